Context: an optimization exercise on an open-source flow, tuned for small area. The choices shown serve that exercise and are no tape-out recipe.
In this exercise RTL edits were held to simulation tests only and were not proved equivalent to the original.
The runs stand in the order in which they began. Some may have run side by side, so a run need not build on the results above it, and the first need not be the original design.
Not every run is shown, and edits may drop behaviour that the tests do not exercise.
Power is estimated from default activity; no workload was simulated.

==> flow/design.v <==
module Generador(input Clk, Reset,                      
                 input START_STB, RNW,                  
                 input [6:0] I2C_ADDR,                  
                 input [15:0] WR_DATA,                  
                 input SDA_IN,                          
                 output SCL,                            
                 output reg [15:0] RD_DATA,             
                 output reg SDA_OUT, SDA_OE);           
    reg [6:0] EstPres, ProxEstado;
    reg [1:0] cont_SCL;                           
    reg start_SCL, next_start_SCL;                
    reg prev_SCL;                                 
    assign SCL = cont_SCL[1];                     
    wire posedge_SCL;                             
    wire negedge_SCL;                             
    assign posedge_SCL = !prev_SCL && SCL;
    assign negedge_SCL = prev_SCL && !SCL;
    reg [4:0] cont_BYTES, next_cont_BYTES;
    reg next_SDA_OUT, next_SDA_OE;
    reg [15:0] next_RD_DATA;
    localparam Estado_Idle        = 7'b0000001;
    localparam Iniciar_Trans      = 7'b0000010;
    localparam Ack_Nack_Lectura   = 7'b0000100;
    localparam Estado_Lectura     = 7'b0001000;
    localparam Ack_Nack_Escritura = 7'b0010000;
    localparam Estado_Escritura   = 7'b0100000;
    localparam Parar_Trans        = 7'b1000000;
    always @(posedge Clk, negedge Reset)
        if (~Reset)  begin
            EstPres    <= Estado_Idle;
            cont_SCL   <= 2'b11;
            SDA_OUT    <= 1'b1;
            SDA_OE     <= 1'b1;
            start_SCL  <= 1'b0;
            prev_SCL   <= 1'b1;
            cont_BYTES <= 5'b0;
            RD_DATA    <= 16'b0;
        end
        else begin
            EstPres    <= ProxEstado;
            SDA_OUT    <= next_SDA_OUT;
            SDA_OE     <= next_SDA_OE;
            prev_SCL   <= SCL;
            start_SCL  <= next_start_SCL;
            cont_BYTES <= next_cont_BYTES;
            RD_DATA    <= next_RD_DATA;
            if(start_SCL) cont_SCL <= cont_SCL + 1;
            else cont_SCL <= 2'b11;
        end
    always @(*) begin
    ProxEstado = EstPres;
    next_start_SCL = start_SCL;
    next_cont_BYTES = cont_BYTES;
    next_RD_DATA = RD_DATA;
    next_SDA_OUT = SDA_OUT;
    next_SDA_OE = SDA_OE;
    case (EstPres)
        Estado_Idle: begin
            if(START_STB) begin
                next_SDA_OUT = 1'b0;
                next_start_SCL = 1'b1;
                ProxEstado = Iniciar_Trans;
            end
        end
        Iniciar_Trans:
            if(negedge_SCL) begin
                next_cont_BYTES = cont_BYTES + 1;
                if(cont_BYTES == 5'd7) begin
                    next_SDA_OUT = RNW;
                end
                else if (cont_BYTES == 5'd8) begin
                    next_SDA_OE = 5'b0;
                    next_SDA_OUT = 1'b1;
                    next_cont_BYTES = 5'b0;
                    if(RNW) ProxEstado = Ack_Nack_Lectura;
                    else    ProxEstado = Ack_Nack_Escritura;
                end
                else begin
                    next_SDA_OUT = I2C_ADDR[6-cont_BYTES];
                    ProxEstado = Iniciar_Trans;
                end
            end
        Ack_Nack_Lectura: begin
            if(posedge_SCL && cont_BYTES == 5'd0) begin
                if(SDA_IN) ProxEstado = Parar_Trans;
                else       ProxEstado = Estado_Lectura;
            end
            if(posedge_SCL && SDA_OE) begin
                if(cont_BYTES == 5'd8) ProxEstado = Estado_Lectura;
                else ProxEstado = Parar_Trans;
            end
            else if(negedge_SCL) begin
                if(cont_BYTES == 5'd8) begin
                    next_SDA_OUT = 1'b0;
                    next_SDA_OE = 1'b1;
                end
                if(cont_BYTES == 5'd16) begin
                    next_SDA_OUT = 1'b1;
                    next_SDA_OE = 1'b1;
                end
            end
        end
        Estado_Lectura: begin
            if(negedge_SCL) begin
                next_SDA_OUT = 1'b1;
                next_SDA_OE = 1'b0; 
            end
            if(posedge_SCL) begin
                if(cont_BYTES == 5'd7 || cont_BYTES == 5'd15) ProxEstado = Ack_Nack_Lectura;
                next_cont_BYTES = cont_BYTES + 1;
                next_RD_DATA = {RD_DATA[14:0], SDA_IN}; 
            end
        end
        Ack_Nack_Escritura: begin
            if(posedge_SCL) begin
                if(!SDA_IN) ProxEstado = Estado_Escritura;
                else ProxEstado = Parar_Trans;
            end
            if(negedge_SCL) next_SDA_OE = 4'b0;
        end
        Estado_Escritura: begin
            if(posedge_SCL) begin
                if(cont_BYTES == 5'd8 || cont_BYTES == 5'd16) ProxEstado = Ack_Nack_Escritura;
            end
            if(negedge_SCL) begin
                next_SDA_OE = 1'b1;
                next_cont_BYTES = cont_BYTES + 1;
                next_SDA_OUT = WR_DATA[4'd15-cont_BYTES[3:0]];
            end
        end
        Parar_Trans: begin
            if(negedge_SCL) begin
                next_SDA_OUT = 1'b0;
                next_SDA_OE = 1'b1; 
            end
            if(posedge_SCL) begin
                next_cont_BYTES = 5'b0;      
                next_start_SCL = 1'b0;       
                next_SDA_OUT = 1'b1;         
                ProxEstado = Estado_Idle;    
            end
        end
        default: ProxEstado = Estado_Idle;
    endcase
    end
endmodule
module Receptor(input Clk, Reset,                      
                input [6:0] I2C_ADDR,                  
                input [15:0] RD_DATA,                  
                input SCL,                             
                input SDA_OUT, SDA_OE,                  
                output reg SDA_IN,                     
                output reg [15:0] WR_DATA);            
    reg [6:0] EstPres, ProxEstado;
    reg prev_SCL;                                 
    wire posedge_SCL;                             
    wire negedge_SCL;                             
    assign posedge_SCL = !prev_SCL && SCL;
    assign negedge_SCL = prev_SCL && !SCL;
    reg prev_SDA_OUT;
    wire posedge_SDA_OUT;
    wire negedge_SDA_OUT;
    assign posedge_SDA_OUT = !prev_SDA_OUT && SDA_OUT;
    assign negedge_SDA_OUT = prev_SDA_OUT && !SDA_OUT;
    reg [4:0] cont_BYTES, next_cont_BYTES;
    reg next_SDA_IN;
    reg [15:0] next_WR_DATA;
    localparam Estado_Idle        = 7'b0000001;
    localparam Iniciar_Trans      = 7'b0000010;
    localparam Ack_Nack_Lectura   = 7'b0000100;
    localparam Estado_Lectura     = 7'b0001000;
    localparam Ack_Nack_Escritura = 7'b0010000;
    localparam Estado_Escritura   = 7'b0100000;
    localparam Parar_Trans        = 7'b1000000;
    always @(posedge Clk, negedge Reset)
        if (~Reset)  begin
            EstPres    <= Estado_Idle;
            prev_SCL   <= 1'b1;
            cont_BYTES <= 5'b0;
            WR_DATA    <= 16'b0;
            SDA_IN     <= 1'b1;
            prev_SDA_OUT <= 1'b1;
        end
        else begin
            EstPres    <= ProxEstado;
            prev_SCL   <= SCL;
            cont_BYTES <= next_cont_BYTES;
            WR_DATA    <= next_WR_DATA;
            SDA_IN     <= next_SDA_IN;
            prev_SDA_OUT <= SDA_OUT;
        end
    always @(*) begin
    ProxEstado = EstPres;
    next_cont_BYTES = cont_BYTES;
    next_WR_DATA = WR_DATA;
    next_SDA_IN = SDA_IN;
    case (EstPres)
        Estado_Idle:
            if(negedge_SDA_OUT && SCL) ProxEstado = Iniciar_Trans;
        Iniciar_Trans:
            if(posedge_SCL) begin
                next_cont_BYTES = cont_BYTES + 1;
                if(cont_BYTES == 5'd7) begin
                    next_cont_BYTES = 5'b0;
                    if(SDA_OUT) ProxEstado = Ack_Nack_Lectura;
                    else        ProxEstado = Ack_Nack_Escritura;
                end
                else if (!(I2C_ADDR[6-cont_BYTES] == SDA_OUT)) begin
                    ProxEstado = Parar_Trans;
                end
            end
        Ack_Nack_Lectura: begin
            if(negedge_SCL && cont_BYTES == 5'b0) begin
                next_SDA_IN = 1'b0;
                ProxEstado = Estado_Lectura;
            end
            else if(negedge_SCL) begin
                if(SDA_OUT == 1'b0) ProxEstado = Estado_Lectura;
                else ProxEstado = Parar_Trans;
            end
        end
        Estado_Lectura: begin
            if(negedge_SCL) begin
                next_cont_BYTES = cont_BYTES + 1;
                next_SDA_IN = RD_DATA[4'd15-cont_BYTES[3:0]];
                if(cont_BYTES == 5'd8 || cont_BYTES == 5'd15) ProxEstado = Ack_Nack_Lectura;
            end
        end
        Ack_Nack_Escritura: begin
            if(posedge_SCL) begin
                if(cont_BYTES == 5'd16) ProxEstado = Parar_Trans;
                else ProxEstado = Estado_Escritura;
            end
            if(negedge_SCL) begin
                if(cont_BYTES == 5'd16) next_SDA_IN = 1'b1;
                else next_SDA_IN = 1'b0;      
            end
        end
        Estado_Escritura: begin
            if(negedge_SCL) next_SDA_IN = 1'b1;  
            if(posedge_SCL) begin
                if(cont_BYTES == 5'd7 || cont_BYTES == 5'd15) ProxEstado = Ack_Nack_Escritura;
                next_cont_BYTES = cont_BYTES + 1;
                next_WR_DATA = {WR_DATA[14:0], SDA_OUT};
            end
        end
        Parar_Trans: begin
            if(negedge_SCL) next_SDA_IN = 1'b1;
            if(posedge_SDA_OUT && SCL) begin
                ProxEstado = Estado_Idle;
                next_cont_BYTES = 5'b0;
            end
        end
        default: ProxEstado = Estado_Idle;
    endcase
    end
endmodule
module I2C_Sistema(input         Clk, Reset,
                   input         START_STB, RNW,
                   input  [6:0]  I2C_ADDR_Gen,
                   input  [15:0] WR_DATA_Gen,
                   input  [6:0]  I2C_ADDR_Rec,
                   input  [15:0] RD_DATA_Rec,
                   output [15:0] RD_DATA_Gen,
                   output [15:0] WR_DATA_Rec,
                   output        SCL, SDA_OUT, SDA_OE, SDA_IN);
    Generador G1 (
        .Clk(Clk),
        .Reset(Reset),
        .START_STB(START_STB),
        .RNW(RNW),
        .I2C_ADDR(I2C_ADDR_Gen),
        .WR_DATA(WR_DATA_Gen),
        .SDA_IN(SDA_IN),
        .SCL(SCL),
        .RD_DATA(RD_DATA_Gen),
        .SDA_OUT(SDA_OUT),
        .SDA_OE(SDA_OE)
    );
    Receptor R1 (
        .Clk(Clk),
        .Reset(Reset),
        .I2C_ADDR(I2C_ADDR_Rec),
        .WR_DATA(WR_DATA_Rec),
        .SDA_IN(SDA_IN),
        .SCL(SCL),
        .RD_DATA(RD_DATA_Rec),
        .SDA_OUT(SDA_OUT),
        .SDA_OE(SDA_OE)
    );
endmodule
==> flow/run.sh <==
#!/bin/bash
# synth_recipe.tcl (not shown) runs the flow's synth.tcl, then flattens the netlist and writes it again
# the make line also repeats each setting of config.mk as NAME=value (left out here)
make -C /OpenROAD-flow-scripts/flow DESIGN_CONFIG=/design/flow/config.mk WORK_HOME=/design/flow/orfs CLKGATE_MAP_FILE= SYNTH_SCRIPT=/design/flow/synth_recipe.tcl finish
==> flow/config.mk <==
export PLATFORM = sky130hd
export DESIGN_NAME = I2C_Sistema
export DESIGN_NICKNAME = I2C_Sistema
export VERILOG_FILES = /design/flow/design.v
export SDC_FILE = /design/flow/constraint.sdc
export NUM_CORES = 4
export LEC_CHECK = 0
export CAP_MARGIN = 20
export CORE_MARGIN = 2
export CORE_UTILIZATION = 40
export SLEW_MARGIN = 20
==> flow/constraint.sdc <==
create_clock -name core_clock -period 5.0 [get_ports {Clk}]
set_input_delay 1.0000 -clock core_clock [delete_from_list [all_inputs] [get_ports {Clk}]]
set_output_delay 1.0000 -clock core_clock [all_outputs]
set_load 0.01 [all_outputs]
==> results_dict.tcl, run 1 <==
set metrics [dict create \
    setup_slack_ns 2.05 \
    clk_transition_reported_paths_ns 0.07 \
    ir_worst_vdd_uv 199 \
    initialDrtViolationCount 247 \
    share_of_flip_flops_with_an_asynchronous_set_or_reset_pct 100 \
    floorplan.core_area_um2 9770 \
    pre_cts_slack_ns 1.72 \
    detail_route.wirelength_um 9190 \
    register_area_um2 1610 \
    grt_antenna_before_repair 0 \
    worst_setup_sp_type "primary input" \
    gp_congestion 0.886 \
    synth.avg_cell_area_um2 10.3 \
    final_period_minus_worst_setup_slack_ns 2.95 \
    cts_setup_buffers 0 \
    final_min_period_over_clock_period_pct 59.0 \
    totalPowerFinal_mw 2.04 \
    timing.hold.worst.class "reg2reg" \
    yosys_warnings 2 \
    cts-resized-gates 0 \
    p_leak_nw 2.09 \
    status "timing/DRC/antenna clean" \
    postCtsHoldBufs 0 \
    setup_tns_ns 0 \
    final_antenna_net_count 0 \
    worst_slew_pin_slew_ns 0.823 \
    p_per_area_nw_per_um2 399 \
    synth.distinct_cells 70 \
    area_of_the_multi_input_gates_um2 2270 \
    synth_top_area_share_pct 34.2 \
    vias 3341 \
    initial_util_pct 41.2 \
    synth-seq-area-share_pct 40.1 \
    nets 520 \
    clk_latency_ns 0.34 \
    drcViolationCount 0 \
    post_layout_instance_count_excluding_filler_cells 602 \
    critical_path.max_stage_delay_ns 0.61 \
    first_global_vias 3112 \
    cts-root-to-sink-buffers 2 \
    die_w_um 104 \
    cell_count_after_placement 586 \
    numCtsBuffers 9 \
    syn2layout_area_growth_pct 27.2 \
    grt_usage_pct 17.3 \
    cp_data_arrival_time_ns 3.17 \
    cpMaxStageDelayCell "a211oi_1" \
    timing.final.hold_violations 0 \
    drive_above_1_share_pct 15.1 \
    htreeDepth 3 \
    postSynthRegisterBits 64 \
    die_y_um 104 \
    n_antenna_cell 0 \
    dpl.hpwl_um 6980 \
    synth_nets 447 \
    floorplan.die_area_um2 10900 \
    finClkSkew_ns 0.0128 \
    synth_top_cell_by_area "dfrtp_1" \
    numPortBuffers 85 \
    report.final.slew_viol_count 0 \
    worst-endpoint-required_ns 5.22 \
    vias_per_cell 5.55 \
    drtPass1Iterations 4 \
    crit_path_max_fanout 5 \
    tritoncts "yes" \
    synth-main-ff-cell "dfrtp_1" \
    slew-limit-headroom_pct 45.0 \
    rsz0062_at_grt "no" \
    post_syn_area_um2 4020 \
    numClockSinks 64 \
    timing.final.setup_violations 0 \
    avgRoutedWirePerCell_um 15.3 \
    cts-root-buf "clkbuf_8" \
    drv.max_cap_violation_count 0 \
    design.portCount 86 \
    maximum_number_of_pins_on_one_net_before_global_route_repair 47 \
    critical_path_cell_by_cell "clkdlybuf4s50_1 -> mux4_2 -> mux2i_1 -> nor2_1 -> a211oi_1 -> mux2_1" \
    post_synth_main_area_contributors "dfrtp_1, mux4_2, dfstp_2, mux2_1, mux2_2" \
    synth-edff-count 0 \
    global_route_wire_length_before_repair_um 15300 \
    end_kind "register" \
    setup.worst_path.class "in2reg" \
    fmax_mhz 339 \
    core.rowCount 36 \
    grt_total_ovfl 0 \
    fill_cells 899 \
    postSynthCellCount 391 \
]
[metrics by stage]
stage	util [%]	hold WS (ns)	instance area, um2
2_1_floorplan	-	0.381	4020
3_3_place_gp	50.6	0.403	4950
3_5_place_dp	50.6	0.405	4950
4_1_cts	52.4	0.416	5120
5_1_grt	52.4	0.426	5120
6_report	52.4	0.423	5120
[cell type report]
type,count,area share [%]
multi-input combinational,292,44.4
sequential,64,31.5
timing repair buffer,86,16.7
tap,133,3.25
clock buffer,9,2.42
clock inverter,7,0.953
inverter,11,0.807
[state kept, by name (all words and copies together) (netlist names)]
name             cells
G1.EstPres           7
G1.RD_DATA          16
G1.SDA_OE            1
G1.SDA_OUT           1
G1.cont_BYTES        5
G1.cont_SCL          2
G1.start_SCL         1
R1.EstPres           7
R1.SDA_IN            1
R1.WR_DATA          16
R1.cont_BYTES        5
R1.prev_SCL          1
R1.prev_SDA_OUT      1
[critical path, delay by kind of cell]
| kind | cells | cell delay (ns) |
|---|---|---|
| muxes | 3 | 1.07 |
| buffers and inverters | 1 | 0.40 |
| and+or+nand+nor | 1 | 0.10 |
| AOI/OAI and AO/OA | 1 | 0.61 |
[metal layers]
metal	routed length [um]	part of all wire (%)	GRT usage (%)	vias up
met3	655	7.1	4.20	5
li1	-	-	-	1621
met2	4100	45	26.9	133
met1	4380	48	23.9	1582
met5	0	0	0	-
met4	54	0.59	4.92	0
[report_power, final]
group	total [mW]	internal [mW]	switching, mW
Clock	0.390	0.178	0.211
Combinational	0.856	0.419	0.437
Sequential	0.796	0.613	0.182
Total	2.04	1.21	0.831
[cells in the final DEF, fill, tap and decap left out, types with 5 or more instances in the layout]
master,n
clkdlybuf4s50_1,84
dfrtp_1,55
nand2_1,27
mux2_1,21
nor2_1,19
nand2b_1,18
o21ai_0,18
mux2_2,18
o21ai_1,16
a21oi_1,16
inv_1,11
mux4_2,11
dfstp_2,9
nand3_1,9
nor3_1,9
clkbuf_8,9
nor2b_1,6
nor4_1,6
ha_1,6
a211oi_1,5
xnor2_1,5
[logic make-up after synthesis]
logic type / count (synthesis) / share of synthesized area (%)
flops: 64 / 40.1
xor+xnor: 7 / 1.52
simple gates: 134 / 19.9
buf+inv: 35 / 3.45
compound gates: 91 / 15.1
mux: 54 / 18.1
fa+ha+maj: 6 / 1.87
[Yosys cell counts (4+ instances only)]
cell type and number:
dfrtp_1 55, nand2_1 27, mux2_1 21, nor2_1 19, mux2_2 18, nand2b_1 18, o21ai_0 18, a21oi_1 16
clkbuf_1 16, o21ai_1 16, inv_1 11, mux4_2 11, dfstp_2 9, nand3_1 9, nor3_1 9, buf_2 6
ha_1 6, nor2b_1 6, nor4_1 6, a211oi_1 5, xnor2_1 5, a31oi_1 4, mux2i_1 4, nand3b_1 4
nor4b_1 4, o31ai_1 4, or4_1 4, or4b_1 4
[final timing paths]
check	start	cells past startpoint	slack, ns	end
hold reg to reg	G1.SDA_OUT	0	0.42	R1.prev_SDA_OUT
min in group asynchronous	Reset	1	0.58	G1.EstPres[3]
max in group asynchronous	Reset	2	3.48	G1.RD_DATA[14]
setup / recovery	I2C_ADDR_Rec[1]	6	2.05	R1.EstPres[3]
hold / removal	G1.SDA_OUT	0	0.42	R1.prev_SDA_OUT
setup reg to reg	R1.cont_BYTES[0]	8	2.07	R1.EstPres[3]
==> run 2: changes to the inputs <==
==> flow/design.v (replaced) <==
module I2C_Sistema(input         Clk, Reset,
                   input         START_STB, RNW,
                   input  [6:0]  I2C_ADDR_Gen,
                   input  [15:0] WR_DATA_Gen,
                   input  [6:0]  I2C_ADDR_Rec,
                   input  [15:0] RD_DATA_Rec,
                   output reg [15:0] RD_DATA_Gen,
                   output reg [15:0] WR_DATA_Rec,
                   output        SCL,
                   output reg    SDA_OUT, SDA_OE, SDA_IN);
    localparam [2:0] G_IDLE = 3'd0, G_INI = 3'd1, G_ANL = 3'd2, G_LEC = 3'd3,
                     G_ANE  = 3'd4, G_ESC = 3'd5, G_PAR = 3'd6;
    localparam [2:0] R_IDLE = 3'd0, R_INI = 3'd1, R_ANL = 3'd2, R_LEC = 3'd3,
                     R_ANE  = 3'd4, R_ESC = 3'd5, R_PAR = 3'd6;
    reg [2:0] gst, rst;
    reg [1:0] c;           
    reg [4:0] gb, rb;      
    assign SCL = c[1];
    wire pos = c[1] & ~c[0];     
    wire neg = ~c[1] & ~c[0];    
    wire [7:0] addr_v = {I2C_ADDR_Gen, RNW};
    always @(posedge Clk, negedge Reset)
        if (~Reset) begin
            gst <= G_IDLE; c <= 2'b11; SDA_OUT <= 1'b1; SDA_OE <= 1'b1;
            gb <= 5'd0; RD_DATA_Gen <= 16'd0;
        end else begin
            c <= (gst == G_IDLE) ? 2'b11 : c + 2'd1;
            case (gst)
                G_IDLE: if (START_STB) begin SDA_OUT <= 1'b0; gst <= G_INI; end
                G_INI: if (neg) begin
                    if (gb[3]) begin
                        SDA_OE <= 1'b0; SDA_OUT <= 1'b1; gb <= 5'd0;
                        gst <= RNW ? G_ANL : G_ANE;
                    end else begin
                        gb <= gb + 5'd1;
                        SDA_OUT <= addr_v[~gb[2:0]];
                    end
                end
                G_ANL: begin
                    if (pos) begin
                        if (SDA_OE) gst <= gb[3] ? G_LEC : G_PAR;
                        else if (~gb[3] & ~gb[4]) gst <= SDA_IN ? G_PAR : G_LEC;
                    end
                    if (neg) begin
                        if (gb[3]) begin SDA_OUT <= 1'b0; SDA_OE <= 1'b1; end
                        if (gb[4]) begin SDA_OUT <= 1'b1; SDA_OE <= 1'b1; end
                    end
                end
                G_LEC: begin
                    if (neg) begin SDA_OUT <= 1'b1; SDA_OE <= 1'b0; end
                    if (pos) begin
                        if (gb[2:0] == 3'd7) gst <= G_ANL;
                        gb <= gb + 5'd1;
                        RD_DATA_Gen <= {RD_DATA_Gen[14:0], SDA_IN};
                    end
                end
                G_ANE: begin
                    if (pos) gst <= SDA_IN ? G_PAR : G_ESC;
                    if (neg) SDA_OE <= 1'b0;
                end
                G_ESC: begin
                    if (pos & (gb == 5'd8 || gb == 5'd16)) gst <= G_ANE;
                    if (neg) begin
                        SDA_OE <= 1'b1; gb <= gb + 5'd1;
                        SDA_OUT <= WR_DATA_Gen[~gb[3:0]];
                    end
                end
                default: begin  
                    if (neg) begin SDA_OUT <= 1'b0; SDA_OE <= 1'b1; end
                    if (pos) begin gb <= 5'd0; SDA_OUT <= 1'b1; gst <= G_IDLE; end
                end
            endcase
        end
    wire start_seen = (gst == G_INI) & (gb == 5'd0) & c[1];
    wire stop_seen  = (gst == G_IDLE);
    always @(posedge Clk, negedge Reset)
        if (~Reset) begin
            rst <= R_IDLE; rb <= 5'd0; SDA_IN <= 1'b1; WR_DATA_Rec <= 16'd0;
        end else begin
            case (rst)
                R_IDLE: if (start_seen) rst <= R_INI;
                R_INI: if (pos) begin
                    if (rb[2:0] == 3'd7) begin
                        rb <= 5'd0; rst <= SDA_OUT ? R_ANL : R_ANE;
                    end else begin
                        rb <= rb + 5'd1;
                        if (I2C_ADDR_Rec[3'd6 - rb[2:0]] != SDA_OUT) rst <= R_PAR;
                    end
                end
                R_ANL: if (neg) begin
                    if (rb == 5'd0) begin SDA_IN <= 1'b0; rst <= R_LEC; end
                    else rst <= SDA_OUT ? R_PAR : R_LEC;
                end
                R_LEC: if (neg) begin
                    rb <= rb + 5'd1;
                    SDA_IN <= RD_DATA_Rec[~rb[3:0]];
                    if (rb == 5'd8 || rb == 5'd15) rst <= R_ANL;
                end
                R_ANE: begin
                    if (pos) rst <= rb[4] ? R_PAR : R_ESC;
                    if (neg) SDA_IN <= rb[4];
                end
                R_ESC: begin
                    if (neg) SDA_IN <= 1'b1;
                    if (pos) begin
                        if (rb[2:0] == 3'd7) rst <= R_ANE;
                        rb <= rb + 5'd1;
                        WR_DATA_Rec <= {WR_DATA_Rec[14:0], SDA_OUT};
                    end
                end
                default: begin  
                    if (neg) SDA_IN <= 1'b1;
                    if (stop_seen) begin rst <= R_IDLE; rb <= 5'd0; end
                end
            endcase
        end
endmodule
==> run 2 against run 1 <==
Against the previous run: largest power group unchanged; fmax is 16% higher; first-iteration DRC count decreased by 58%; routed wire length shrank 27%; setup slack improved by 0.40 ns; synthesized area decreased by 21%.
==> results_dict.tcl, run 2 <==
set metrics [dict create \
    status "timing/DRC/antenna clean" \
    postSynthCellCount 296 \
    post_synth_main_area_contributors "dfrtp_1, mux2_2, mux4_2, ha_1, dfstp_2" \
    drcViolationCount 0 \
    die_y_um 93.1 \
    post_synthesis_compound_gate_area_fraction_pct 13.6 \
    cpMaxStageDelayCell "dfstp_2" \
    cts-root-buf "clkbuf_8" \
    synth_nets 357 \
    drtPass1Iterations 6 \
    r2r_setup_slack_ns 2.46 \
    drv.max_cap_violation_count 0 \
    dpl.hpwl_um 4950 \
    cp_data_arrival_time_ns 1.55 \
    synth.distinct_cells 53 \
    initial_util_pct 41.3 \
    final_period_minus_worst_setup_slack_ns 2.55 \
    holdCritStartpoint "c[0]" \
    synth-edff-count 0 \
    grt_antenna_before_repair 0 \
    p_leak_nw 1.79 \
    rsz0062_at_grt "no" \
    clk_transition_reported_paths_ns 0.11 \
    postCtsHoldBufs 0 \
    syn2layout_area_growth_pct 30.6 \
    fmax_mhz 392 \
    first_global_vias 2444 \
    numPortBuffers 85 \
    mostFrequentLayoutCell "clkdlybuf4s50_1" \
    worst_slew_pin_slew_ns 0.786 \
    synth-seq-area-share_pct 42.0 \
    finClkSkew_ns 0.0131 \
    r2r_end "rst[0]" \
    worst-endpoint-required_ns 4.00 \
    floorplan.die_area_um2 8660 \
    post_syn_area_um2 3170 \
    avgRoutedWirePerCell_um 14.1 \
    setup_slack_ns 2.45 \
    timing.final.setup_violations 0 \
    top_layer_used "met4" \
    final_min_period_over_clock_period_pct 51.0 \
    post_synth_mux_area_share_pct 21.6 \
    drive_above_1_share_pct 17.2 \
    synth_xor_xnor_area_share_pct 0.552 \
    yosys_warnings 1 \
    met3WireLength_um 371 \
    crit_path_max_fanout 9 \
    synth_top_cell_by_area "dfrtp_1" \
    reg.largest.list "RD_DATA_Gen (16), WR_DATA_Rec (16)" \
    end_kind "output pin" \
    numCtsBuffers 5 \
    design.portCount 86 \
    synthTopCellsByCount "dfrtp_1, mux2_2, nand2_1" \
    postSynthRegisterBits 53 \
    nets 432 \
    reg2reg_from "rb[0]" \
    grt_total_ovfl 0 \
    worstPathBufferInverterCount 1 \
    cts-resized-gates 0 \
    worst_setup_sp_type "register" \
    setup.worst_path.class "reg2out" \
    synth.avg_cell_area_um2 10.7 \
    timing.hold.worst.class "reg2reg" \
    clk_latency_ns 0.30 \
    ir_worst_vdd_uv 250 \
    numClockSinks 53 \
    cts-root-to-sink-buffers 2 \
    critical_path.max_stage_delay_ns 0.67 \
    timing.final.hold_violations 0 \
    vias 2514 \
    rr_worst_depth 8 \
    vias_per_cell 5.30 \
    min_path_cells 1 \
    fill_cells 719 \
    synth_top_area_share_pct 37.9 \
    tritoncts "yes" \
    pre_cts_slack_ns 2.25 \
    synth_top_family_by_area "multiplexers" \
    totalPowerFinal_mw 1.78 \
    grt_usage_pct 16.1 \
    die_w_um 93.1 \
    floorplan.core_area_um2 7690 \
    core.rowCount 32 \
    synth-main-ff-cell "dfrtp_1" \
    detail_route.wirelength_um 6680 \
    share_of_flip_flops_with_an_asynchronous_set_or_reset_pct 100 \
    initialDrtViolationCount 103 \
    gp_congestion 0.806 \
    min_to "c[0]" \
    route.layer.met1.wl_um 3290 \
    global_route_wire_length_before_repair_um 11400 \
    synth_simple_gate_area_share_pct 12.8 \
    maximum_number_of_pins_on_one_net_before_global_route_repair 54 \
    layout.cells.most_common_list "clkdlybuf4s50_1, dfrtp_1, mux2_2" \
    slew-limit-headroom_pct 47.4 \
    final_core_utilization_pct 53.9 \
    area_share_of_fa_ha_maj_cells_after_synthesis_pct 4.34 \
    area_of_the_multi_input_gates_um2 1680 \
    critical_path.top_delay_family "flip-flops" \
    setup_tns_ns 0 \
    final_antenna_net_count 0 \
    htreeDepth 2 \
    cts_setup_buffers 0 \
    register_area_um2 1330 \
    yosysMostFrequentCell "dfrtp_1" \
    p_per_area_nw_per_um2 430 \
    n_antenna_cell 0 \
    report.final.slew_viol_count 0 \
    critical_path_cell_by_cell "clkdlybuf4s50_1" \
    wl_met2_um 3000 \
]
run 2: cell types whose count changed after synthesis, moves of 7 or more:
| cell | change |
|---|---|
| mux2_1 | -21 |
| mux2_2 | +16 |
| o21ai_1 | -16 |
| clkbuf_1 | -14 |
| nand2b_1 | -13 |
| dfrtp_1 | -7 |
run 2: kinds of logic (layout without fill, tap and decap cells):
group,count (synthesis),count (layout)
AOI/OAI and AO/OA,63,63
xor gates and xnor gates,2,2
adders and majority gates,11,11
buffers and inverters,35,111
DFF,53,53
muxes,53,53
and+or+nand+nor,79,79
run 2: how the worst max path moves through the flow:
stage,startpoint,end,depth (start not counted)
after global routing,rb[0],rst[0],8
after global placement,I2C_ADDR_Rec[2],rst[0],7
after floorplan,rb[1],rst[0],8
final,SDA_OUT,SDA_OUT,1
after CTS,rb[0],rst[0],8
after detailed placement,I2C_ADDR_Rec[2],rst[0],7
run 2: per-layer routing:
metal  GRT usage (%)  up-vias
met5               0        -
met4            2.70        0
met3            3.06        2
met2            25.9       86
met1            23.1     1187
li1                -     1239
run 2: report_power, final:
part	total [mW]	switching [mW]	internal, mW
sequential	0.716	0.192	0.524
combinational	0.823	0.396	0.428
clock	0.241	0.142	0.0990
total	1.78	0.730	1.05
run 2: cell type report:
cell class	count	area share, %
Clock buffer	6	1.75
Clock inverter	2	0.362
Inverter	17	1.54
Multi-Input combinational cell	208	40.5
Sequential cell	53	32.2
Tap cell	102	3.08
Timing Repair Buffer	86	20.6
run 2: metrics by stage:
step | std cells | hold slack (ns) | cell area (um2)
after floorplan | 296 | 0.434 | 3170
after CTS | 474 | 0.484 | 4140
after global routing | 474 | 0.495 | 4140
after detailed placement | 466 | 0.464 | 4060
final | 474 | 0.477 | 4140
after global placement | 466 | 0.440 | 4060
==> run 3: changes to the inputs <==
==> flow/flow/run.sh (new file) <==
#!/bin/bash
set -euo pipefail
export BUFFER_PORTS_ARGS="-buffer_cell sky130_fd_sc_hd__buf_1"
bash standard.sh > standard_flow.log 2>&1
==> flow/standard.sh (new file) <==
#!/bin/bash
# synth_recipe.tcl (not shown) runs the flow's synth.tcl, then flattens the netlist and writes it again
# the make line also repeats each setting of config.mk as NAME=value (left out here)
make -C /OpenROAD-flow-scripts/flow DESIGN_CONFIG=/design/flow/config.mk WORK_HOME=/design/flow/orfs CLKGATE_MAP_FILE= SYNTH_SCRIPT=/design/flow/synth_recipe.tcl "${@:-finish}"
removed: flow/run.sh
==> run 3 against run 2 <==
Against the previous run: setup slack better by 0.0050 ns; largest power group unchanged; critical endpoint is now rst[0]; non-clock buffer count stayed put; power is 3.2% lower; first-iteration DRC count is 13% higher.
==> results_dict.tcl, run 3 <==
set metrics [dict create \
    worst_setup_sp_type "register" \
    floorplan.die_area_um2 8660 \
    r2r_end "rst[0]" \
    cts-resized-gates 0 \
    cts_setup_buffers 0 \
    synth.avg_cell_area_um2 10.7 \
    final_design_area_no_fill_um2 3620 \
    yosysMostFrequentCell "dfrtp_1" \
    nets 432 \
    rr_worst_depth 8 \
    synth-edff-count 0 \
    syn2layout_area_growth_pct 14.0 \
    maximum_number_of_pins_on_one_net_before_global_route_repair 54 \
    drive_above_1_share_pct 17.2 \
    rsz0062_at_grt "no" \
    gp_congestion 0.793 \
    grt_total_ovfl 0 \
    worst-endpoint-required_ns 5.24 \
    share_of_flip_flops_with_an_asynchronous_set_or_reset_pct 100 \
    fmax_mhz 393 \
    timing.hold.worst.class "reg2reg" \
    design.portCount 86 \
    r2r_setup_slack_ns 2.45 \
    htreeDepth 2 \
    postSynthCellCount 296 \
    initialDrtViolationCount 116 \
    placedInstanceArea_um2 3530 \
    slew-limit-headroom_pct 43.6 \
    area_of_the_multi_input_gates_um2 1680 \
    post_layout_instance_count_excluding_filler_cells 474 \
    register_area_um2 1330 \
    ir_worst_vdd_uv 206 \
    die_w_um 93.1 \
    initial_util_pct 41.3 \
    drtPass1Iterations 5 \
    status "timing/DRC/antenna clean" \
    reg2reg_from "rb[0]" \
    layout.cells.most_common_list "buf_1, dfrtp_1, mux2_2" \
    setup_tns_ns 0 \
    p_leak_nw 1.57 \
    end_kind "register" \
    detail_route.wirelength_um 6590 \
    synth.distinct_cells 53 \
    numCtsBuffers 5 \
    synthTopCellsByCount "dfrtp_1, mux2_2, nand2_1" \
    dpl.hpwl_um 4830 \
    drcViolationCount 0 \
    timing.final.setup_violations 0 \
    grt_antenna_before_repair 0 \
    whs_ns 0.464 \
    p_per_area_nw_per_um2 476 \
    yosys_warnings 1 \
    floorplan.core_area_um2 7690 \
    cts-root-to-sink-buffers 2 \
    tritoncts "yes" \
    final_antenna_net_count 0 \
    post_synth_main_area_contributors "dfrtp_1, mux2_2, mux4_2, ha_1, dfstp_2" \
    numClockSinks 53 \
    synth_top_cell_by_area "dfrtp_1" \
    postSynthRegisterBits 53 \
    cts-root-buf "clkbuf_8" \
    report.final.slew_viol_count 0 \
    setup.worst_path.class "reg2reg" \
    n_antenna_cell 0 \
    reg.largest.list "RD_DATA_Gen (16), WR_DATA_Rec (16)" \
    synth-main-ff-cell "dfrtp_1" \
    die_y_um 93.1 \
    post_syn_area_um2 3170 \
    core.rowCount 32 \
    postCtsHoldBufs 0 \
    fill_cells 752 \
    startpoint "rb[0]" \
    vias 2522 \
    cell_count_after_placement 466 \
    worst_slew_pin_slew_ns 0.843 \
    drv.max_cap_violation_count 0 \
    synth_nets 357 \
    grt_usage_pct 16.2 \
    synth_top_area_share_pct 37.9 \
    final_min_period_over_clock_period_pct 50.9 \
    final_period_minus_worst_setup_slack_ns 2.55 \
    mostFrequentLayoutCell "buf_1" \
    vias_per_cell 5.32 \
    crit_path_max_fanout 9 \
    synth-seq-area-share_pct 42.0 \
    clk_latency_ns 0.30 \
    timing.critical_path.to "rst[0]" \
    global_route_wire_length_before_repair_um 11500 \
    first_global_vias 2493 \
    cp_data_arrival_time_ns 2.78 \
    avgRoutedWirePerCell_um 13.9 \
    timing.final.hold_violations 0 \
    finClkSkew_ns 0.0110 \
    numPortBuffers 85 \
    final_core_utilization_pct 47.1 \
    clk_transition_reported_paths_ns 0.10 \
]
run 3: per-stage QoR:
stage / setup slack, ns / power [mW]
finish: 2.45 / 1.72
global route: 2.24 / 1.89
CTS: 2.45 / 1.74
detailed placement: 2.48 / 1.49
global placement: 2.54 / 1.48
floorplan: 2.78 / 1.32
run 3: area by class of cell:
cell class / instances / share of cell area, %
Timing Repair Buffer: 86 / 9.06
Clock inverter: 2 / 0.415
Inverter: 17 / 1.76
Multi-Input combinational cell: 208 / 46.4
Sequential cell: 53 / 36.8
Clock buffer: 6 / 2.01
Tap cell: 102 / 3.53
run 3: worst min-delay path by stage:
stage,cells after the start,end,from
final,1,c[0],c[0]
after global routing,1,c[0],c[0]
after CTS,1,c[0],c[0]
after detailed placement,1,c[0],c[0]
after global placement,1,c[0],c[0]
after floorplan,1,c[0],c[0]
run 3: power by group:
part | switching (mW) | internal (mW)
Sequential | 0.191 | 0.524
Combinational | 0.395 | 0.370
Clock | 0.143 | 0.0990
run 3: worst max-delay path, stage by stage, from the launching register on:
cell	delay, ns
dfrtp_1	0.53
ha_1	0.30
ha_1	0.34
mux2i_1	0.15
a22oi_1	0.23
a21oi_1	0.10
or4_4	0.43
nor2_2	0.20
mux2i_1	0.20
run 3: cell families after synthesis:
group                      after synthesis  share of synthesized area [%]
and+or+nand+nor                         79                           12.8
AOI/OAI and AO/OA                       63                           13.6
muxes                                   53                           21.6
DFF                                     53                           42.0
buffers and inverters                   35                           5.09
adders and majority gates               11                           4.34
xor gates and xnor gates                 2                          0.552
run 3: layer usage:
layer / GRT usage, % / vias up / part of all wire (%)
li1: - / 1233 / -
met1: 23.0 / 1194 / 50
met2: 26.0 / 89 / 43
met3: 2.74 / 6 / 5.9
met4: 3.92 / 0 / 0.88
met5: 0 / - / 0
==> run 4: changes to the inputs <==
--- a/flow/config.mk
+++ b/flow/config.mk
@@ -8,4 +8,7 @@
 export CAP_MARGIN = 20
 export CORE_MARGIN = 2
 export CORE_UTILIZATION = 40
+export CTS_BUF_LIST = sky130_fd_sc_hd__clkbuf_8
+export CTS_CLUSTER_DIAMETER = 100
+export CTS_CLUSTER_SIZE = 30
 export SLEW_MARGIN = 20
==> run 4 against run 3 <==
Against the previous run: first-iteration DRC count did not move; hold slack did not move; die area did not move; sequential power barely moved; register-to-register slack barely moved; sequential share of layout area did not move; setup slack barely moved; power fell by 0.12%; non-clock buffer count did not move; clock-buffer cell count fell by 1; clock skew did not move; critical endpoint unchanged; largest power group unchanged.
==> results_dict.tcl, run 4 <==
set metrics [dict create \
    status "timing/DRC/antenna clean" \
    floorplan.core_area_um2 7690 \
    final_min_period_over_clock_period_pct 50.9 \
    synthTopCellsByCount "dfrtp_1, mux2_2, nand2_1" \
    first_global_vias 2493 \
    grt_antenna_before_repair 0 \
    power.sequential.fraction_pct 41.6 \
    die_w_um 93.1 \
    tritoncts "yes" \
    slew-limit-headroom_pct 43.6 \
    layout.cells.most_common_list "buf_1, dfrtp_1, mux2_2" \
    placedInstanceArea_um2 3530 \
    timing.final.setup_violations 0 \
    timing.hold.worst.class "reg2reg" \
    design.portCount 86 \
    share_of_flip_flops_with_an_asynchronous_set_or_reset_pct 100 \
    report.final.slew_viol_count 0 \
    internal_cell_power_mw 0.991 \
    synth_top_cell_by_area "dfrtp_1" \
    final_design_area_no_fill_um2 3620 \
    setup.worst_path.class "reg2reg" \
    post_synth_main_area_contributors "dfrtp_1, mux2_2, mux4_2, ha_1, dfstp_2" \
    end_kind "register" \
    detail_route.wirelength_um 6590 \
    synth-main-ff-cell "dfrtp_1" \
    syn2layout_area_growth_pct 14.0 \
    grtUsageMet2_pct 26.0 \
    numPortBuffers 85 \
    worst_setup_sp_type "register" \
    r2r_setup_slack_ns 2.45 \
    crit_path_max_fanout 9 \
    worst-endpoint-required_ns 5.24 \
    grt_util_met3_pct 2.74 \
    postCtsHoldBufs 0 \
    grtUsageMet1_pct 23.0 \
    core.rowCount 32 \
    post_layout_instance_count_excluding_filler_cells 474 \
    worst_slew_pin_slew_ns 0.843 \
    initial_util_pct 41.3 \
    post_syn_area_um2 3170 \
    final_antenna_net_count 0 \
    initialDrtViolationCount 116 \
    drive_above_1_share_pct 17.2 \
    clk_transition_reported_paths_ns 0.10 \
    fmax_mhz 393 \
    htreeDepth 2 \
    timing.final.hold_violations 0 \
    clk_latency_ns 0.30 \
    reg.largest.list "RD_DATA_Gen (16), WR_DATA_Rec (16)" \
    numCtsBuffers 5 \
    synth_nets 357 \
    grt_total_ovfl 0 \
    synth.distinct_cells 53 \
    postSynthRegisterBits 53 \
    vias 2521 \
    synth-edff-count 0 \
    grt_usage_pct 16.2 \
    gp_congestion 0.793 \
    p_leak_nw 1.58 \
    cts_setup_buffers 0 \
    power_switching_mw 0.729 \
    die_y_um 93.1 \
    mostFrequentLayoutCell "buf_1" \
    cts-root-to-sink-buffers 2 \
    cts-resized-gates 0 \
    global_route_wire_length_before_repair_um 11500 \
    drcViolationCount 0 \
    pre_cts_slack_ns 2.48 \
    p_clk_share_pct 14.0 \
    postSynthCellCount 296 \
    synth-seq-area-share_pct 42.0 \
    drv.max_cap_violation_count 0 \
    n_antenna_cell 0 \
    swShare_pct 42.4 \
    avgRoutedWirePerCell_um 13.9 \
    most_congested_layer_reported_by_global_routing "met2" \
    rsz0062_at_grt "no" \
    setup_tns_ns 0 \
    cp_data_arrival_time_ns 2.79 \
    synth.avg_cell_area_um2 10.7 \
    ir_worst_vdd_uv 206 \
    drtPass1Iterations 4 \
    final_period_minus_worst_setup_slack_ns 2.55 \
    cts-root-buf "clkbuf_8" \
    yosys_warnings 1 \
    vias_per_cell 5.32 \
    floorplan.die_area_um2 8660 \
    nets 432 \
    yosysMostFrequentCell "dfrtp_1" \
    dpl.hpwl_um 4830 \
    setup_slack_ns 2.45 \
    combPwrFrac_pct 44.5 \
    cell_count_after_placement 466 \
    maximum_number_of_pins_on_one_net_before_global_route_repair 54 \
    synth_top_area_share_pct 37.9 \
    numClockSinks 53 \
    p_per_area_nw_per_um2 475 \
    finClkSkew_ns 0.0110 \
]
[run 4: final cells by class]
class	instances	area [um2]
fill	752	4070
sequential	53	1330
tap	102	128
clock inverter	3	18.8
multi-input combinational	208	1680
inverter	17	63.8
timing repair buffer	86	328
clock buffer	5	68.8
[run 4: worst paths after layout]
| kind | depth (start not counted) | startpoint | end |
|---|---|---|---|
| min | 1 | c[0] | c[0] |
| max in group asynchronous | 2 | Reset | gst[1] |
| min reg2reg | 1 | c[0] | c[0] |
| min in group asynchronous | 2 | Reset | WR_DATA_Rec[8] |
| max | 8 | rb[0] | rst[0] |
| max reg2reg | 8 | rb[0] | rst[0] |
[run 4: routing by layer]
layer | up-vias | part of all wire, %
li1 | 1232 | -
met1 | 1194 | 50
met2 | 89 | 43
met3 | 6 | 5.9
met4 | 0 | 0.88
met5 | - | 0
[run 4: power groups by stage]
| stage | logic, mW | clock network (mW) | registers [mW] |
|---|---|---|---|
| after CTS | 0.769 | 0.254 | 0.716 |
| after floorplan | 0.723 | 0 | 0.602 |
| after global routing | 0.874 | 0.271 | 0.745 |
| final | 0.765 | 0.240 | 0.715 |
| after global placement | 0.752 | 0 | 0.725 |
| after detailed placement | 0.766 | 0 | 0.725 |
[run 4: critical path, stage by stage, from the launching register on]
cell	delay (ns)
dfrtp_1	0.53
ha_1	0.30
ha_1	0.34
mux2i_1	0.15
a22oi_1	0.23
a21oi_1	0.10
or4_4	0.43
nor2_2	0.20
mux2i_1	0.20
[run 4: stage by stage]
step,hold slack [ns],power [mW],utilization (%)
global route,0.483,1.89,47.1
finish,0.464,1.72,47.1
detailed placement,0.450,1.49,45.9
CTS,0.470,1.74,47.1
floorplan,0.434,1.32,-
global placement,0.440,1.48,45.9
[run 4: cells by family (layout without fill, tap and decap cells)]
kind of cell | after synthesis | after routing | share of synthesized area, %
DFF | 53 | 53 | 42.0
buffers and inverters | 35 | 111 | 5.09
adders and majority gates | 11 | 11 | 4.34
xor gates and xnor gates | 2 | 2 | 0.552
AOI/OAI and AO/OA | 63 | 63 | 13.6
and+or+nand+nor | 79 | 79 | 12.8
muxes | 53 | 53 | 21.6
==> run 5: changes to the inputs <==
--- a/flow/config.mk
+++ b/flow/config.mk
@@ -8,7 +8,7 @@
 export CAP_MARGIN = 20
 export CORE_MARGIN = 2
 export CORE_UTILIZATION = 40
-export CTS_BUF_LIST = sky130_fd_sc_hd__clkbuf_8
-export CTS_CLUSTER_DIAMETER = 100
-export CTS_CLUSTER_SIZE = 30
+export CTS_BUF_LIST = sky130_fd_sc_hd__clkbuf_16
+export CTS_CLUSTER_DIAMETER = 200
+export CTS_CLUSTER_SIZE = 60
 export SLEW_MARGIN = 20
==> run 5 against run 4 <==
Against the previous run: global-route usage rose by 0.22 points; register-to-register slack barely moved; final cell count did not move; hold slack got worse by 0.0064 ns; critical path depth did not move; still clean on timing, DRC and antenna; setup slack improved by 0.0034 ns; non-clock buffer count did not move; power rose by 5.7%; sequential power barely moved; combinational power barely moved.
==> results_dict.tcl, run 5 <==
set metrics [dict create \
    synth-seq-area-share_pct 42.0 \
    status "timing/DRC/antenna clean" \
    reg.largest.list "RD_DATA_Gen (16), WR_DATA_Rec (16)" \
    synth_xor_xnor_area_share_pct 0.552 \
    numCtsBuffers 5 \
    final_antenna_net_count 0 \
    synth_nets 357 \
    synth.avg_cell_area_um2 10.7 \
    layout.cells.most_common_list "buf_1, dfrtp_1, mux2_2" \
    postCtsHoldBufs 0 \
    nets 432 \
    setup_tns_ns 0 \
    final_min_period_over_clock_period_pct 50.9 \
    fmax_mhz 393 \
    drcViolationCount 0 \
    initialDrtViolationCount 118 \
    worst_slew_pin_slew_ns 0.841 \
    gp_congestion 0.793 \
    dpl.hpwl_um 4830 \
    finClkSkew_ns 0.00692 \
    vias_per_cell 5.28 \
    pre_cts_slack_ns 2.48 \
    numClockSinks 53 \
    global_route_wire_length_before_repair_um 11600 \
    timing.hold.worst.class "reg2reg" \
    die_y_um 93.1 \
    maximum_number_of_pins_on_one_net_before_global_route_repair 54 \
    postSynthCellCount 296 \
    share_of_flip_flops_with_an_asynchronous_set_or_reset_pct 100 \
    synthTopCellsByCount "dfrtp_1, mux2_2, nand2_1" \
    first_global_vias 2494 \
    die_w_um 93.1 \
    drv.max_cap_violation_count 0 \
    synth_simple_gate_area_share_pct 12.8 \
    vias 2504 \
    critical_path_cell_by_cell "ha_1 -> ha_1 -> mux2i_1 -> a22oi_1 -> a21oi_1 -> or4_4 -> nor2_2 -> mux2i_1" \
    tritoncts "yes" \
    synth.distinct_cells 53 \
    postSynthRegisterBits 53 \
    startpoint "rb[0]" \
    timing.final.setup_violations 0 \
    cts-root-buf "clkbuf_16" \
    grt_antenna_before_repair 0 \
    drive_above_1_share_pct 17.2 \
    synth_top_family_by_area "multiplexers" \
    syn2layout_area_growth_pct 15.8 \
    setup_slack_ns 2.46 \
    synth_top_area_share_pct 37.9 \
    htreeDepth 2 \
    cts_setup_buffers 0 \
    floorplan.core_area_um2 7690 \
    p_per_area_nw_per_um2 495 \
    end_kind "register" \
    report.final.slew_viol_count 0 \
    final_core_utilization_pct 47.8 \
    cpMaxStageDelayCell "dfrtp_1" \
    slew-limit-headroom_pct 43.8 \
    numPortBuffers 85 \
    post_synth_mux_area_share_pct 21.6 \
    core.rowCount 32 \
    critical_path.max_stage_delay_ns 0.52 \
    rsz0062_at_grt "no" \
    cp_data_arrival_time_ns 2.76 \
    clk_latency_ns 0.29 \
    worst-endpoint-required_ns 5.22 \
    area_share_of_fa_ha_maj_cells_after_synthesis_pct 4.34 \
    reg2reg_from "rb[0]" \
    post_syn_area_um2 3170 \
    post_synth_main_area_contributors "dfrtp_1, mux2_2, mux4_2, ha_1, dfstp_2" \
    post_synthesis_compound_gate_area_fraction_pct 13.6 \
    mostFrequentLayoutCell "buf_1" \
    synth-edff-count 0 \
    avgRoutedWirePerCell_um 13.9 \
    register_area_um2 1330 \
    initial_util_pct 41.3 \
    fill_cells 754 \
    cts-root-to-sink-buffers 2 \
    floorplan.die_area_um2 8660 \
    p_leak_nw 1.60 \
    worst_setup_sp_type "register" \
    timing.final.hold_violations 0 \
    final_period_minus_worst_setup_slack_ns 2.54 \
    setup.worst_path.class "reg2reg" \
    design.portCount 86 \
    ir_worst_vdd_uv 204 \
    clk_transition_reported_paths_ns 0.07 \
    grt_usage_pct 16.4 \
    cts-resized-gates 0 \
    yosys_warnings 1 \
    detail_route.wirelength_um 6590 \
    grt_total_ovfl 0 \
    area_of_the_multi_input_gates_um2 1680 \
    yosysMostFrequentCell "dfrtp_1" \
    synth-main-ff-cell "dfrtp_1" \
    holdCritStartpoint "c[0]" \
    crit_path_max_fanout 9 \
    synth_top_cell_by_area "dfrtp_1" \
    drtPass1Iterations 4 \
    n_antenna_cell 0 \
]
[run 5: final cells by class]
| cell class | count | share of cell area [%] |
|---|---|---|
| Inverter | 17 | 1.74 |
| Clock buffer | 5 | 3.40 |
| Multi-Input combinational cell | 208 | 45.7 |
| Sequential cell | 53 | 36.3 |
| Timing Repair Buffer | 86 | 8.92 |
| Clock inverter | 3 | 0.511 |
| Tap cell | 102 | 3.47 |
[run 5: logic make-up (layout without fill, tap and decap cells)]
family          Yosys count  in the layout
flops                    53             53
simple gates             79             79
xor+xnor                  2              2
fa+ha+maj                11             11
compound gates           63             63
buf+inv                  35            111
mux                      53             53
[run 5: power by group]
part | leakage (nW) | switching, mW | internal, mW | total, mW
Clock | 0.0672 | 0.152 | 0.184 | 0.336
Sequential | 0.701 | 0.193 | 0.524 | 0.717
Combinational | 0.834 | 0.395 | 0.370 | 0.766
[run 5: critical path, delay by kind of cell (launching register included)]
| family | cells | cell delay (ns) |
|---|---|---|
| flops | 1 | 0.52 |
| mux | 2 | 0.35 |
| simple gates | 2 | 0.63 |
| compound gates | 2 | 0.33 |
| fa+ha+maj | 2 | 0.64 |
[run 5: final timing paths]
path | end | slack [ns] | cells after the start
max | rst[0] | 2.46 | 8
min | c[0] | 0.46 | 1
max reg2reg | rst[0] | 2.46 | 8
min reg2reg | c[0] | 0.46 | 1
max in group asynchronous | gst[2] | 3.72 | 2
min in group asynchronous | WR_DATA_Rec[8] | 0.83 | 2
[run 5: routing by layer]
layer	vias to the layer above	track usage [%]	wire length, um
met3	5	2.98	374
met5	-	0	0
met4	0	5.02	77
li1	1238	-	-
met2	84	25.9	2850
met1	1177	23.1	3290
[run 5: per-stage QoR]
step | hold WS (ns) | power, mW | cells | area (um2)
finish | 0.458 | 1.82 | 474 | 3670
CTS | 0.463 | 1.84 | 474 | 3670
detailed placement | 0.450 | 1.49 | 466 | 3530
global placement | 0.440 | 1.48 | 466 | 3530
floorplan | 0.434 | 1.32 | 296 | 3170
global route | 0.474 | 1.99 | 474 | 3670
==> run 6: changes to the inputs <==
==> flow/flow/run.sh (replaced) <==
#!/bin/bash
set -euo pipefail
export BUFFER_PORTS_ARGS="-buffer_cell sky130_fd_sc_hd__buf_1"
export CTS_ARGS="-sink_clustering_enable -repair_clock_nets -dont_use_dummy_load"
bash standard.sh > standard_flow.log 2>&1
--- a/flow/config.mk
+++ b/flow/config.mk
@@ -8,7 +8,4 @@
 export CAP_MARGIN = 20
 export CORE_MARGIN = 2
 export CORE_UTILIZATION = 40
-export CTS_BUF_LIST = sky130_fd_sc_hd__clkbuf_16
-export CTS_CLUSTER_DIAMETER = 200
-export CTS_CLUSTER_SIZE = 60
 export SLEW_MARGIN = 20
==> run 6 against run 5 <==
Against the previous run: still clean on timing, DRC and antenna; non-clock buffer count stayed put; hold slack gained 0.0063 ns; routed wire length grew 0.27%; synthesized area unchanged; fmax fell by 0.24%; combinational power is essentially flat; synthesized cell count is the same; setup slack worse by 0.0061 ns; critical path depth stayed put; final cell count shrank 0.63%; critical path type unchanged; critical endpoint unchanged; largest cell class unchanged.
==> results_dict.tcl, run 6 <==
set metrics [dict create \
    postCtsHoldBufs 0 \
    post_synth_main_area_contributors "dfrtp_1, mux2_2, mux4_2, ha_1, dfstp_2" \
    maximum_number_of_pins_on_one_net_before_global_route_repair 54 \
    crit_path_max_fanout 9 \
    vias_per_cell 5.34 \
    drv.max_cap_violation_count 0 \
    tritoncts "yes" \
    drtPass1Iterations 4 \
    fill_cells 758 \
    setup_tns_ns 0 \
    timing.final.hold_violations 0 \
    reg.largest.list "RD_DATA_Gen (16), WR_DATA_Rec (16)" \
    power_switching_mw 0.717 \
    numCtsBuffers 5 \
    synth-main-ff-cell "dfrtp_1" \
    share_of_flip_flops_with_an_asynchronous_set_or_reset_pct 100 \
    numPortBuffers 85 \
    grt_antenna_before_repair 0 \
    ir_worst_vdd_uv 206 \
    cts-root-to-sink-buffers 2 \
    gp_congestion 0.793 \
    cp_data_arrival_time_ns 2.77 \
    slew-limit-headroom_pct 43.8 \
    synthTopCellsByCount "dfrtp_1, mux2_2, nand2_1" \
    timing.hold.worst.class "reg2reg" \
    global_route_wire_length_before_repair_um 11500 \
    design.portCount 86 \
    cts-root-buf "clkbuf_8" \
    setup.worst_path.class "reg2reg" \
    cpMaxStageDelayCell "dfrtp_1" \
    clk_latency_ns 0.30 \
    synth_top_area_share_pct 37.9 \
    whs_ns 0.464 \
    postSynthRegisterBits 53 \
    core.rowCount 32 \
    p_leak_nw 1.57 \
    cts-resized-gates 0 \
    post_synth_mux_area_share_pct 21.6 \
    syn2layout_area_growth_pct 13.4 \
    timing.final.setup_violations 0 \
    p_clk_share_pct 12.9 \
    yosysMostFrequentCell "dfrtp_1" \
    cts_setup_buffers 0 \
    synth-edff-count 0 \
    grt_usage_pct 16.3 \
    first_global_vias 2481 \
    grt_total_ovfl 0 \
    swShare_pct 42.1 \
    final_period_minus_worst_setup_slack_ns 2.55 \
    synth_top_family_by_area "multiplexers" \
    die_w_um 93.1 \
    area_share_of_fa_ha_maj_cells_after_synthesis_pct 4.34 \
    final_antenna_net_count 0 \
    clk_transition_reported_paths_ns 0.09 \
    power.sequential.fraction_pct 42.1 \
    area_of_the_multi_input_gates_um2 1680 \
    die_y_um 93.1 \
    worst_slew_pin_slew_ns 0.841 \
    register_area_um2 1330 \
    synth.avg_cell_area_um2 10.7 \
    finClkSkew_ns 0.0113 \
    p_per_area_nw_per_um2 473 \
    internal_cell_power_mw 0.985 \
    numClockSinks 53 \
    avgRoutedWirePerCell_um 14.0 \
    dpl.hpwl_um 4830 \
    synth_simple_gate_area_share_pct 12.8 \
    nets 432 \
    final_min_period_over_clock_period_pct 51.0 \
    initialDrtViolationCount 86 \
    detail_route.wirelength_um 6610 \
    drcViolationCount 0 \
    floorplan.die_area_um2 8660 \
    mostFrequentLayoutCell "buf_1" \
    post_syn_area_um2 3170 \
    layout.cells.most_common_list "buf_1, dfrtp_1, mux2_2" \
    yosys_warnings 1 \
    initial_util_pct 41.3 \
    synth_top_cell_by_area "dfrtp_1" \
    critical_path_cell_by_cell "ha_1 -> ha_1 -> mux2i_1 -> a22oi_1 -> a21oi_1 -> or4_4 -> nor2_2 -> mux2i_1" \
    rsz0062_at_grt "no" \
    synth_xor_xnor_area_share_pct 0.552 \
    drive_above_1_share_pct 16.8 \
    end_kind "register" \
    synth.distinct_cells 53 \
    status "timing/DRC/antenna clean" \
    worst_setup_sp_type "register" \
    synth_nets 357 \
    report.final.slew_viol_count 0 \
    n_antenna_cell 0 \
    post_synthesis_compound_gate_area_fraction_pct 13.6 \
    critical_path.max_stage_delay_ns 0.52 \
    htreeDepth 2 \
    vias 2514 \
    floorplan.core_area_um2 7690 \
    combPwrFrac_pct 45.1 \
    worst-endpoint-required_ns 5.22 \
    postSynthCellCount 296 \
    synth-seq-area-share_pct 42.0 \
    fmax_mhz 392 \
]
## run 6: cell counts after synthesis
No cell type changed its count.
## run 6: cell families (layout without fill, tap and decap cells)
logic type	after synthesis	after routing
mux	53	53
flops	53	53
xor+xnor	2	2
fa+ha+maj	11	11
buf+inv	35	108
simple gates	79	79
compound gates	63	63
## run 6: critical path, delay by kind of cell, from the launching register on
family	cells	cell delay, ns
adder cells (fa/ha/maj)	2	0.64
AND/OR/NAND/NOR	2	0.63
flip-flops	1	0.52
AO/OA/AOI/OAI	2	0.33
multiplexers	2	0.35
## run 6: layout make-up
cell class,instances,share of cell area [%]
timing repair buffer,86,9.11
sequential,53,37.0
tap,102,3.55
clock buffer,5,1.91
multi-input combinational,208,46.6
inverter,17,1.77
## run 6: worst paths after layout
kind	start	end	slack [ns]	depth (start not counted)
worst max-delay path	rb[0]	rst[0]	2.45	8
worst min-delay path	c[0]	c[0]	0.46	1
min in group asynchronous	Reset	WR_DATA_Rec[8]	0.81	2
worst max register to register	rb[0]	rst[0]	2.45	8
worst min register to register	c[0]	c[0]	0.46	1
max in group asynchronous	Reset	gst[1]	3.72	2
## run 6: through the flow
step                cells  area (um2)  setup slack (ns)  util (%)  power, mW
global route          471        3600              2.25      46.8       1.87
floorplan             296        3170              2.78         -       1.32
CTS                   471        3600              2.46      46.8       1.72
detailed placement    466        3530              2.48      45.9       1.49
global placement      466        3530              2.54      45.9       1.48
finish                471        3600              2.45      46.8       1.70
## run 6: power by group through the flow
| stage | Sequential, mW | Clock (mW) | Combinational, mW |
|---|---|---|---|
| 4_1_cts | 0.717 | 0.235 | 0.769 |
| 2_1_floorplan | 0.602 | 0 | 0.723 |
| 5_1_grt | 0.746 | 0.251 | 0.874 |
| 6_report | 0.716 | 0.219 | 0.767 |
| 3_5_place_dp | 0.725 | 0 | 0.766 |
| 3_3_place_gp | 0.725 | 0 | 0.752 |
## run 6: layer usage
metal | global-route usage (%) | routed length (um) | up-vias
met5 | 0 | 0 | -
met4 | 3.92 | 36 | 0
met3 | 2.98 | 372 | 4
met2 | 26.1 | 2890 | 82
met1 | 22.9 | 3310 | 1195
li1 | - | - | 1233
==> run 7: changes to the inputs <==
==> flow/flow/run.sh (replaced) <==
#!/bin/bash
set -euo pipefail
export BUFFER_PORTS_ARGS="-buffer_cell sky130_fd_sc_hd__buf_1"
export CTS_ARGS="-sink_clustering_enable -repair_clock_nets -dont_use_dummy_load -buf_list sky130_fd_sc_hd__clkbuf_16 -root_buf sky130_fd_sc_hd__clkbuf_16 -sink_clustering_size 60 -sink_clustering_max_diameter 300 -sink_clustering_levels 1"
bash standard.sh > standard_flow.log 2>&1
==> run 7 against run 6 <==
Against the previous run: still clean on timing, DRC and antenna; clock skew down 0.0039 ns; critical path depth unchanged; register-to-register slack hardly changed; global-route usage increased by 0.086 points; setup slack better by 0.0058 ns.
==> results_dict.tcl, run 7 <==
set metrics [dict create \
    status "timing/DRC/antenna clean" \
    synth.distinct_cells 53 \
    syn2layout_area_growth_pct 15.2 \
    fill_cells 758 \
    synth_top_area_share_pct 37.9 \
    drtPass1Iterations 4 \
    yosysMostFrequentCell "dfrtp_1" \
    grt_usage_pct 16.4 \
    worst_setup_sp_type "register" \
    die_w_um 93.1 \
    cp_data_arrival_time_ns 2.75 \
    fmax_mhz 393 \
    timing.hold.worst.class "reg2reg" \
    vias_per_cell 5.31 \
    design.portCount 86 \
    critical_path.top_delay_family "adder cells" \
    holdCritStartpoint "c[0]" \
    grt_total_ovfl 0 \
    finClkSkew_ns 0.00742 \
    avgRoutedWirePerCell_um 14.1 \
    p_per_area_nw_per_um2 492 \
    tritoncts "yes" \
    synth-main-ff-cell "dfrtp_1" \
    yosys_warnings 1 \
    gp_congestion 0.793 \
    share_of_flip_flops_with_an_asynchronous_set_or_reset_pct 100 \
    final_min_period_over_clock_period_pct 50.9 \
    startpoint "rb[0]" \
    mostFrequentLayoutCell "buf_1" \
    grt_antenna_before_repair 0 \
    numClockSinks 53 \
    floorplan.die_area_um2 8660 \
    numCtsBuffers 5 \
    cts_setup_buffers 0 \
    nets 432 \
    worst_slew_pin_slew_ns 0.843 \
    die_y_um 93.1 \
    critical_path_cell_by_cell "ha_1 -> ha_1 -> mux2i_1 -> a22oi_1 -> a21oi_1 -> or4_4 -> nor2_2 -> mux2i_1" \
    synthTopCellsByCount "dfrtp_1, mux2_2, nand2_1" \
    area_of_the_multi_input_gates_um2 1680 \
    final_antenna_net_count 0 \
    drive_above_1_share_pct 16.8 \
    cpMaxStageDelayCell "dfrtp_1" \
    clk_latency_ns 0.28 \
    drcViolationCount 0 \
    timing.final.hold_violations 0 \
    detail_route.wirelength_um 6630 \
    initialDrtViolationCount 114 \
    vias 2501 \
    critical_path.max_stage_delay_ns 0.51 \
    end_kind "register" \
    initial_util_pct 41.3 \
    worstPathBufferInverterCount 0 \
    layout.cells.most_common_list "buf_1, dfrtp_1, mux2_2" \
    htreeDepth 2 \
    cts-resized-gates 0 \
    postSynthCellCount 296 \
    post_layout_instance_count_excluding_filler_cells 471 \
    worst-endpoint-required_ns 5.21 \
    n_antenna_cell 0 \
    cts-root-to-sink-buffers 2 \
    synth-seq-area-share_pct 42.0 \
    rsz0062_at_grt "no" \
    setup_slack_ns 2.46 \
    slew-limit-headroom_pct 43.6 \
    post_synth_main_area_contributors "dfrtp_1, mux2_2, mux4_2, ha_1, dfstp_2" \
    report.final.slew_viol_count 0 \
    cell_count_after_placement 466 \
    pre_cts_slack_ns 2.48 \
    synth_top_cell_by_area "dfrtp_1" \
    p_leak_nw 1.60 \
    postCtsHoldBufs 0 \
    first_global_vias 2485 \
    clk_transition_reported_paths_ns 0.07 \
    synth.avg_cell_area_um2 10.7 \
    timing.final.setup_violations 0 \
    core.rowCount 32 \
    numPortBuffers 85 \
    ir_worst_vdd_uv 205 \
    drv.max_cap_violation_count 0 \
    register_area_um2 1330 \
    maximum_number_of_pins_on_one_net_before_global_route_repair 54 \
    dpl.hpwl_um 4830 \
    postSynthRegisterBits 53 \
    crit_path_max_fanout 9 \
    final_period_minus_worst_setup_slack_ns 2.54 \
    reg2reg_from "rb[0]" \
    setup_tns_ns 0 \
    cts-root-buf "clkbuf_16" \
    synth-edff-count 0 \
    floorplan.core_area_um2 7690 \
    reg.largest.list "RD_DATA_Gen (16), WR_DATA_Rec (16)" \
    global_route_wire_length_before_repair_um 11500 \
    synth_nets 357 \
    post_syn_area_um2 3170 \
    setup.worst_path.class "reg2reg" \
]
-- run 7: logic make-up (layout without fill, tap and decap cells) --
group	Yosys count	after routing	share of synthesized area (%)
AND/OR/NAND/NOR	79	79	12.8
AO/OA/AOI/OAI	63	63	13.6
multiplexers	53	53	21.6
flip-flops	53	53	42.0
buffers and inverters	35	108	5.09
adder cells (fa/ha/maj)	11	11	4.34
XOR/XNOR	2	2	0.552
-- run 7: final timing paths --
| kind | endpoint | slack [ns] | cells past startpoint |
|---|---|---|---|
| worst max-delay path | rst[0] | 2.46 | 8 |
| max in group asynchronous | gst[1] | 3.69 | 2 |
| worst max register to register | rst[0] | 2.46 | 8 |
| worst min-delay path | c[0] | 0.46 | 1 |
| min in group asynchronous | WR_DATA_Rec[8] | 0.83 | 2 |
| worst min register to register | c[0] | 0.46 | 1 |
-- run 7: layer usage --
metal,wire length [um],GRT usage [%],vias to the layer above,part of all wire (%)
met5,0,0,-,0
met4,77,5.15,0,1.2
met3,386,2.98,5,5.8
met2,2860,25.5,79,43
met1,3310,23.1,1185,50
li1,-,-,1232,-
-- run 7: final cells by class --
cell class / count / share of cell area (%)
multi-input cells: 208 / 45.9
flip-flops and latches: 53 / 36.4
repair buffers: 86 / 8.97
well taps: 102 / 3.49
clock buffers: 5 / 3.42
inverters: 17 / 1.75
-- run 7: power breakdown --
part / switching (mW) / internal (mW) / leakage [nW] / total (mW)
Sequential: 0.194 / 0.524 / 0.701 / 0.718
Combinational: 0.396 / 0.370 / 0.834 / 0.766
Clock: 0.138 / 0.177 / 0.0616 / 0.315
-- run 7: through the flow --
stage	power, mW	hold slack (ns)	area (um2)	util, %
after CTS	1.82	0.463	3660	47.6
after global placement	1.48	0.440	3530	45.9
after detailed placement	1.49	0.450	3530	45.9
final	1.80	0.458	3660	47.6
after floorplan	1.32	0.434	3170	-
after global routing	1.97	0.474	3660	47.6
==> run 8: changes to the inputs <==
==> flow/flow/run.sh (replaced) <==
#!/bin/bash
set -euo pipefail
export BUFFER_PORTS_ARGS="-buffer_cell sky130_fd_sc_hd__buf_1"
export CTS_ARGS="-sink_clustering_enable -repair_clock_nets -dont_use_dummy_load -root_buf sky130_fd_sc_hd__clkbuf_8 -buf_list sky130_fd_sc_hd__clkbuf_4"
bash standard.sh > standard_flow.log 2>&1
==> run 8 against run 7 <==
Against the previous run: still clean on timing, DRC and antenna; sequential cell count unchanged; routed wire length down 0.35%; clock power down about 30%; global-route usage down 0.086 points; synthesized area unchanged; register-to-register slack about the same; sequential share of layout area up 0.57 points; setup slack worse by 0.0058 ns; first-iteration DRC count down 25%; largest cell class unchanged; power down 5.4%.
==> results_dict.tcl, run 8 <==
set metrics [dict create \
    n_antenna_cell 0 \
    cts-root-buf "clkbuf_8" \
    yosysMostFrequentCell "dfrtp_1" \
    combPwrFrac_pct 45.1 \
    timing.final.setup_violations 0 \
    post_layout_instance_count_excluding_filler_cells 471 \
    grt_usage_pct 16.3 \
    initial_util_pct 41.3 \
    cp_data_arrival_time_ns 2.77 \
    holdCritStartpoint "c[0]" \
    slew-limit-headroom_pct 43.8 \
    ir_worst_vdd_uv 206 \
    postSynthCellCount 296 \
    power.sequential.fraction_pct 42.1 \
    grt_antenna_before_repair 0 \
    finClkSkew_ns 0.0113 \
    setup_tns_ns 0 \
    floorplan.die_area_um2 8660 \
    timing.final.hold_violations 0 \
    numPortBuffers 85 \
    grt_total_ovfl 0 \
    post_synth_main_area_contributors "dfrtp_1, mux2_2, mux4_2, ha_1, dfstp_2" \
    layout.cells.most_common_list "buf_1, dfrtp_1, mux2_2" \
    synth_top_cell_by_area "dfrtp_1" \
    dpl.hpwl_um 4830 \
    reg.largest.list "RD_DATA_Gen (16), WR_DATA_Rec (16)" \
    floorplan.core_area_um2 7690 \
    timing.hold.worst.class "reg2reg" \
    vias 2514 \
    htreeDepth 2 \
    r2r_end "rst[0]" \
    internal_cell_power_mw 0.985 \
    tritoncts "yes" \
    end_kind "register" \
    final_period_minus_worst_setup_slack_ns 2.55 \
    power_switching_mw 0.717 \
    final_min_period_over_clock_period_pct 51.0 \
    nets 432 \
    numCtsBuffers 5 \
    share_of_flip_flops_with_an_asynchronous_set_or_reset_pct 100 \
    fill_cells 758 \
    global_route_wire_length_before_repair_um 11500 \
    cell_count_after_placement 466 \
    maximum_number_of_pins_on_one_net_before_global_route_repair 54 \
    core.rowCount 32 \
    avgRoutedWirePerCell_um 14.0 \
    synthTopCellsByCount "dfrtp_1, mux2_2, nand2_1" \
    min_path_cells 1 \
    min_to "c[0]" \
    initialDrtViolationCount 86 \
    synth-main-ff-cell "dfrtp_1" \
    cts_setup_buffers 0 \
    setup_slack_ns 2.45 \
    vias_per_cell 5.34 \
    syn2layout_area_growth_pct 13.4 \
    detail_route.wirelength_um 6610 \
    worst_setup_sp_type "register" \
    p_per_area_nw_per_um2 473 \
    r2r_setup_slack_ns 2.45 \
    drtPass1Iterations 4 \
    yosys_warnings 1 \
    die_y_um 93.1 \
    numClockSinks 53 \
    design.portCount 86 \
    drv.max_cap_violation_count 0 \
    clk_transition_reported_paths_ns 0.09 \
    crit_path_max_fanout 9 \
    worst_slew_pin_slew_ns 0.841 \
    startpoint "rb[0]" \
    p_leak_nw 1.57 \
    report.final.slew_viol_count 0 \
    pre_cts_slack_ns 2.48 \
    first_global_vias 2481 \
    reg2reg_from "rb[0]" \
    status "timing/DRC/antenna clean" \
    p_clk_share_pct 12.9 \
    cts-root-to-sink-buffers 2 \
    mostFrequentLayoutCell "buf_1" \
    setup.worst_path.class "reg2reg" \
    synth.distinct_cells 53 \
    synth-seq-area-share_pct 42.0 \
    whs_ns 0.464 \
    rsz0062_at_grt "no" \
    final_core_utilization_pct 46.8 \
    synth.avg_cell_area_um2 10.7 \
    post_syn_area_um2 3170 \
    worst-endpoint-required_ns 5.22 \
    cts-resized-gates 0 \
    synth_top_area_share_pct 37.9 \
    swShare_pct 42.1 \
    fmax_mhz 392 \
    gp_congestion 0.793 \
    postSynthRegisterBits 53 \
    postCtsHoldBufs 0 \
    die_w_um 93.1 \
    synth_nets 357 \
    clk_latency_ns 0.30 \
    drive_above_1_share_pct 16.8 \
    final_antenna_net_count 0 \
    synth-edff-count 0 \
    drcViolationCount 0 \
    rr_worst_depth 8 \
]
run 8: cell counts after synthesis:
Identical to the previous run, type by type.
run 8: how the worst max path moves through the flow:
| stage | end | slack [ns] | depth (start not counted) |
|---|---|---|---|
| after global placement | rst[0] | 2.54 | 8 |
| after global routing | rst[0] | 2.25 | 8 |
| final | rst[0] | 2.45 | 8 |
| after floorplan | rst[0] | 2.78 | 8 |
| after detailed placement | rst[0] | 2.48 | 8 |
| after CTS | rst[0] | 2.46 | 8 |
run 8: cell families (layout without fill, tap and decap cells):
group	Yosys count	after routing	synth area share (%)
XOR/XNOR	2	2	0.552
buffers and inverters	35	108	5.09
AND/OR/NAND/NOR	79	79	12.8
multiplexers	53	53	21.6
AO/OA/AOI/OAI	63	63	13.6
flip-flops	53	53	42.0
adder cells (fa/ha/maj)	11	11	4.34
run 8: cell type report:
cell class	instances	area [um2]	area share (%)
flip-flops and latches	53	1330	37.0
multi-input cells	208	1680	46.6
inverters	17	63.8	1.77
clock buffers	5	68.8	1.91
well taps	102	128	3.55
repair buffers	86	328	9.11
run 8: stage by stage:
step / area (um2) / power [mW]
after floorplan: 3170 / 1.32
final: 3600 / 1.70
after CTS: 3600 / 1.72
after global placement: 3530 / 1.48
after global routing: 3600 / 1.87
after detailed placement: 3530 / 1.49
run 8: layer usage:
layer | vias up | track usage (%) | share of wire, %
met1 | 1195 | 22.9 | 50
met5 | - | 0 | 0
met2 | 82 | 26.1 | 44
met4 | 0 | 3.92 | 0.54
met3 | 4 | 2.98 | 5.6
li1 | 1233 | - | -
run 8: power by group through the flow:
| stage | Combinational, mW | Clock (mW) | Sequential (mW) |
|---|---|---|---|
| after floorplan | 0.723 | 0 | 0.602 |
| after global placement | 0.752 | 0 | 0.725 |
| after detailed placement | 0.766 | 0 | 0.725 |
| after CTS | 0.769 | 0.235 | 0.717 |
| after global routing | 0.874 | 0.251 | 0.746 |
| final | 0.767 | 0.219 | 0.716 |
run 8: critical path: stages, from the launching register on:
cell and delay [ns]:
dfrtp_1 0.52, ha_1 0.30, ha_1 0.34, mux2i_1 0.15, a22oi_1 0.23, a21oi_1 0.10, or4_4 0.43, nor2_2 0.20
mux2i_1 0.20
==> run 9: changes to the inputs <==
==> flow/flow/run.sh (replaced) <==
#!/bin/bash
# The standard layout, with three changes to how the layout is made:
#  - synthesis maps the combinational logic with an area-oriented ABC script
#    (flow/area.abc); registers are mapped as in the standard flow's own synthesis;
#  - the port buffers are the smallest buffer cell;
#  - CTS uses no dummy load cells.
set -euo pipefail
W=$PWD
export AREA_ABC_SCRIPT=$W/flow/area.abc
export FLOW_SYNTH_TCL=$W/synth_recipe.tcl
export BUFFER_PORTS_ARGS="-buffer_cell sky130_fd_sc_hd__buf_1"
export CTS_ARGS="-sink_clustering_enable -repair_clock_nets -dont_use_dummy_load"
sed -e "s#SYNTH_SCRIPT=[^ ]*#SYNTH_SCRIPT=$W/flow/synth_area.tcl ADDER_MAP_FILE=#" standard.sh > area_standard.sh
bash area_standard.sh > standard_flow.log 2>&1
==> flow/flow/area.abc (new file) <==
strash
&get -n
&deepsyn -T 30
&put
dch
amap
topo
==> flow/flow/synth_area.tcl (new file) <==
# The standard flow's synthesis (synth_recipe.tcl) with an area-oriented ABC script for the
# combinational logic; the registers are mapped exactly as synth_recipe.tcl maps them.
proc abc {args} {
  set i [lsearch -exact $args -script]
  if { $i >= 0 } {
    set args [lreplace $args $i [expr {$i + 1}] -script $::env(AREA_ABC_SCRIPT)]
  }
  yosys abc {*}$args
}
source $::env(FLOW_SYNTH_TCL)
==> run 9 against run 8 <==
Against the previous run: highest routed layer unchanged; core utilization grew 2.6 points; non-clock buffer count grew 1; critical path depth grew 2; die area shrank 16%; clock skew is 0.011 ns higher; fmax decreased by 5.8%; synthesized area fell by 17%; critical path type unchanged; sequential power is 5.9% lower; clock power is essentially flat; power fell by 3.5%; sequential cell count unchanged.
==> results_dict.tcl, run 9 <==
set metrics [dict create \
    layout.cells.most_common_list "buf_1, clkinv_1, dfrtp_1" \
    reg.largest.list "RD_DATA_Gen (16), WR_DATA_Rec (16)" \
    pre_cts_slack_ns 2.38 \
    rr_worst_depth 10 \
    cts-root-buf "clkbuf_8" \
    critPathMostFrequentCell "nor2_1" \
    maximum_number_of_pins_on_one_net_before_global_route_repair 54 \
    detail_route.wirelength_um 6670 \
    synth_xor_xnor_area_share_pct 0 \
    floorplan.core_area_um2 6350 \
    tritoncts "yes" \
    report.final.slew_viol_count 0 \
    synth_nets 365 \
    status "timing/DRC/antenna clean" \
    initialDrtViolationCount 188 \
    critical_path_cell_by_cell "nand2_1 -> nor2_1 -> o21ai_0 -> nor2_1 -> nand2_1 -> nor2_1 -> a21oi_1 -> o31a_1 -> a21o_1 -> o32ai_1" \
    initial_util_pct 41.5 \
    share_of_flip_flops_with_an_asynchronous_set_or_reset_pct 100 \
    ir_worst_vdd_uv 292 \
    dpl.hpwl_um 4970 \
    grt_antenna_before_repair 0 \
    setup_slack_ns 2.29 \
    crit_path_max_fanout 7 \
    clk_latency_ns 0.31 \
    syn2layout_area_growth_pct 19.0 \
    slew-limit-headroom_pct 55.3 \
    reg2reg_from "c[1]" \
    synth.distinct_cells 36 \
    setup_tns_ns 0 \
    vias 2653 \
    numPortBuffers 85 \
    synth_simple_gate_area_share_pct 15.0 \
    floorplan.die_area_um2 7260 \
    mostFrequentLayoutCell "buf_1" \
    r2r_end "gst[1]" \
    final_antenna_net_count 0 \
    end_kind "register" \
    postCtsHoldBufs 0 \
    grt_util_met3_pct 4.09 \
    n_antenna_cell 0 \
    area_share_of_fa_ha_maj_cells_after_synthesis_pct 0 \
    die_y_um 85.2 \
    post_synthesis_compound_gate_area_fraction_pct 25.2 \
    final_design_area_no_fill_um2 3140 \
    htreeDepth 2 \
    cp_data_arrival_time_ns 2.89 \
    fmax_mhz 369 \
    drv.max_cap_violation_count 0 \
    drcViolationCount 0 \
    nets 459 \
    gp_congestion 0.929 \
    final_period_minus_worst_setup_slack_ns 2.71 \
    finClkSkew_ns 0.0225 \
    timing.critical_path.to "gst[1]" \
    numClockSinks 53 \
    post_synth_mux_area_share_pct 0 \
    core.rowCount 29 \
    grt_usage_pct 18.8 \
    yosysMostFrequentCell "clkinv_1" \
    cts-root-to-sink-buffers 2 \
    cts_setup_buffers 0 \
    critical_path.top_delay_family "compound AO/OA/AOI/OAI gates" \
    timing.final.hold_violations 0 \
    yosys_warnings 1 \
    totalPowerFinal_mw 1.64 \
    placedInstanceArea_um2 3070 \
    cts-resized-gates 0 \
    grtUsageMet2_pct 29.5 \
    die_w_um 85.2 \
    postSynthCellCount 315 \
    p_leak_nw 1.23 \
    first_global_vias 2510 \
    final_min_period_over_clock_period_pct 54.2 \
    startpoint "c[1]" \
    worst_setup_sp_type "register" \
    setup.worst_path.class "reg2reg" \
    cpMaxStageDelayCell "dfstp_2" \
    postSynthRegisterBits 53 \
    post_synth_main_area_contributors "dfrtp_1, clkinv_1, o22ai_1, nor2_1, dfstp_2" \
    rsz0062_at_grt "no" \
    critical_path.max_stage_delay_ns 0.59 \
    synthTopCellsByCount "clkinv_1, dfrtp_1, nor2_1" \
    grtUsageMet1_pct 26.5 \
    worst-endpoint-required_ns 5.18 \
    synth_top_area_share_pct 45.5 \
    drive_above_1_share_pct 3.19 \
    drtPass1Iterations 5 \
    vias_per_cell 5.48 \
    r2r_setup_slack_ns 2.29 \
    synth-edff-count 0 \
    timing.final.setup_violations 0 \
    design.portCount 86 \
    fill_cells 633 \
    synth.avg_cell_area_um2 8.37 \
    synth_top_family_by_area "compound AO/OA/AOI/OAI gates" \
    numCtsBuffers 5 \
    avgRoutedWirePerCell_um 13.8 \
    grt_total_ovfl 0 \
    worstPathBufferInverterCount 0 \
    global_route_wire_length_before_repair_um 11200 \
    worst_slew_pin_slew_ns 0.671 \
    synth-main-ff-cell "dfrtp_1" \
    cp.depth 10 \
    clk_transition_reported_paths_ns 0.09 \
    p_per_area_nw_per_um2 523 \
    synth-seq-area-share_pct 50.5 \
    timing.hold.worst.class "reg2reg" \
    synth_top_cell_by_area "dfrtp_1" \
    post_syn_area_um2 2640 \
    most_congested_layer_reported_by_global_routing "met2" \
    whs_ns 0.457 \
]
run 9: cell count changes after synthesis, sizes merged, moves of 9 or more:
| cell | previous run | this run |
|---|---|---|
| o22ai | 0 | 37 |
| ha | 11 | 0 |
| mux4 | 9 | 0 |
| mux2 | 34 | 0 |
| buf | 15 | 0 |
| inv | 17 | 0 |
| mux2i | 10 | 0 |
| nor2 | 19 | 44 |
| clkinv | 0 | 65 |
run 9: through the flow:
step,util (%),cells
floorplan,-,315
global placement,48.3,479
detailed placement,48.3,479
CTS,49.4,484
global route,49.4,484
finish,49.4,484
run 9: how the worst min path moves through the flow:
stage                     startpoint   end  slack, ns  cells past startpoint
after detailed placement        c[0]  c[0]       0.44                      1
after floorplan                 c[0]  c[0]       0.43                      1
after global placement          c[0]  c[0]       0.45                      1
after global routing            c[0]  c[0]       0.48                      1
after CTS                       c[0]  c[0]       0.46                      1
final                           c[0]  c[0]       0.46                      1
run 9: power by group:
group	leakage, nW	switching (mW)	internal [mW]
logic	0.499	0.491	0.255
clock network	0.0359	0.131	0.0908
registers	0.694	0.118	0.556
run 9: final cells by class:
| class | instances | area [um2] | area share, % |
|---|---|---|---|
| clock buffers | 5 | 68.8 | 2.19 |
| well taps | 77 | 96.3 | 3.07 |
| repair buffers | 87 | 335 | 10.7 |
| flip-flops and latches | 53 | 1330 | 42.5 |
| inverters | 65 | 244 | 7.78 |
| multi-input cells | 197 | 1060 | 33.8 |
run 9: cells by family after synthesis:
kind of cell | count (synthesis)
AO/OA/AOI/OAI | 104
buffers and inverters | 65
flip-flops | 53
AND/OR/NAND/NOR | 93
run 9: metal layers:
| metal | part of all wire, % | wire length [um] |
|---|---|---|
| met5 | 0 | 0 |
| met4 | 1.8 | 117 |
| met1 | 47 | 3150 |
| met2 | 44 | 2910 |
| met3 | 7.3 | 490 |
==> run 10: changes to the inputs <==
--- a/flow/design.v
+++ b/flow/design.v
@@ -28,23 +28,16 @@
             case (gst)
                 G_IDLE: if (START_STB) begin SDA_OUT <= 1'b0; gst <= G_INI; end
                 G_INI: if (neg) begin
+                    SDA_OUT <= gb[3] | addr_v[~gb[2:0]];
                     if (gb[3]) begin
-                        SDA_OE <= 1'b0; SDA_OUT <= 1'b1; gb <= 5'd0;
+                        SDA_OE <= 1'b0; gb <= 5'd0;
                         gst <= RNW ? G_ANL : G_ANE;
-                    end else begin
+                    end else
                         gb <= gb + 5'd1;
-                        SDA_OUT <= addr_v[~gb[2:0]];
-                    end
                 end
                 G_ANL: begin
-                    if (pos) begin
-                        if (SDA_OE) gst <= gb[3] ? G_LEC : G_PAR;
-                        else if (~gb[3] & ~gb[4]) gst <= SDA_IN ? G_PAR : G_LEC;
-                    end
-                    if (neg) begin
-                        if (gb[3]) begin SDA_OUT <= 1'b0; SDA_OE <= 1'b1; end
-                        if (gb[4]) begin SDA_OUT <= 1'b1; SDA_OE <= 1'b1; end
-                    end
+                    if (pos) gst <= (gb[4] | (~gb[3] & SDA_IN)) ? G_PAR : G_LEC;
+                    if (neg) begin SDA_OUT <= gb[4]; SDA_OE <= 1'b1; end
                 end
                 G_LEC: begin
                     if (neg) begin SDA_OUT <= 1'b1; SDA_OE <= 1'b0; end
@@ -59,7 +52,7 @@
                     if (neg) SDA_OE <= 1'b0;
                 end
                 G_ESC: begin
-                    if (pos & (gb == 5'd8 || gb == 5'd16)) gst <= G_ANE;
+                    if (pos & (gb[2:0] == 3'd0) & (gb[3] ^ gb[4])) gst <= G_ANE;
                     if (neg) begin
                         SDA_OE <= 1'b1; gb <= gb + 5'd1;
                         SDA_OUT <= WR_DATA_Gen[~gb[3:0]];
@@ -71,25 +64,24 @@
                 end
             endcase
         end
-    wire start_seen = (gst == G_INI) & (gb == 5'd0) & c[1];
-    wire stop_seen  = (gst == G_IDLE);
+    wire gen_idle = (gst == G_IDLE);
+    wire rec_esc_end = (gst == G_ESC) ? (gb[2:0] == 3'd0) : (gb[2:0] == 3'd7);
     always @(posedge Clk, negedge Reset)
         if (~Reset) begin
             rst <= R_IDLE; rb <= 5'd0; SDA_IN <= 1'b1; WR_DATA_Rec <= 16'd0;
         end else begin
             case (rst)
-                R_IDLE: if (start_seen) rst <= R_INI;
+                R_IDLE: begin
+                    rb <= 5'd0;
+                    if (~gen_idle) rst <= R_INI;
+                end
                 R_INI: if (pos) begin
-                    if (rb[2:0] == 3'd7) begin
-                        rb <= 5'd0; rst <= SDA_OUT ? R_ANL : R_ANE;
-                    end else begin
-                        rb <= rb + 5'd1;
-                        if (I2C_ADDR_Rec[3'd6 - rb[2:0]] != SDA_OUT) rst <= R_PAR;
-                    end
+                    if (gb[3]) rst <= SDA_OUT ? R_ANL : R_ANE;
+                    else if (I2C_ADDR_Rec[~gb[2:0]] != SDA_OUT) rst <= R_PAR;
                 end
                 R_ANL: if (neg) begin
-                    if (rb == 5'd0) begin SDA_IN <= 1'b0; rst <= R_LEC; end
-                    else rst <= SDA_OUT ? R_PAR : R_LEC;
+                    if (~(rb[0] | rb[4])) SDA_IN <= 1'b0;
+                    rst <= ((rb[0] | rb[4]) & SDA_OUT) ? R_PAR : R_LEC;
                 end
                 R_LEC: if (neg) begin
                     rb <= rb + 5'd1;
@@ -97,20 +89,19 @@
                     if (rb == 5'd8 || rb == 5'd15) rst <= R_ANL;
                 end
                 R_ANE: begin
-                    if (pos) rst <= rb[4] ? R_PAR : R_ESC;
-                    if (neg) SDA_IN <= rb[4];
+                    if (pos) rst <= gb[4] ? R_PAR : R_ESC;
+                    if (neg) SDA_IN <= gb[4];
                 end
                 R_ESC: begin
                     if (neg) SDA_IN <= 1'b1;
                     if (pos) begin
-                        if (rb[2:0] == 3'd7) rst <= R_ANE;
-                        rb <= rb + 5'd1;
+                        if (rec_esc_end) rst <= R_ANE;
                         WR_DATA_Rec <= {WR_DATA_Rec[14:0], SDA_OUT};
                     end
                 end
                 default: begin  
                     if (neg) SDA_IN <= 1'b1;
-                    if (stop_seen) begin rst <= R_IDLE; rb <= 5'd0; end
+                    if (gen_idle) rst <= R_IDLE;
                 end
             endcase
         end
==> run 10 against run 9 <==
Against the previous run: routed wire length decreased by 4.2%; setup slack improved by 0.042 ns; cell area shrank 0.60%; sequential share of layout area is 0.26 points higher; clock power hardly changed; combinational power is about 10% lower; core utilization down 0.30 points; register-to-register slack improved by 0.04 ns; synthesized cell count decreased by 3.5%; clock-buffer cell count did not move.
==> results_dict.tcl, run 10 <==
set metrics [dict create \
    post_synth_main_area_contributors "dfrtp_1, clkinv_1, o22ai_1, nor2_1, dfstp_2" \
    reg.largest.list "RD_DATA_Gen (16), WR_DATA_Rec (16)" \
    pre_cts_slack_ns 2.38 \
    fmax_mhz 375 \
    floorplan.core_area_um2 6350 \
    cts-root-buf "clkbuf_8" \
    cp.depth 13 \
    worstPathBufferInverterCount 2 \
    numPortBuffers 85 \
    numClockSinks 53 \
    timing.final.setup_violations 0 \
    setup_slack_ns 2.33 \
    tritoncts "yes" \
    clk_transition_reported_paths_ns 0.10 \
    cts-root-to-sink-buffers 2 \
    global_route_wire_length_before_repair_um 10500 \
    initial_util_pct 41.4 \
    synth_nets 354 \
    postSynthCellCount 304 \
    die_y_um 85.0 \
    ir_worst_vdd_uv 203 \
    syn2layout_area_growth_pct 18.8 \
    share_of_flip_flops_with_an_asynchronous_set_or_reset_pct 100 \
    synth_top_cell_by_area "dfrtp_1" \
    synth-edff-count 0 \
    r2r_setup_slack_ns 2.33 \
    cp_data_arrival_time_ns 2.85 \
    timing.hold.worst.class "reg2reg" \
    mostFrequentLayoutCell "buf_1" \
    numCtsBuffers 5 \
    synth.avg_cell_area_um2 8.64 \
    n_antenna_cell 0 \
    grt_usage_pct 17.7 \
    drv.max_cap_violation_count 0 \
    critical_path.max_stage_delay_ns 0.40 \
    drcViolationCount 0 \
    yosysMostFrequentCell "clkinv_1" \
    core.rowCount 29 \
    worst-endpoint-required_ns 5.18 \
    timing.final.hold_violations 0 \
    final_period_minus_worst_setup_slack_ns 2.67 \
    rsz0062_at_grt "no" \
    maximum_number_of_pins_on_one_net_before_global_route_repair 54 \
    report.final.slew_viol_count 0 \
    critical_path_cell_by_cell "nor2_1 -> clkinv_1 -> nor2_1 -> nand3_1 -> nor2_1 -> nand2_1 -> clkinv_1 -> nand2_1 -> o21ai_0 -> a311oi_1 -> a41oi_1 -> nand2_1 -> a32o_1" \
    final_antenna_net_count 0 \
    detail_route.wirelength_um 6390 \
    post_layout_instance_count_excluding_filler_cells 472 \
    finClkSkew_ns 0.0198 \
    worst_setup_sp_type "register" \
    synth-main-ff-cell "dfrtp_1" \
    design.portCount 86 \
    worst_slew_pin_slew_ns 0.655 \
    initialDrtViolationCount 141 \
    yosys_warnings 1 \
    fill_cells 633 \
    cts-resized-gates 0 \
    p_leak_nw 1.22 \
    drive_above_1_share_pct 3.04 \
    die_w_um 85.0 \
    slew-limit-headroom_pct 56.3 \
    rr_worst_depth 13 \
    timing.critical_path.to "rst[1]" \
    gp_congestion 0.897 \
    setup_tns_ns 0 \
    end_kind "register" \
    cts_setup_buffers 0 \
    vias 2561 \
    synth_top_area_share_pct 45.7 \
    nets 447 \
    dpl.hpwl_um 4800 \
    grt_total_ovfl 0 \
    postCtsHoldBufs 0 \
    grt_antenna_before_repair 0 \
    cell_count_after_placement 467 \
    r2r_end "rst[1]" \
    avgRoutedWirePerCell_um 13.5 \
    min_path_cells 1 \
    layout.cells.most_common_list "buf_1, clkinv_1, dfrtp_1" \
    drtPass1Iterations 4 \
    setup.worst_path.class "reg2reg" \
    synth.distinct_cells 31 \
    synth-seq-area-share_pct 50.7 \
    floorplan.die_area_um2 7230 \
    final_min_period_over_clock_period_pct 53.3 \
    cpMaxStageDelayCell "dfstp_2" \
    synthTopCellsByCount "clkinv_1, dfrtp_1, nor2_1" \
    p_per_area_nw_per_um2 493 \
    startpoint "c[1]" \
    postSynthRegisterBits 53 \
    critical_path.top_delay_family "simple AND/OR/NAND/NOR gates" \
    crit_path_max_fanout 5 \
    clk_latency_ns 0.31 \
    status "timing/DRC/antenna clean" \
    reg2reg_from "c[1]" \
    post_syn_area_um2 2630 \
    first_global_vias 2328 \
    htreeDepth 2 \
    vias_per_cell 5.43 \
]
run 10: cell types whose count changed in the layout (fill, tap and decap cells not counted), moves of 3 or more:
cell,delta
a32oi_1,+3
o22ai_1,-5
a21oi_1,+4
o221ai_1,+3
o21ai_0,-7
or2_0,+3
nor2_1,-8
nor4_1,-6
and3_1,+5
a211oi_1,-3
run 10: report_power, final:
group	leakage (nW)	total, mW	switching, mW	internal (mW)
combinational	0.480	0.669	0.432	0.237
clock	0.0359	0.222	0.131	0.0908
sequential	0.700	0.647	0.105	0.542
total	1.22	1.54	0.668	0.870
run 10: how the worst min path moves through the flow:
stage / from / to / slack (ns)
2_1_floorplan: c[0] / c[0] / 0.43
3_3_place_gp: c[0] / c[0] / 0.44
3_5_place_dp: c[0] / c[0] / 0.45
4_1_cts: c[0] / c[0] / 0.47
5_1_grt: c[0] / c[0] / 0.47
6_report: c[0] / c[0] / 0.46
run 10: per-layer routing:
metal  share of wire, %  GRT usage, %  wire length (um)
met5                  0             0                 0
met4                1.1          4.76                69
met3                6.1          3.79               388
met2                 46          28.9              2960
met1                 47          24.0              2970
run 10: area by class of cell:
cell class              count  area, um2  area share, %
inverters                  66        248           7.94
clock buffers               5       68.8           2.21
multi-input cells         185       1050           33.5
flip-flops and latches     53       1330           42.7
well taps                  77       96.3           3.09
repair buffers             86        328           10.5
run 10: per-stage QoR:
stage / hold slack [ns] / area [um2] / power (mW) / utilization, %
5_1_grt: 0.473 / 3120 / 1.66 / 49.1
3_5_place_dp: 0.446 / 3050 / 1.32 / 48.0
3_3_place_gp: 0.443 / 3050 / 1.31 / 48.0
6_report: 0.463 / 3120 / 1.54 / 49.1
2_1_floorplan: 0.431 / 2630 / 1.12 / -
4_1_cts: 0.467 / 3120 / 1.55 / 49.1
run 10: worst reg2reg max path, delay by kind of cell, from the launching register on:
family / cells / cell delay [ns]
AOI/OAI and AO/OA: 4 / 0.88
and+or+nand+nor: 7 / 1.01
DFF: 1 / 0.40
buffers and inverters: 2 / 0.25
run 10: kinds of logic (layout without fill, tap and decap cells):
| kind of cell | after synthesis | after routing | synth area share (%) |
|---|---|---|---|
| buffers and inverters | 66 | 157 | 9.43 |
| AOI/OAI and AO/OA | 104 | 104 | 26.8 |
| and+or+nand+nor | 81 | 81 | 13.1 |
| DFF | 53 | 53 | 50.7 |
==> run 11: changes to the inputs <==
--- a/flow/config.mk
+++ b/flow/config.mk
@@ -7,5 +7,6 @@
 export LEC_CHECK = 0
 export CAP_MARGIN = 20
 export CORE_MARGIN = 2
-export CORE_UTILIZATION = 40
+export CORE_UTILIZATION = 70
+export PLACE_DENSITY = 0.8
 export SLEW_MARGIN = 20
==> run 11 against run 10 <==
Against the previous run: combinational power rose by 2%; final cell count fell by 6.1%; still clean on timing, DRC and antenna; critical path depth did not move.
==> results_dict.tcl, run 11 <==
set metrics [dict create \
    holdCritStartpoint "c[0]" \
    synth.avg_cell_area_um2 8.64 \
    design.portCount 86 \
    die_y_um 65.3 \
    p_clk_share_pct 13.6 \
    mostFrequentLayoutCell "buf_1" \
    r2r_setup_slack_ns 2.38 \
    synth-seq-area-share_pct 50.7 \
    yosysMostFrequentCell "clkinv_1" \
    synth-main-ff-cell "dfrtp_1" \
    cts-resized-gates 0 \
    final_period_minus_worst_setup_slack_ns 2.62 \
    crit_path_max_fanout 5 \
    whs_ns 0.468 \
    numClockSinks 53 \
    finClkSkew_ns 0.0218 \
    timing.final.setup_violations 0 \
    cpMaxStageDelayCell "dfstp_2" \
    detail_route.wirelength_um 6280 \
    cp.depth 13 \
    floorplan.core_area_um2 3630 \
    combPwrFrac_pct 44.2 \
    die_w_um 65.3 \
    p_per_area_nw_per_um2 499 \
    fill_cells 223 \
    setup.worst_path.class "reg2reg" \
    initialDrtViolationCount 227 \
    power_switching_mw 0.669 \
    dpl.hpwl_um 4690 \
    cts-root-to-sink-buffers 2 \
    postCtsHoldBufs 0 \
    reg.largest.list "RD_DATA_Gen (16), WR_DATA_Rec (16)" \
    share_of_flip_flops_with_an_asynchronous_set_or_reset_pct 100 \
    floorplan.die_area_um2 4260 \
    grt_total_ovfl 0 \
    syn2layout_area_growth_pct 17.4 \
    slew-limit-headroom_pct 57.7 \
    internal_cell_power_mw 0.870 \
    fmax_mhz 382 \
    synth-edff-count 0 \
    worst-endpoint-required_ns 5.18 \
    timing.final.hold_violations 0 \
    postSynthCellCount 304 \
    synth_top_area_share_pct 45.7 \
    status "timing/DRC/antenna clean" \
    clk_transition_reported_paths_ns 0.07 \
    htreeDepth 2 \
    post_synth_main_area_contributors "dfrtp_1, clkinv_1, o22ai_1, nor2_1, dfstp_2" \
    cts_setup_buffers 0 \
    synth.distinct_cells 31 \
    totalPowerFinal_mw 1.54 \
    report.final.slew_viol_count 0 \
    nets 447 \
    worst_setup_sp_type "register" \
    critical_path_cell_by_cell "nor2_1 -> clkinv_1 -> nor2_1 -> nand3_1 -> nor2_1 -> nand2_1 -> clkinv_1 -> nand2_1 -> o21ai_0 -> a311oi_1 -> a41oi_1 -> nand2_1 -> a32o_1" \
    grt_usage_pct 32.3 \
    synthTopCellsByCount "clkinv_1, dfrtp_1, nor2_1" \
    drcViolationCount 0 \
    maximum_number_of_pins_on_one_net_before_global_route_repair 54 \
    setup_tns_ns 0 \
    initial_util_pct 72.3 \
    postSynthRegisterBits 53 \
    cts-root-buf "clkbuf_8" \
    rsz0062_at_grt "no" \
    critical_path.max_stage_delay_ns 0.38 \
    tritoncts "yes" \
    first_global_vias 2429 \
    grt_antenna_before_repair 0 \
    numCtsBuffers 5 \
    r2r_end "rst[1]" \
    synth_nets 354 \
    final_min_period_over_clock_period_pct 52.4 \
    worstPathBufferInverterCount 2 \
    drtPass1Iterations 5 \
    cp_data_arrival_time_ns 2.80 \
    reg2reg_from "c[0]" \
    p_leak_nw 1.22 \
    critical_path.top_delay_family "simple AND/OR/NAND/NOR gates" \
    ir_worst_vdd_uv 345 \
    swShare_pct 43.5 \
    timing.hold.worst.class "reg2reg" \
    vias 2636 \
    n_antenna_cell 0 \
    clk_latency_ns 0.31 \
    avgRoutedWirePerCell_um 14.2 \
    drv.max_cap_violation_count 0 \
    core.rowCount 22 \
    end_kind "register" \
    global_route_wire_length_before_repair_um 10700 \
    yosys_warnings 1 \
    layout.cells.most_common_list "buf_1, clkinv_1, dfrtp_1" \
    vias_per_cell 5.95 \
    min_to "c[0]" \
    final_antenna_net_count 0 \
    gp_congestion 0.938 \
    numPortBuffers 85 \
    synth_top_cell_by_area "dfrtp_1" \
    rr_worst_depth 13 \
    worst_slew_pin_slew_ns 0.634 \
    post_syn_area_um2 2630 \
    drive_above_1_share_pct 3.04 \
    min_path_cells 1 \
    power.sequential.fraction_pct 42.2 \
]
run 11: how the worst max path moves through the flow:
stage                          startpoint     end  slack (ns)
after floorplan           I2C_ADDR_Rec[4]  rst[1]        2.67
after global placement    I2C_ADDR_Rec[4]  rst[1]        2.47
after CTS                            c[0]  rst[1]        2.45
after global routing                 c[0]  rst[1]        2.09
after detailed placement  I2C_ADDR_Rec[4]  rst[1]        2.38
final                                c[0]  rst[1]        2.38
run 11: metal layers:
| layer | part of all wire (%) | vias up | global-route usage, % | wire (um) |
|---|---|---|---|---|
| li1 | - | 1282 | - | - |
| met1 | 40 | 1210 | 42.9 | 2540 |
| met2 | 49 | 128 | 53.8 | 3070 |
| met3 | 9.1 | 16 | 7.53 | 569 |
| met4 | 1.5 | 0 | 9.11 | 95 |
| met5 | 0 | - | 0 | 0 |
run 11: kinds of logic after synthesis:
group,after synthesis,share of synthesized area [%]
AOI/OAI and AO/OA,104,26.8
and+or+nand+nor,81,13.1
buffers and inverters,66,9.43
DFF,53,50.7
run 11: worst reg2reg max path: stages (launching register included):
cell and delay [ns]:
dfstp_2 0.38, nor2_1 0.22, clkinv_1 0.17, nor2_1 0.18, nand3_1 0.17, nor2_1 0.19
nand2_1 0.09, clkinv_1 0.07, nand2_1 0.08, o21ai_0 0.12, a311oi_1 0.13, a41oi_1 0.38
nand2_1 0.10, a32o_1 0.23
run 11: cell type report:
cell class	count	area [um2]	share of cell area, %
multi-input cells	185	1050	33.9
inverters	66	248	8.04
repair buffers	86	328	10.6
well taps	48	60.1	1.95
flip-flops and latches	53	1330	43.2
clock buffers	5	68.8	2.23
run 11: through the flow:
stage               util [%]  worst slack [ns]  area [um2]  instances
floorplan                  -              2.67        2630        304
global route            84.8              2.09        3080        443
global placement        83.0              2.47        3010        438
finish                  84.8              2.38        3080        443
CTS                     84.8              2.45        3080        443
detailed placement      83.0              2.38        3010        438
run 11: power by group through the flow:
| stage | clock network, mW | registers (mW) | logic, mW |
|---|---|---|---|
| after floorplan | 0 | 0.652 | 0.464 |
| after global placement | 0 | 0.646 | 0.641 |
| after detailed placement | 0 | 0.653 | 0.663 |
| after CTS | 0.214 | 0.646 | 0.671 |
| after global routing | 0.229 | 0.662 | 0.768 |
| final | 0.210 | 0.650 | 0.680 |
==> run 12: changes to the inputs <==
==> flow/flow/run.sh (replaced) <==
#!/bin/bash
# The standard layout, with three changes to how the layout is made:
#  - synthesis maps the combinational logic with an area-oriented ABC script,
#    keeping the smallest of several tries (flow/synth_area.tcl); registers are
#    mapped as in the standard flow's own synthesis;
#  - the port buffers are the smallest buffer cell;
#  - CTS uses no dummy load cells.
set -euo pipefail
W=$PWD
export AREA_WORK=$W
export AREA_MUX_MAP=$W/flow/a22o_map.v
export AREA_SEEDS="1 2 3 4 5 6"
export AREA_DEEPSYN_T=8
export FLOW_SYNTH_TCL=$W/synth_recipe.tcl
export BUFFER_PORTS_ARGS="-buffer_cell sky130_fd_sc_hd__buf_1"
export CTS_ARGS="-sink_clustering_enable -repair_clock_nets -dont_use_dummy_load"
sed -e "s#SYNTH_SCRIPT=[^ ]*#SYNTH_SCRIPT=$W/flow/synth_area.tcl ADDER_MAP_FILE=#" standard.sh > area_standard.sh
bash area_standard.sh > standard_flow.log 2>&1
==> flow/flow/a22o_map.v (new file) <==
// Hold/shift multiplexer of a data shift-register bit as one AND-OR cell.
module \$_MUX_ (A, B, S, Y);
  input A, B, S;
  output Y;
  wire sn;
  \$_NOT_ inv (.A(S), .Y(sn));
  sky130_fd_sc_hd__a22o_1 g (.A1(B), .A2(S), .B1(A), .B2(sn), .X(Y));
endmodule
==> flow/flow/synth_area.tcl (replaced) <==
# The standard flow's synthesis (synth_recipe.tcl) with an area-oriented ABC mapping of the
# combinational logic. The registers are mapped exactly as synth_recipe.tcl maps
# them. ABC's deepsyn is randomised, so the mapping is tried with several seeds,
# with and without the data shift registers' multiplexers pre-mapped to AND-OR
# cells, and the smallest result is kept.
proc abc {args} {
  set i [lsearch -exact $args -script]
  set base [lreplace $args $i [expr {$i + 1}]]
  set lib [lindex $base [expr {[lsearch -exact $base -liberty] + 1}]]
  set wd $::env(AREA_WORK)
  yosys design -save pre_abc
  set best 1e18
  foreach pre {0 1} {
    foreach seed $::env(AREA_SEEDS) {
      yosys design -load pre_abc
      if { $pre } {
        yosys select -set m w:RD_DATA_Gen w:WR_DATA_Rec %u %ci1:+\[Q\] t:sky130_fd_sc_hd__dfrtp_1 %i %ci1:+\[D\] %ci1:+\[Y\] t:\$_MUX_ %i
        yosys techmap -map $::env(AREA_MUX_MAP) @m
        yosys opt_merge
      }
      set f [open $wd/area_$pre\_$seed.abc w]
      puts $f "strash\n&get -n\n&deepsyn -T $::env(AREA_DEEPSYN_T) -S $seed\n&put\ndch\namap\ntopo"
      close $f
      yosys abc {*}$base -script $wd/area_$pre\_$seed.abc
      set s [tee -q -s result.string stat -liberty $lib]
      regexp {Chip area for module [^:]*:\s*([0-9.]+)} $s -> a
      puts "AREA_TRY pre=$pre seed=$seed area=$a"
      if { $a < $best } {
        set best $a
        yosys design -save best_abc
      }
    }
  }
  yosys design -load best_abc
  puts "AREA_BEST $best"
}
source $::env(FLOW_SYNTH_TCL)
--- a/flow/config.mk
+++ b/flow/config.mk
@@ -7,6 +7,5 @@
 export LEC_CHECK = 0
 export CAP_MARGIN = 20
 export CORE_MARGIN = 2
-export CORE_UTILIZATION = 70
-export PLACE_DENSITY = 0.8
+export CORE_UTILIZATION = 40
 export SLEW_MARGIN = 20
removed: flow/flow/area.abc
==> run 12 against run 11 <==
Against the previous run: synthesized cell count shrank 8.6%; fmax shrank 7.5%; core utilization shrank 36 points; register-to-register slack lost 0.21 ns; critical path depth shrank 4; synthesized area shrank 2.0%; cell area shrank 0.41%; sequential cell count is the same; routed wire length grew 0.24%; die area grew 66%.
==> results_dict.tcl, run 12 <==
set metrics [dict create \
    drive_above_1_share_pct 3.52 \
    grt_usage_pct 18.1 \
    die_w_um 84.2 \
    tritoncts "yes" \
    drv.max_cap_violation_count 0 \
    synthTopCellsByCount "nor2_1, dfrtp_1, a22o_1" \
    final_antenna_net_count 0 \
    setup.worst_path.class "reg2reg" \
    design.portCount 86 \
    cp_data_arrival_time_ns 2.98 \
    p_leak_nw 1.28 \
    post_syn_area_um2 2570 \
    n_antenna_cell 0 \
    core.rowCount 29 \
    synth-main-ff-cell "dfrtp_1" \
    initial_util_pct 41.0 \
    worst_setup_sp_type "register" \
    share_of_flip_flops_with_an_asynchronous_set_or_reset_pct 100 \
    grt_antenna_before_repair 0 \
    layout.cells.most_common_list "buf_1, nor2_1, dfrtp_1" \
    die_y_um 84.2 \
    status "timing/DRC/antenna clean" \
    yosysMostFrequentCell "nor2_1" \
    ir_worst_vdd_uv 221 \
    vias 2465 \
    floorplan.core_area_um2 6280 \
    synth_top_area_share_pct 46.7 \
    cts-resized-gates 0 \
    cts-root-to-sink-buffers 2 \
    fill_cells 605 \
    clk_transition_reported_paths_ns 0.08 \
    crit_path_max_fanout 17 \
    timing.final.setup_violations 0 \
    slew-limit-headroom_pct 31.5 \
    worst_slew_pin_slew_ns 1.02 \
    setup_tns_ns 0 \
    fmax_mhz 353 \
    report.final.slew_viol_count 0 \
    register_area_um2 1330 \
    postSynthCellCount 278 \
    detail_route.wirelength_um 6290 \
    worst-endpoint-required_ns 5.15 \
    most_congested_layer_reported_by_global_routing "met2" \
    clk_latency_ns 0.31 \
    grt_total_ovfl 0 \
    postSynthRegisterBits 53 \
    finClkSkew_ns 0.0296 \
    nets 421 \
    drcViolationCount 0 \
    synth-edff-count 0 \
    gp_congestion 0.881 \
    initialDrtViolationCount 107 \
    final_period_minus_worst_setup_slack_ns 2.83 \
    floorplan.die_area_um2 7090 \
    yosys_warnings 1 \
    post_synth_main_area_contributors "dfrtp_1, a22o_1, nor2_1, dfstp_2, clkinv_1" \
    final_min_period_over_clock_period_pct 56.6 \
    dpl.hpwl_um 4660 \
    avgRoutedWirePerCell_um 14.1 \
    first_global_vias 2204 \
    cts_setup_buffers 0 \
    synth.distinct_cells 32 \
    p_per_area_nw_per_um2 427 \
    synth_nets 328 \
    whs_ns 0.463 \
    mostFrequentLayoutCell "buf_1" \
    timing.final.hold_violations 0 \
    maximum_number_of_pins_on_one_net_before_global_route_repair 54 \
    grtUsageMet1_pct 26.4 \
    area_of_the_multi_input_gates_um2 1130 \
    syn2layout_area_growth_pct 19.4 \
    numPortBuffers 85 \
    htreeDepth 2 \
    synth-seq-area-share_pct 51.8 \
    timing.hold.worst.class "reg2reg" \
    rsz0062_at_grt "no" \
    synth_top_cell_by_area "dfrtp_1" \
    postCtsHoldBufs 0 \
    numCtsBuffers 5 \
    grtUsageMet2_pct 27.6 \
    reg.largest.list "RD_DATA_Gen (16), WR_DATA_Rec (16)" \
    drtPass1Iterations 4 \
    synth.avg_cell_area_um2 9.25 \
    end_kind "register" \
    global_route_wire_length_before_repair_um 10500 \
    cts-root-buf "clkbuf_8" \
    numClockSinks 53 \
    vias_per_cell 5.53 \
    grt_util_met3_pct 3.34 \
]
## run 12: through the flow
stage | cell area [um2] | setup slack, ns | cells | utilization, % | total power, mW
final | 3070 | 2.17 | 446 | 48.9 | 1.31
after global routing | 3070 | 1.88 | 446 | 48.9 | 1.42
after CTS | 3070 | 2.18 | 446 | 48.9 | 1.32
after detailed placement | 3000 | 2.19 | 441 | 47.8 | 1.10
after global placement | 3000 | 2.22 | 441 | 47.8 | 1.09
after floorplan | 2570 | 2.26 | 278 | - | 0.942
## run 12: layout make-up
| type | instances | share of cell area (%) |
|---|---|---|
| clock buffers | 5 | 2.24 |
| inverters | 31 | 3.79 |
| multi-input cells | 194 | 36.8 |
| flip-flops and latches | 53 | 43.4 |
| well taps | 77 | 3.14 |
| repair buffers | 86 | 10.7 |
## run 12: critical path, cell delays in order (launching register included)
cell and delay, ns:
dfstp_2 0.55, clkinv_1 0.08, nand2_1 0.08, clkinv_1 0.10, nand2_1 0.13, nor2_1 0.07
nand2_1 0.43, clkinv_1 0.57, a221oi_1 0.53, o31ai_1 0.14
## run 12: metal layers
layer  part of all wire, %  vias to the layer above
met4                  0.87                        0
li1                      -                     1217
met2                    44                       95
met3                   6.1                        4
met1                    49                     1149
met5                     0                        -
## run 12: cell families (layout without fill, tap and decap cells)
family,after synthesis,count (layout),share of synthesized area [%]
AOI/OAI and AO/OA,96,96,27.6
buffers and inverters,31,122,4.52
DFF,53,53,51.8
and+or+nand+nor,98,98,16.1
## run 12: final timing paths
kind	depth (start not counted)	end	slack, ns	from
setup / recovery	9	gst[0]	2.17	c[0]
hold / removal	1	c[0]	0.46	c[0]
setup reg to reg	9	gst[0]	2.17	c[0]
hold reg to reg	1	c[0]	0.46	c[0]
max in group asynchronous	2	gb[3]	3.74	Reset
min in group asynchronous	2	RD_DATA_Gen[1]	0.80	Reset
## run 12: where the power goes
group | leakage [nW] | total (mW) | internal, mW | switching (mW)
clock | 0.0359 | 0.216 | 0.0907 | 0.125
sequential | 0.708 | 0.593 | 0.511 | 0.0814
combinational | 0.531 | 0.502 | 0.176 | 0.326
==> run 13: changes to the inputs <==
--- a/flow/design.v
+++ b/flow/design.v
@@ -9,9 +9,8 @@
                    output        SCL,
                    output reg    SDA_OUT, SDA_OE, SDA_IN);
     localparam [2:0] G_IDLE = 3'd0, G_INI = 3'd1, G_ANL = 3'd2, G_LEC = 3'd3,
-                     G_ANE  = 3'd4, G_ESC = 3'd5, G_PAR = 3'd6;
-    localparam [2:0] R_IDLE = 3'd0, R_INI = 3'd1, R_ANL = 3'd2, R_LEC = 3'd3,
-                     R_ANE  = 3'd4, R_ESC = 3'd5, R_PAR = 3'd6;
+                     G_ANE  = 3'd4, G_ESC = 3'd7, G_PAR = 3'd5;
+    localparam [2:0] R_ADR = 3'd0, R_ANL = 3'd1, R_LEC = 3'd3, R_WR = 3'd2, R_PAR = 3'd4;
     reg [2:0] gst, rst;
     reg [1:0] c;           
     reg [4:0] gb, rb;      
@@ -65,19 +64,18 @@
             endcase
         end
     wire gen_idle = (gst == G_IDLE);
-    wire rec_esc_end = (gst == G_ESC) ? (gb[2:0] == 3'd0) : (gb[2:0] == 3'd7);
+    wire gen_wr   = (gst == G_ESC) | (gst == G_LEC);    
     always @(posedge Clk, negedge Reset)
         if (~Reset) begin
-            rst <= R_IDLE; rb <= 5'd0; SDA_IN <= 1'b1; WR_DATA_Rec <= 16'd0;
+            rst <= R_ADR; rb <= 5'd0; SDA_IN <= 1'b1; WR_DATA_Rec <= 16'd0;
         end else begin
             case (rst)
-                R_IDLE: begin
+                R_ADR: begin
                     rb <= 5'd0;
-                    if (~gen_idle) rst <= R_INI;
-                end
-                R_INI: if (pos) begin
-                    if (gb[3]) rst <= SDA_OUT ? R_ANL : R_ANE;
-                    else if (I2C_ADDR_Rec[~gb[2:0]] != SDA_OUT) rst <= R_PAR;
+                    if (pos) begin
+                        if (gb[3]) rst <= SDA_OUT ? R_ANL : R_WR;
+                        else if (I2C_ADDR_Rec[~gb[2:0]] != SDA_OUT) rst <= R_PAR;
+                    end
                 end
                 R_ANL: if (neg) begin
                     if (~(rb[0] | rb[4])) SDA_IN <= 1'b0;
@@ -88,20 +86,16 @@
                     SDA_IN <= RD_DATA_Rec[~rb[3:0]];
                     if (rb == 5'd8 || rb == 5'd15) rst <= R_ANL;
                 end
-                R_ANE: begin
-                    if (pos) rst <= gb[4] ? R_PAR : R_ESC;
-                    if (neg) SDA_IN <= gb[4];
-                end
-                R_ESC: begin
-                    if (neg) SDA_IN <= 1'b1;
+                R_WR: begin
+                    if (neg) SDA_IN <= gen_wr | gb[4];
                     if (pos) begin
-                        if (rec_esc_end) rst <= R_ANE;
-                        WR_DATA_Rec <= {WR_DATA_Rec[14:0], SDA_OUT};
+                        if (~gen_wr & gb[4]) rst <= R_PAR;
+                        if (gen_wr) WR_DATA_Rec <= {WR_DATA_Rec[14:0], SDA_OUT};
                     end
                 end
                 default: begin  
                     if (neg) SDA_IN <= 1'b1;
-                    if (gen_idle) rst <= R_IDLE;
+                    if (gen_idle) rst <= R_ADR;
                 end
             endcase
         end
--- a/flow/flow/run.sh
+++ b/flow/flow/run.sh
@@ -9,7 +9,7 @@
 W=$PWD
 export AREA_WORK=$W
 export AREA_MUX_MAP=$W/flow/a22o_map.v
-export AREA_SEEDS="1 2 3 4 5 6"
+export AREA_SEEDS="1 2 3 4 5 6 7 8 9 10 11 12"
 export AREA_DEEPSYN_T=8
 export FLOW_SYNTH_TCL=$W/synth_recipe.tcl
 export BUFFER_PORTS_ARGS="-buffer_cell sky130_fd_sc_hd__buf_1"
--- a/flow/flow/synth_area.tcl
+++ b/flow/flow/synth_area.tcl
@@ -1,7 +1,7 @@
 # The standard flow's synthesis (synth_recipe.tcl) with an area-oriented ABC mapping of the
 # combinational logic. The registers are mapped exactly as synth_recipe.tcl maps
 # them. ABC's deepsyn is randomised, so the mapping is tried with several seeds,
-# with and without the data shift registers' multiplexers pre-mapped to AND-OR
+# with the data shift registers' multiplexers pre-mapped to AND-OR
 # cells, and the smallest result is kept.
 proc abc {args} {
   set i [lsearch -exact $args -script]
@@ -10,7 +10,7 @@
   set wd $::env(AREA_WORK)
   yosys design -save pre_abc
   set best 1e18
-  foreach pre {0 1} {
+  foreach pre {1} {
     foreach seed $::env(AREA_SEEDS) {
       yosys design -load pre_abc
       if { $pre } {
==> run 13 against run 12 <==
Against the previous run: still clean on timing, DRC and antenna; synthesized area shrank 2.0%; register-to-register slack lost 0.07 ns; non-clock buffer count is the same; global-route usage grew 0.060 points; clock power is essentially flat; synthesized cell count shrank 8.3%; clock skew shrank 0.0065 ns; cell area shrank 2.0%; sequential share of layout area grew 0.87 points; fmax shrank 2.6%; first-iteration DRC count shrank 19%; critical path type unchanged; highest routed layer unchanged.
==> results_dict.tcl, run 13 <==
set metrics [dict create \
    maximum_number_of_pins_on_one_net_before_global_route_repair 54 \
    first_global_vias 2262 \
    fmax_mhz 344 \
    core.rowCount 28 \
    synth_nets 305 \
    grt_usage_pct 18.1 \
    detail_route.wirelength_um 6210 \
    timing.final.hold_violations 0 \
    final_min_period_over_clock_period_pct 58.1 \
    dpl.hpwl_um 4510 \
    synth-seq-area-share_pct 52.9 \
    startpoint "gst[1]" \
    cpMaxStageDelayCell "nor3_1" \
    vias 2382 \
    reg2reg_from "gst[1]" \
    final_antenna_net_count 0 \
    final_period_minus_worst_setup_slack_ns 2.91 \
    synthTopCellsByCount "dfrtp_1, nor2_1, a22o_1" \
    htreeDepth 2 \
    synth_top_area_share_pct 47.7 \
    yosys_warnings 1 \
    reg.largest.list "RD_DATA_Gen (16), WR_DATA_Rec (16)" \
    ir_worst_vdd_uv 277 \
    post_synth_main_area_contributors "dfrtp_1, a22o_1, nor2_1, dfstp_2, clkinv_1" \
    synth-main-ff-cell "dfrtp_1" \
    timing.hold.worst.class "reg2reg" \
    initial_util_pct 42.1 \
    critical_path.max_stage_delay_ns 0.71 \
    p_leak_nw 1.23 \
    tritoncts "yes" \
    numCtsBuffers 5 \
    share_of_flip_flops_with_an_asynchronous_set_or_reset_pct 100 \
    worst_setup_sp_type "register" \
    n_antenna_cell 0 \
    worst_slew_pin_slew_ns 0.758 \
    totalPowerFinal_mw 1.49 \
    postSynthCellCount 255 \
    vias_per_cell 5.66 \
    global_route_wire_length_before_repair_um 10600 \
    slew-limit-headroom_pct 49.1 \
    nets 398 \
    floorplan.core_area_um2 5990 \
    die_y_um 83.4 \
    grt_antenna_before_repair 0 \
    drive_above_1_share_pct 3.47 \
    drtPass1Iterations 4 \
    layout.cells.most_common_list "buf_1, dfrtp_1, nor2_1" \
    rsz0062_at_grt "no" \
    clk_latency_ns 0.31 \
    critical_path_cell_by_cell "clkinv_1 -> nor2_1 -> o22ai_1 -> clkinv_1 -> o221ai_1 -> nor3_1 -> a31oi_1 -> nand2b_1 -> o22ai_1 -> a21oi_1 -> o31ai_1" \
    post_syn_area_um2 2520 \
    yosysMostFrequentCell "dfrtp_1" \
    cts-root-to-sink-buffers 2 \
    clk_transition_reported_paths_ns 0.09 \
    setup.worst_path.class "reg2reg" \
    cts_setup_buffers 0 \
    numClockSinks 53 \
    holdCritStartpoint "SDA_OE" \
    synth-edff-count 0 \
    cp_data_arrival_time_ns 3.07 \
    finClkSkew_ns 0.0232 \
    initialDrtViolationCount 87 \
    floorplan.die_area_um2 6950 \
    report.final.slew_viol_count 0 \
    postSynthRegisterBits 53 \
    numPortBuffers 85 \
    timing.final.setup_violations 0 \
    cts-root-buf "clkbuf_8" \
    avgRoutedWirePerCell_um 14.7 \
    syn2layout_area_growth_pct 19.5 \
    synth_top_cell_by_area "dfrtp_1" \
    drv.max_cap_violation_count 0 \
    end_kind "register" \
    synth.avg_cell_area_um2 9.88 \
    die_w_um 83.4 \
    synth.distinct_cells 33 \
    grt_total_ovfl 0 \
    status "timing/DRC/antenna clean" \
    p_per_area_nw_per_um2 496 \
    setup_tns_ns 0 \
    mostFrequentLayoutCell "buf_1" \
    worst-endpoint-required_ns 5.16 \
    crit_path_max_fanout 7 \
    gp_congestion 0.813 \
    postCtsHoldBufs 0 \
    design.portCount 86 \
    cts-resized-gates 0 \
    drcViolationCount 0 \
]
==> run 13: worst paths after layout <==
check                           cells after the start              to  slack (ns)
worst max-delay path                               11          gst[1]        2.09
worst min-delay path                                2          SDA_OE        0.50
worst max register to register                     11          gst[1]        2.09
worst min register to register                      2          SDA_OE        0.50
max in group asynchronous                           2           gb[4]        3.73
min in group asynchronous                           2  RD_DATA_Gen[9]        0.81
==> run 13: critical path, delay by kind of cell, from the launching register on <==
kind / cells / cell delay (ns)
and+or+nand+nor: 3 / 1.14
buffers and inverters: 2 / 0.25
AOI/OAI and AO/OA: 6 / 0.93
DFF: 1 / 0.46
==> run 13: layer usage <==
layer | vias up | GRT usage [%] | share of wire, %
met4 | 0 | 4.02 | 1.0
li1 | 1167 | - | -
met3 | 8 | 3.18 | 5.6
met5 | - | 0 | 0
met1 | 1119 | 26.6 | 49
met2 | 88 | 28.0 | 45
==> run 13: power by group <==
part           switching (mW)  total (mW)  internal [mW]
sequential              0.113       0.643          0.530
clock                   0.128       0.218         0.0907
combinational           0.391       0.631          0.240
total                   0.632        1.49          0.861
==> run 13: area by class of cell <==
| type | instances | area [um2] |
|---|---|---|
| Fill cell | 581 | 2980 |
| Clock buffer | 5 | 68.8 |
| Tap cell | 75 | 93.8 |
| Inverter | 30 | 113 |
| Sequential cell | 53 | 1330 |
| Timing Repair Buffer | 86 | 328 |
| Multi-Input combinational cell | 172 | 1070 |
==> run 13: cell families (layout without fill, tap and decap cells) <==
group | Yosys count | after routing | share of synthesized area, %
simple gates | 72 | 72 | 12.2
compound gates | 100 | 100 | 30.4
buf+inv | 30 | 121 | 4.47
flops | 53 | 53 | 52.9
==> run 13: metrics by stage <==
| step | std cells | util [%] | instance area, um2 | setup slack (ns) | hold slack (ns) |
|---|---|---|---|---|---|
| 2_1_floorplan | 255 | - | 2520 | 2.47 | 0.467 |
| 3_3_place_gp | 416 | 49.1 | 2940 | 2.24 | 0.481 |
| 3_5_place_dp | 416 | 49.1 | 2940 | 2.15 | 0.474 |
| 4_1_cts | 421 | 50.3 | 3010 | 2.12 | 0.499 |
| 5_1_grt | 421 | 50.3 | 3010 | 1.74 | 0.524 |
| 6_report | 421 | 50.3 | 3010 | 2.09 | 0.500 |
==> run 14: changes to the inputs <==
--- a/flow/flow/run.sh
+++ b/flow/flow/run.sh
@@ -9,7 +9,7 @@
 W=$PWD
 export AREA_WORK=$W
 export AREA_MUX_MAP=$W/flow/a22o_map.v
-export AREA_SEEDS="1 2 3 4 5 6 7 8 9 10 11 12"
+export AREA_SEEDS="1 2 3 4 5 6 7 8 9 10 11 12 13 14 15 16"
 export AREA_DEEPSYN_T=8
 export FLOW_SYNTH_TCL=$W/synth_recipe.tcl
 export BUFFER_PORTS_ARGS="-buffer_cell sky130_fd_sc_hd__buf_1"
--- a/flow/flow/synth_area.tcl
+++ b/flow/flow/synth_area.tcl
@@ -19,7 +19,7 @@
         yosys opt_merge
       }
       set f [open $wd/area_$pre\_$seed.abc w]
-      puts $f "strash\n&get -n\n&deepsyn -T $::env(AREA_DEEPSYN_T) -S $seed\n&put\ndch\namap\ntopo"
+      puts $f "strash\n&get -n\n&deepsyn -T $::env(AREA_DEEPSYN_T) -S $seed\n&put\ndch\namap\nstrash\ndch\namap\ntopo"
       close $f
       yosys abc {*}$base -script $wd/area_$pre\_$seed.abc
       set s [tee -q -s result.string stat -liberty $lib]
==> run 14 against run 13 <==
Against the previous run: hold slack got worse by 0.013 ns; core utilization hardly changed; cell area about the same; combinational power fell by 2%; critical path type unchanged; critical endpoint unchanged; largest cell class unchanged.
==> results_dict.tcl, run 14 <==
set metrics [dict create \
    global_route_wire_length_before_repair_um 10200 \
    grt_usage_pct 17.5 \
    setup.worst_path.class "reg2reg" \
    post_syn_area_um2 2510 \
    die_w_um 83.3 \
    worst_slew_pin_slew_ns 0.995 \
    finClkSkew_ns 0.0205 \
    mostFrequentLayoutCell "buf_1" \
    r2r_setup_slack_ns 2.02 \
    timing.final.setup_violations 0 \
    drv.max_cap_violation_count 0 \
    p_clk_share_pct 14.6 \
    vias 2419 \
    die_y_um 83.3 \
    p_leak_nw 1.24 \
    first_global_vias 2225 \
    syn2layout_area_growth_pct 19.7 \
    fmax_mhz 336 \
    post_synth_main_area_contributors "dfrtp_1, a22o_1, nor2_1, dfstp_2, clkinv_1" \
    synth.distinct_cells 29 \
    synth.avg_cell_area_um2 9.89 \
    timing.final.hold_violations 0 \
    gp_congestion 0.863 \
    numPortBuffers 85 \
    cts_setup_buffers 0 \
    detail_route.wirelength_um 5950 \
    clk_latency_ns 0.31 \
    rsz0062_at_grt "no" \
    status "timing/DRC/antenna clean" \
    floorplan.core_area_um2 5990 \
    cell_count_after_placement 415 \
    share_of_flip_flops_with_an_asynchronous_set_or_reset_pct 100 \
    combPwrFrac_pct 41.8 \
    power_switching_mw 0.626 \
    yosys_warnings 1 \
    synth-edff-count 0 \
    cp_data_arrival_time_ns 3.19 \
    reg.largest.list "RD_DATA_Gen (16), WR_DATA_Rec (16)" \
    cts-root-buf "clkbuf_8" \
    drtPass1Iterations 4 \
    final_period_minus_worst_setup_slack_ns 2.98 \
    end_kind "register" \
    timing.hold.worst.class "reg2reg" \
    vias_per_cell 5.76 \
    htreeDepth 2 \
    worst-endpoint-required_ns 5.21 \
    grt_total_ovfl 0 \
    internal_cell_power_mw 0.853 \
    cts-resized-gates 0 \
    n_antenna_cell 0 \
    numCtsBuffers 5 \
    core.rowCount 28 \
    post_layout_instance_count_excluding_filler_cells 420 \
    slew-limit-headroom_pct 33.3 \
    final_min_period_over_clock_period_pct 59.5 \
    avgRoutedWirePerCell_um 14.2 \
    totalPowerFinal_mw 1.48 \
    placedInstanceArea_um2 2940 \
    grt_antenna_before_repair 0 \
    setup_tns_ns 0 \
    synthTopCellsByCount "dfrtp_1, nor2_1, a22o_1" \
    maximum_number_of_pins_on_one_net_before_global_route_repair 54 \
    ir_worst_vdd_uv 267 \
    final_antenna_net_count 0 \
    synth-main-ff-cell "dfrtp_1" \
    design.portCount 86 \
    synth_nets 304 \
    swShare_pct 42.3 \
    min_path_cells 2 \
    numClockSinks 53 \
    power.sequential.fraction_pct 43.6 \
    crit_path_max_fanout 7 \
    yosysMostFrequentCell "dfrtp_1" \
    tritoncts "yes" \
    floorplan.die_area_um2 6930 \
    postCtsHoldBufs 0 \
    initial_util_pct 41.9 \
    dpl.hpwl_um 4410 \
    postSynthRegisterBits 53 \
    cts-root-to-sink-buffers 2 \
    postSynthCellCount 254 \
    synth-seq-area-share_pct 53.0 \
    clk_transition_reported_paths_ns 0.07 \
    synth_top_area_share_pct 47.8 \
    synth_top_cell_by_area "dfrtp_1" \
    nets 397 \
    initialDrtViolationCount 117 \
    worst_setup_sp_type "register" \
    p_per_area_nw_per_um2 492 \
    fill_cells 561 \
    drive_above_1_share_pct 3.77 \
    rr_worst_depth 12 \
    layout.cells.most_common_list "buf_1, dfrtp_1, nor2_1" \
    drcViolationCount 0 \
    report.final.slew_viol_count 0 \
    final_design_area_no_fill_um2 3010 \
]
-- run 14: cell type report --
type / instances / area, um2 / area share, %
sequential: 53 / 1330 / 44.3
clock buffer: 5 / 68.8 / 2.29
multi-input combinational: 171 / 1070 / 35.6
inverter: 30 / 113 / 3.74
timing repair buffer: 86 / 328 / 10.9
tap: 75 / 93.8 / 3.12
-- run 14: critical path: stages (launching register included) --
cell and delay [ns]:
dfrtp_1 0.41, clkinv_1 0.16, nor2_1 0.39, o22ai_1 0.18, nand2_1 0.10, o2111ai_1 0.24
nor3_1 0.68, o21bai_1 0.22, or2_0 0.15, o22ai_1 0.09, clkinv_1 0.11, nand3_1 0.07
o211ai_1 0.08
-- run 14: final timing paths --
path                             start               to
worst max-delay path            gst[0]           gst[1]
worst min-delay path            SDA_OE           SDA_OE
worst max register to register  gst[0]           gst[1]
worst min register to register  SDA_OE           SDA_OE
max in group asynchronous        Reset   WR_DATA_Rec[4]
min in group asynchronous        Reset  RD_DATA_Gen[10]
-- run 14: stage by stage --
stage	hold WS [ns]	util, %	setup WS [ns]
after detailed placement	0.474	49.1	2.02
final	0.487	50.2	2.02
after floorplan	0.450	-	2.08
after CTS	0.495	50.2	2.03
after global routing	0.513	50.2	1.69
after global placement	0.469	49.1	2.04
-- run 14: power groups by stage --
stage / Sequential, mW / Combinational, mW / Clock, mW
after global routing: 0.659 / 0.701 / 0.243
after CTS: 0.643 / 0.620 / 0.226
final: 0.644 / 0.619 / 0.216
after detailed placement: 0.649 / 0.618 / 0
after global placement: 0.651 / 0.619 / 0
after floorplan: 0.635 / 0.442 / 0
-- run 14: cells by family (layout without fill, tap and decap cells) --
| group | count (synthesis) | in the layout | synth area share [%] |
|---|---|---|---|
| AO/OA/AOI/OAI | 97 | 97 | 30.1 |
| AND/OR/NAND/NOR | 74 | 74 | 12.4 |
| flip-flops | 53 | 53 | 53.0 |
| buffers and inverters | 30 | 121 | 4.48 |
-- run 14: routing by layer --
| metal | GRT usage (%) | wire [um] | vias to the layer above |
|---|---|---|---|
| met5 | 0 | 0 | - |
| met2 | 25.5 | 2680 | 97 |
| met3 | 3.68 | 370 | 8 |
| met4 | 5.37 | 78 | 0 |
| li1 | - | - | 1160 |
| met1 | 26.1 | 2820 | 1154 |

-- port drivers added, routing unchanged --
No port has a modelled driver above. Below, the same layouts with a new extraction and two added sets of constraints.
Step 1, drivers: a clkbuf_16 drives Clk and a buf_2 each remaining input, both assumed.
Step 2, shift: input delay + t, output delay - t, t = (earliest + latest rising clock arrival at the registers) / 2. This alone moves slack from input paths to output paths.
a / b / c = ideal ports / drivers / drivers and shift; a / b = the first two.
run | shift t [ns] | setup WS [ns] | worst setup path at the end | worst data-port slew with drivers (ns)
run 1 | 0.367 | 2.049 / 2.060 / 1.693 | input to register | 0.04
run 2 | 0.330 | 2.448 / 2.416 / 2.246 | input to register | 0.04
run 3 | 0.330 | 2.453 / 2.453 / 2.453 | register to register | 0.03
run 4 | 0.330 | 2.452 / 2.452 / 2.452 | register to register | 0.03
run 5 | 0.321 | 2.456 / 2.456 / 2.456 | register to register | 0.03
run 6 | 0.322 | 2.450 / 2.450 / 2.450 | register to register | 0.03
run 7 | 0.315 | 2.456 / 2.456 / 2.456 | register to register | 0.03
run 8 | 0.322 | 2.450 / 2.450 / 2.450 | register to register | 0.03
run 9 | 0.322 | 2.292 / 2.292 / 2.292 | register to register | 0.04
run 10 | 0.325 | 2.334 / 2.334 / 2.334 | register to register | 0.04
run 11 | 0.325 | 2.380 / 2.380 / 2.350 | input to register | 0.04
run 12 | 0.321 | 2.168 / 2.168 / 2.168 | register to register | 0.03
run 13 | 0.322 | 2.094 / 2.094 / 2.094 | register to register | 0.04
run 14 | 0.324 | 2.024 / 2.024 / 2.024 | register to register | 0.03
After both steps every run listed still meets setup and hold. The setup slack of run 1, which loses most, moves by +0.011 ns with the drivers and by -0.356 ns with both steps.
